What follows belongs to an exercise in optimizing a design on an open flow for small area; a production flow would make more cautious choices. Only simulation tests tie the RTL to the original design; equivalence was not proved. The runs stand in the order in which they began. Some may have run side by side, so a run need not build on the results above it, and the first need not be the original design. Some runs may be left out. An edit can pass the tests and still lose a function that they never use. Power is estimated from default activity; no workload was simulated.

## flow/config.mk

```make
export PLATFORM = sky130hd
export DESIGN_NAME = MIPS
export DESIGN_NICKNAME = MIPS
export VERILOG_FILES = /design/flow/design.v
export SDC_FILE = /design/flow/constraint.sdc
export NUM_CORES = 4
export LEC_CHECK = 0
export CAP_MARGIN = 20
export CORE_MARGIN = 2
export CORE_UTILIZATION = 40
export SLEW_MARGIN = 20
export SYNTH_MEMORY_MAX_BITS = 8192
```

## flow/constraint.sdc

```tcl
create_clock -name core_clock -period 22.0 [get_ports {Clk}]
set_input_delay 4.4000 -clock core_clock [delete_from_list [all_inputs] [get_ports {Clk}]]
set_output_delay 4.4000 -clock core_clock [all_outputs]
set_load 0.01 [all_outputs]
```

## flow/design.v

```verilog
module MIPS(input logic Clk, input logic reset,
			input  logic [31:0] MemData,
			output logic [31:0] Address,
			output logic [31:0] WriteDataMem,
			output logic [04:0] WriteRegister,
			output logic [31:0] WriteDataReg,
			output logic wr,
			output logic RegWrite
  );
	localparam logic [5:0]
		S_RESET   = 6'd0,
		S_STACK   = 6'd1,
		S_FETCH   = 6'd2,
		S_F1      = 6'd3,
		S_F2      = 6'd4,
		S_DECODE  = 6'd5,
		S_ALU     = 6'd6,    
		S_WB      = 6'd7,    
		S_SLT     = 6'd8,    
		S_LUI     = 6'd9,
		S_BEQ     = 6'd10,   
		S_J       = 6'd11,
		S_JR      = 6'd12,
		S_JALC    = 6'd13,
		S_JAL31   = 6'd14,
		S_RTE     = 6'd15,
		S_NOP     = 6'd16,
		S_BREAK   = 6'd17,
		S_MULT0   = 6'd18,
		S_MULT1   = 6'd19,
		S_MFX     = 6'd20,
		S_MFST    = 6'd21,
		S_SH1     = 6'd22,
		S_SH2     = 6'd23,
		S_SHW     = 6'd24,
		S_LWA     = 6'd25,
		S_LW      = 6'd26,
		S_LWD1    = 6'd27,
		S_LWD2    = 6'd28,
		S_LWWB    = 6'd29,
		S_SWA     = 6'd30,
		S_SW      = 6'd31,
		S_SBA     = 6'd32,   
		S_SBD1    = 6'd33,
		S_SBD2    = 6'd34,
		S_SBD3    = 6'd35,
		S_SBW     = 6'd36,
		S_LBA     = 6'd37,   
		S_LB2     = 6'd38,
		S_LBD1    = 6'd39,
		S_LBD2    = 6'd40,
		S_LB3     = 6'd41,
		S_EX1     = 6'd42,   
		S_EX2     = 6'd43,
		S_EXD1    = 6'd44,
		S_EXD2    = 6'd45,
		S_EXLD    = 6'd46;
	logic [5:0] state, nstate;
	logic [31:0] PC, EPC, IR, A, HI, LO;
	logic [5:0]  cnt;
	logic        eq;
	logic [31:0] regs [0:31];
	wire [5:0]  op    = IR[31:26];
	wire [4:0]  rs    = IR[25:21];
	wire [4:0]  rt    = IR[20:16];
	wire [4:0]  rd    = IR[15:11];
	wire [4:0]  shamt = IR[10:6];
	wire [5:0]  funct = IR[5:0];
	wire [15:0] imm   = IR[15:0];
	wire [31:0] simm  = {{16{imm[15]}}, imm};
	wire [31:0] boff  = {simm[29:0], 2'b00};
	wire [4:0]  raddr = (state == S_F2) ? MemData[25:21] : rt;
	wire [31:0] B     = regs[raddr];
	logic [1:0]  lsel;    
	logic [1:0]  rsel;    
	logic [1:0]  aop;     
	logic [31:0] L, R, Rx, res;
	logic [32:0] sum;
	logic        ovf, lt, zero;
	always_comb begin
		case (lsel)
			2'd0:    L = PC;
			2'd1:    L = A;
			default: L = HI;
		endcase
		case (rsel)
			2'd0: R = B;
			2'd1: R = 32'd4;
			2'd2: R = simm;
			2'd3: R = boff;
		endcase
	end
	assign Rx  = (aop == 2'd1) ? ~R : R;
	assign sum = {1'b0, L} + {1'b0, Rx} + {32'd0, (aop == 2'd1)};
	assign ovf = (L[31] == Rx[31]) && (sum[31] != L[31]);
	assign lt  = (L[31] != R[31]) ? L[31] : sum[31];
	always_comb begin
		case (aop)
			2'd2:    res = L & R;
			2'd3:    res = L ^ R;
			default: res = sum[31:0];
		endcase
	end
	assign zero = (res == 32'd0);
	wire rtype   = (op == 6'h00);
	logic [1:0] iop;
	always_comb begin
		if (rtype) begin
			case (funct[2:1])
				2'b00:   iop = 2'd0;             
				2'b01:   iop = 2'd1;             
				2'b10:   iop = 2'd2;             
				default: iop = 2'd3;             
			endcase
		end else begin
			case (op[2:1])
				2'b00:   iop = 2'd0;             
				2'b10:   iop = 2'd2;             
				default: iop = 2'd3;             
			endcase
		end
	end
	wire trapov = rtype ? (funct == 6'h20 || funct == 6'h22) : (op == 6'h08);
	wire [4:0]  shn   = funct[2] ? A[4:0] : shamt;
	wire        left  = (funct[1:0] == 2'b00);
	wire        arith = funct[0] & funct[1];
	logic [31:0] shin, shout;
	logic [63:0] shr;
	always_comb begin
		for (int i = 0; i < 32; i++) shin[i] = left ? B[31-i] : B[i];
		shr = {{32{arith & B[31]}}, shin} >> shn;
		for (int i = 0; i < 32; i++) shout[i] = left ? shr[31-i] : shr[i];
	end
	always_comb begin
		lsel = 2'd1; rsel = 2'd2; aop = 2'd0;
		case (state)
			S_F2, S_EX1:            begin lsel = 2'd0; rsel = 2'd1; aop = (state == S_EX1) ? 2'd1 : 2'd0; end
			S_DECODE:               begin rsel = 2'd0; aop = 2'd3; end
			S_ALU, S_WB:            begin rsel = rtype ? 2'd0 : 2'd2; aop = iop; end
			S_SLT:                  begin rsel = rtype ? 2'd0 : 2'd2; aop = 2'd1; end
			S_J, S_JR, S_BEQ:       begin lsel = 2'd0; rsel = 2'd3; end
			S_MULT1:                begin lsel = 2'd2; rsel = 2'd0; end
			default: ;
		endcase
	end
	always_comb begin
		nstate = state;
		case (state)
			S_RESET:  nstate = S_STACK;
			S_STACK:  nstate = S_FETCH;
			S_FETCH:  nstate = S_F1;
			S_F1:     nstate = S_F2;
			S_F2:     nstate = S_DECODE;
			S_DECODE: begin
				case (op)
					6'h00: begin
						case (funct)
							6'h20, 6'h21, 6'h22, 6'h23, 6'h24, 6'h26: nstate = S_ALU;
							6'h0d: nstate = S_BREAK;
							6'h00: nstate = (shamt == 5'd0) ? S_NOP : S_SH1;
							6'h02, 6'h03, 6'h04, 6'h07: nstate = S_SH1;
							6'h18: nstate = S_MULT0;
							6'h10, 6'h12: nstate = S_MFX;
							6'h08: nstate = S_JR;
							6'h2a: nstate = S_SLT;
							default: nstate = S_EX1;
						endcase
					end
					6'h10:   nstate = (funct == 6'h10) ? S_RTE : S_EX1;
					6'h24, 6'h25: nstate = S_LBA;
					6'h04, 6'h05: nstate = S_BEQ;
					6'h08, 6'h09, 6'h0c, 6'h0e: nstate = S_ALU;
					6'h23:   nstate = S_LWA;
					6'h2b:   nstate = S_SWA;
					6'h28, 6'h29: nstate = S_SBA;
					6'h0f:   nstate = S_LUI;
					6'h02:   nstate = S_J;
					6'h03:   nstate = S_JALC;
					6'h0a:   nstate = S_SLT;
					default: nstate = S_EX1;
				endcase
			end
			S_ALU:    nstate = (trapov && ovf) ? S_EX1 : S_WB;
			S_JALC:   nstate = S_JAL31;
			S_BREAK:  nstate = S_BREAK;
			S_MULT0:  nstate = S_MULT1;
			S_MULT1:  nstate = (cnt == 6'd33) ? S_FETCH : S_MULT1;
			S_MFX:    nstate = S_MFST;
			S_SH1:    nstate = S_SH2;
			S_SH2:    nstate = S_SHW;
			S_LWA:    nstate = S_LW;
			S_LW:     nstate = S_LWD1;
			S_LWD1:   nstate = S_LWD2;
			S_LWD2:   nstate = S_LWWB;
			S_SWA:    nstate = S_SW;
			S_SBA:    nstate = S_SBD1;
			S_SBD1:   nstate = S_SBD2;
			S_SBD2:   nstate = S_SBD3;
			S_SBD3:   nstate = S_SBW;
			S_LBA:    nstate = S_LB2;
			S_LB2:    nstate = S_LBD1;
			S_LBD1:   nstate = S_LBD2;
			S_LBD2:   nstate = S_LB3;
			S_EX1:    nstate = S_EX2;
			S_EX2:    nstate = S_EXD1;
			S_EXD1:   nstate = S_EXD2;
			S_EXD2:   nstate = S_EXLD;
			default:  nstate = S_FETCH;   
		endcase
	end
	wire addr_alu = (state == S_LW) || (state == S_LWD1) || (state == S_LWD2) ||
	                (state == S_SW) || (state == S_SBD1) || (state == S_SBD2) ||
	                (state == S_SBD3) || (state == S_SBW) || (state == S_LB2) ||
	                (state == S_J) || (state == S_JR);
	wire addr_exc = (state == S_EX2);
	always_comb begin
		if (addr_alu)      Address = res;
		else if (addr_exc) Address = 32'd252;
		else               Address = PC;
	end
	assign wr = (state == S_SW) || (state == S_SBW);
	always_comb begin
		if (state == S_SW)  WriteDataMem = B;
		else if (op[0])     WriteDataMem = {MemData[31:16], B[15:0]};    
		else                WriteDataMem = {MemData[31:8],  B[7:0]};     
	end
	always_comb begin
		RegWrite = 1'b0;
		WriteRegister = rt;
		WriteDataReg = res;
		case (state)
			S_STACK: begin RegWrite = 1'b1; WriteRegister = 5'd29; WriteDataReg = 32'd227; end
			S_WB:    begin RegWrite = 1'b1; WriteRegister = rtype ? rd : rt; end
			S_SLT:   begin RegWrite = 1'b1; WriteRegister = rd; WriteDataReg = {31'd0, lt}; end
			S_LUI:   begin RegWrite = 1'b1; WriteDataReg = {imm, 16'd0}; end
			S_JAL31: begin RegWrite = 1'b1; WriteRegister = 5'd31; WriteDataReg = PC; end
			S_MFST:  begin RegWrite = 1'b1; WriteRegister = rd; WriteDataReg = funct[1] ? LO : HI; end
			S_SHW:   begin RegWrite = 1'b1; WriteRegister = rd; WriteDataReg = shout; end
			S_LWWB:  begin RegWrite = 1'b1; WriteDataReg = MemData; end
			S_LB3:   begin RegWrite = 1'b1; WriteDataReg = op[0] ? {16'd0, A[15:0]} : {24'd0, A[7:0]}; end
			default: ;
		endcase
	end
	always_ff @(posedge Clk) begin
		if (reset) state <= S_RESET;
		else        state <= nstate;
	end
	wire [31:0] wdata = reset ? 32'd0 : WriteDataReg;
	always_ff @(posedge Clk) begin
		for (int i = 0; i < 32; i++)
			if (reset || (RegWrite && WriteRegister == i[4:0]))
				regs[i] <= wdata;
	end
	logic        pc_ld;
	logic [31:0] pc_nx;
	always_comb begin
		pc_ld = 1'b0;
		pc_nx = res;
		case (state)
			S_F2:    pc_ld = 1'b1;
			S_BEQ:   pc_ld = eq ^ op[0];
			S_J, S_JAL31: begin pc_ld = 1'b1; pc_nx = {PC[31:28], IR[25:0], 2'b00}; end
			S_JR:    begin pc_ld = 1'b1; pc_nx = A; end
			S_RTE:   begin pc_ld = 1'b1; pc_nx = EPC; end
			S_EXLD:  begin pc_ld = 1'b1; pc_nx = {24'd0, trapov ? A[7:0] : A[15:8]}; end
			default: ;
		endcase
	end
	always_ff @(posedge Clk) begin
		if (reset)      PC <= 32'd0;
		else if (pc_ld) PC <= pc_nx;
	end
	always_ff @(posedge Clk) begin
		if (reset)               EPC <= 32'd0;
		else if (state == S_EX1) EPC <= res;
	end
	always_ff @(posedge Clk) begin
		if (state == S_F2) IR <= MemData;
	end
	wire a_mem = (state == S_LBD2) || (state == S_EXD2);
	always_ff @(posedge Clk) begin
		if (state == S_F2) A <= B;
		else if (a_mem)    A[15:0] <= MemData[15:0];
	end
	always_ff @(posedge Clk) begin
		if (state == S_DECODE) eq <= zero;
	end
	always_ff @(posedge Clk) begin
		if (reset) begin
			HI <= 32'd0;
			LO <= 32'd0;
		end else if (state == S_MULT0) begin
			HI <= 32'd0;
			LO <= A;
		end else if (state == S_MULT1 && !cnt[5]) begin
			if (LO[0]) begin
				HI <= sum[32:1];
				LO <= {sum[0], LO[31:1]};
			end else begin
				HI <= {1'b0, HI[31:1]};
				LO <= {HI[0], LO[31:1]};
			end
		end
	end
	always_ff @(posedge Clk) begin
		if (state == S_MULT0)      cnt <= 6'd0;
		else if (state == S_MULT1) cnt <= cnt + 6'd1;
	end
endmodule
```

## flow/run.sh

```bash
#!/bin/bash
# synth_recipe.tcl (not shown) runs the flow's synth.tcl, then flattens the netlist and writes it again
# the make line also repeats each setting of config.mk as NAME=value (left out here)
make -C /OpenROAD-flow-scripts/flow DESIGN_CONFIG=/design/flow/config.mk WORK_HOME=/design/flow/orfs CLKGATE_MAP_FILE= SYNTH_SCRIPT=/design/flow/synth_recipe.tcl finish
```

==> impl_metrics.json, run 1 <==
{
  "hold_viol_final": 0,
  "fin_nets": 5670,
  "drc": 0,
  "syn_area_per_cell_um2": 11.13,
  "ir_drop_uv": 74.75,
  "synth.distinct_cells": 109,
  "crit_fanout": 24,
  "post-place-cells": 7447,
  "status": "complete, no violations",
  "synth_nets": 5524,
  "cpMaxStageDelayCell": "nor3_1",
  "crit_top_cell": "a21o_1",
  "cap_viol_max_count": 0,
  "antenna_found_initial": 23,
  "synth_flop_cell": "edfxtp_1",
  "clk_latency_ps": 810,
  "syn-cell-area_um2": 60390,
  "grt_remaining_overflow": 0,
  "totalWireLength_um": 297300,
  "dp_hpwl_um": 191300,
  "ys_ff_latch": 1229,
  "fp.dieH_um": 392.5,
  "async_reset_ff_share_pct": 0,
  "post_cts_resized": 0,
  "fmax_ghz": 0.05663,
  "rsz0062_at_grt": "no",
  "tightest_slew_ps": 1309,
  "area_growth_pct": 16.39,
  "cts.clk_slew.worst_paths_ps": 60,
  "yosysTopAreaCellShare_pct": 54.15,
  "synth_seq_area_share_pct": 58.80,
  "fin_crit_sh_pct": 80.26,
  "slew_headroom_pct": 12.75,
  "arrival_ps": 13260,
  "routabilityCongestion": 1.027,
  "synth_area_leaders": "edfxtp_1, o21ai_0, dfxtp_1",
  "grt_pass1_wl_um": 403600,
  "period_minus_slack_ps": 17660,
  "grt_usage_pct": 37.66,
  "dr.pass1.iters": 9,
  "cp.required_ps": 17600,
  "grt_start_max_net_pins": 73,
  "grt_pass1_vias": 49550,
  "core-area_um2": 150000,
  "crit_buf_inv": 4,
  "yosys_warnings": 2,
  "postRouteAntennaNets": 0,
  "finalNonFillerCells": 7707,
  "leakage_nw": 24.07,
  "die_area_um2": 154100,
  "dieWidth_um": 392.5,
  "cts_setup_buffers": 0,
  "r2r_cells": 30,
  "avgViaCountPerCell": 7.037,
  "htreeDepth": 4,
  "fin_tns_setup_ps": 0,
  "dr_total_vias": 54240,
  "yosysTopAreaCell": "edfxtp_1",
  "power_density_nw_per_um2": 99.91,
  "worst-path-stages": 27,
  "cpPeakStageDelay_ps": 700,
  "cts_buffer_depth": 3,
  "cts_hold_buf": 0,
  "rows": 142,
  "synth_cells": 5424,
  "critPathKind": "input pin to primary output",
  "cts_buffers": 137,
  "critPathTopFamily": "simple AND/OR/NAND/NOR gates",
  "cts_sinks": 1229,
  "wire_per_inst_um": 38.58,
  "hold_depth": 2,
  "synth_edf_count": 1089,
  "clock-root-buffer": "clkbuf_16",
  "cts_tree": "built",
  "cp-end-kind": "primary output",
  "portBuffers": 136,
  "layout-drive-gt1-share_pct": 13.57,
  "boundaryPins": 137,
  "startpoint_type": "input pin",
  "min_path_type": "flip-flop to flip-flop",
  "skew_ps": 45.25,
  "setup_viol": 0,
  "start_util_pct": 40.27,
  "drtIter0Drc": 10690,
  "slew_violations": 0
}
logic make-up after synthesis:
logic type               count (synthesis)  synth area share [%]
AO/OA/AOI/OAI                         1943                 20.76
AND/OR/NAND/NOR                       1505                 12.30
flip-flops                            1229                 58.80
buffers and inverters                  460                 3.081
multiplexers                           157                 2.754
adder cells (fa/ha/maj)                 68                 1.413
XOR/XNOR                                62                0.8993
layer usage:
metal | up-vias | part of all wire (%) | track usage, %
met3 | 1159 | 15 | 12.81
met2 | 5068 | 41 | 53.29
met1 | 26390 | 35 | 47.87
li1 | 21600 | - | -
met5 | - | 0.039 | 0
met4 | 18 | 8.8 | 27.26
tightest hold or removal path: cells and delay by family (launching register included):
kind	cells	cell delay [ps]
simple gates	1	50
compound gates	1	50
flops	1	310
synth_stat cells (47+ instances only):
master    number
a211oi_1     117
a21o_1        47
a21oi_1      277
a222oi_1      49
a22o_1        80
a22oi_1      125
clkbuf_1     329
dfxtp_1      140
edfxtp_1    1089
ha_1          65
mux2i_1      114
nand2_1      424
nand3_1       88
nand4_1      179
nor2_1       379
nor3_1        87
nor4_1        77
o21ai_0      774
o22ai_1       69
or2_2         49
where the power goes:
group / switching [mW] / internal [mW]
Sequential: 0.112 / 3.09
Combinational: 1.12 / 0.378
Clock: 1.01 / 1.32
layout by cell type (no fill, tap or decap), drive strengths merged, types with 32 or more instances in the layout:
master and n:
edfxtp 1089, o21ai 780, nand2 424, nor2 380
buf 291, a21oi 279, nand4 181, clkbuf 171
dfxtp 140, clkdlybuf4s50 135, a22oi 125, a211oi 120
mux2i 114, nand3 89, nor3 89, nor4 86
a22o 80, o22ai 69, ha 65, or2 64
clkinv 50, a222oi 49, a21o 47, xnor2 46
inv 43, mux2 40, o211ai 38, a31oi 38
nand2b 34, a311oi 34, a221oi 34, and2 33
o31ai 32
final cells by class:
class                      instances  area, µm²
clock inverter                    73      819.5
inverter                          41      156.4
multi-input combinational       3735      24080
clock buffer                     171       3628
tap                             2016       2522
antenna                           16      40.04
fill                           13650      79670
sequential                      1229      35500
timing repair buffer             426       3536
state kept, by name (all words and copies together) (netlist names):
name   cells
EPC       32
regs    1024
state      6
HI        32
A         32
PC        32
cnt        6
LO        32
eq         1
IR        32
worst paths after layout:
| path | from | to | slack (ps) |
|---|---|---|---|
| worst max-delay path | MemData[22] | WriteDataReg[31] | 4340 |
| worst min-delay path | EPC[27]$_SDFFE_PP0P_ | EPC[27]$_SDFFE_PP0P_ | 460 |
| worst max register to register | state[2]$_SDFF_PP0_ | regs[29][24]$_DFFE_PP_ | 12180 |
| worst min register to register | EPC[27]$_SDFFE_PP0P_ | EPC[27]$_SDFFE_PP0P_ | 460 |
metrics by stage:
stage                     setup WS, ps  power, mW  hold slack (ps)  cell area [µm²]  utilization (%)
after floorplan                   7989      3.853            435.7            60390                -
after global placement            4803      4.638            442.3            65790            43.87
after detailed placement          4837      4.651            448.7            65790            43.87
after CTS                         4783      6.933            455.3            70240            46.84
after global routing              4196      7.154            468.5            70250            46.85
final                             4342      7.022            458.7            70280            46.87
==> run 2: changes to the inputs <==
==> flow/design.v (replaced) <==
module MIPS(input logic Clk, input logic reset,
			input  logic [31:0] MemData,
			output logic [31:0] Address,
			output logic [31:0] WriteDataMem,
			output logic [04:0] WriteRegister,
			output logic [31:0] WriteDataReg,
			output logic wr,
			output logic RegWrite
  );
	logic [31:0] PC, EPC, IR, A, HI, LO;
	wire [5:0]  op    = IR[31:26];
	wire [4:0]  rt    = IR[20:16];
	wire [4:0]  rd    = IR[15:11];
	wire [4:0]  shamt = IR[10:6];
	wire [5:0]  funct = IR[5:0];
	wire [15:0] imm   = IR[15:0];
	wire [31:0] simm  = {{16{imm[15]}}, imm};
	wire [31:0] boff  = {simm[29:0], 2'b00};
	logic lPC, lA, lHI, lLO;
	logic rB, r4, rImm, rBoff, rFF, rFFFF;
	logic aSub, aAnd, aXor;
	logic adAlu, adExc;
	logic wRes, w227, wLt, wLui, wSh, wMem;
	logic wrRd, wr29, wr31;
	logic pcLd, pRes, pJmp, pA, pEPC;
	logic epcLd, irLd, aLdB, aLdMem, aExcHi, mInit, mStep, rdRs;
	logic ovf, lt;
	mips_ctl u_ctl (
		.Clk(Clk), .reset(reset), .IR(IR), .ovf(ovf), .eq(eq), .lo0(LO[0]),
		.lPC(lPC), .lA(lA), .lHI(lHI), .lLO(lLO),
		.rB(rB), .r4(r4), .rImm(rImm), .rBoff(rBoff), .rFF(rFF), .rFFFF(rFFFF),
		.aSub(aSub), .aAnd(aAnd), .aXor(aXor),
		.adAlu(adAlu), .adExc(adExc), .wr(wr),
		.RegWrite(RegWrite), .wRes(wRes), .w227(w227), .wLt(wLt), .wLui(wLui),
		.wSh(wSh), .wMem(wMem),
		.wrRd(wrRd), .wr29(wr29), .wr31(wr31),
		.pcLd(pcLd), .pRes(pRes), .pJmp(pJmp), .pA(pA), .pEPC(pEPC),
		.epcLd(epcLd), .irLd(irLd), .aLdB(aLdB), .aLdMem(aLdMem), .aExcHi(aExcHi),
		.mInit(mInit), .mStep(mStep), .rdRs(rdRs)
	);
	wire [4:0]  raddr = rdRs ? IR[25:21] : rt;
	logic [31:0] B;
	mips_rf u_rf (.Clk(Clk), .reset(reset), .we(RegWrite), .wa(WriteRegister),
	              .wd(WriteDataReg), .ra(raddr), .rd(B));
	wire [31:0] L = ({32{lPC}} & PC) | ({32{lA}} & A) | ({32{lHI}} & HI) | ({32{lLO}} & LO);
	wire [31:0] R = ({32{rB}} & B) | ({32{r4}} & 32'd4) | ({32{rImm}} & simm) | ({32{rBoff}} & boff) |
	                {16'd0, {8{rFFFF}}, {8{rFF | rFFFF}}};
	wire [31:0] Rx = aSub ? ~R : R;
	logic [32:0] sum;
	mips_add u_add (.a(L), .b(Rx), .ci(aSub), .s(sum));
	assign ovf = (L[31] == Rx[31]) && (sum[31] != L[31]);
	assign lt  = (L[31] != R[31]) ? L[31] : sum[31];
	wire [31:0] res = aAnd ? (L & R) : aXor ? (L ^ R) : sum[31:0];
	wire [4:0]  shn   = funct[2] ? A[4:0] : shamt;
	wire        left  = (funct[1:0] == 2'b00);
	wire        arith = funct[0] & funct[1];
	logic [31:0] shout;
	mips_shift u_sh (.x(B), .n(shn), .left(left), .fill(arith & B[31]), .y(shout));
	assign Address = adAlu ? res : adExc ? 32'd252 : PC;
	assign WriteDataMem = {op[1] ? B[31:16] : MemData[31:16],
	                       (op[1] | op[0]) ? B[15:8] : MemData[15:8], B[7:0]};
	assign WriteRegister = wr29 ? 5'd29 : wr31 ? 5'd31 : wrRd ? rd : rt;
	assign WriteDataReg = ({32{wRes}} & res) | ({32{wSh}} & shout) | ({32{wMem}} & MemData) |
	                      ({32{wLui}} & {imm, 16'd0}) | {24'd0, {8{w227}} & 8'd227} |
	                      {31'd0, wLt & lt};
	wire [31:0] pc_nx = ({32{pRes}} & res) | ({32{pJmp}} & {PC[31:28], IR[25:0], 2'b00}) |
	                    ({32{pA}} & A) | ({32{pEPC}} & EPC);
	always_ff @(posedge Clk) begin
		if (reset)     PC <= 32'd0;
		else if (pcLd) PC <= pc_nx;
	end
	always_ff @(posedge Clk) begin
		if (reset)      EPC <= 32'd0;
		else if (epcLd) EPC <= res;
	end
	always_ff @(posedge Clk) begin
		if (irLd) IR <= MemData;
	end
	always_ff @(posedge Clk) begin
		if (aLdB)        A <= B;
		else if (aLdMem) A[15:0] <= {MemData[15:8], aExcHi ? MemData[15:8] : MemData[7:0]};
	end
	wire eq = (A == B);
	always_ff @(posedge Clk) begin
		if (reset) begin
			HI <= 32'd0;
			LO <= 32'd0;
		end else if (mInit) begin
			HI <= 32'd0;
			LO <= A;
		end else if (mStep) begin
			HI <= sum[32:1];
			LO <= {sum[0], LO[31:1]};
		end
	end
endmodule
module mips_ctl(
	input  logic        Clk, reset,
	input  logic [31:0] IR,
	input  logic        ovf, eq, lo0,
	output logic        lPC, lA, lHI, lLO,
	output logic        rB, r4, rImm, rBoff, rFF, rFFFF,
	output logic        aSub, aAnd, aXor,
	output logic        adAlu, adExc, wr,
	output logic        RegWrite, wRes, w227, wLt, wLui, wSh, wMem,
	output logic        wrRd, wr29, wr31,
	output logic        pcLd, pRes, pJmp, pA, pEPC,
	output logic        epcLd, irLd, aLdB, aLdMem, aExcHi, mInit, mStep, rdRs
);
	localparam logic [5:0]
		S_RESET  = 6'd0,  S_FETCH  = 6'd1,  S_F1    = 6'd2,  S_F2    = 6'd3,
		S_DECODE = 6'd4,  S_ALU    = 6'd5,  S_BEQ   = 6'd6,  S_JALC  = 6'd7,
		S_RTE    = 6'd8,  S_NOP    = 6'd9,  S_BREAK = 6'd10, S_MULT0 = 6'd11,
		S_MULT1  = 6'd12, S_MFX    = 6'd13, S_SH1   = 6'd14, S_SH2   = 6'd15,
		S_LWA    = 6'd16, S_SWA    = 6'd17, S_SBA   = 6'd18, S_LBA   = 6'd19,
		S_LBD1   = 6'd20, S_LBD2   = 6'd21, S_EX1   = 6'd22, S_EX2   = 6'd23,
		S_EXD1   = 6'd24, S_EXD2   = 6'd25, S_EXLD  = 6'd26,
		S_J      = 6'b100000, S_JR   = 6'b100001, S_LW   = 6'b100010, S_LWD1 = 6'b100011,
		S_LWD2   = 6'b100100, S_SBD1 = 6'b100101, S_SBD2 = 6'b100110, S_SBD3 = 6'b100111,
		S_SW     = 6'b101000, S_SBW  = 6'b101001, S_LB2  = 6'b101010,
		S_STACK  = 6'b110000, S_WB   = 6'b110001, S_SLT  = 6'b110010, S_LUI  = 6'b110011,
		S_JAL31  = 6'b110100, S_MFST = 6'b110101, S_SHW  = 6'b110110, S_LWWB = 6'b110111,
		S_LB3    = 6'b111000;
	logic [5:0] state, nstate;
	logic [5:0] cnt;
	wire [5:0] op    = IR[31:26];
	wire [4:0] shamt = IR[10:6];
	wire [5:0] funct = IR[5:0];
	wire rtype = (op == 6'h00);
	wire trapov = rtype ? (funct == 6'h20 || funct == 6'h22) : (op == 6'h08);
	logic iSub, iAnd, iXor;
	always_comb begin
		if (rtype) begin
			iSub = (funct[2:1] == 2'b01);
			iAnd = (funct[2:1] == 2'b10);
			iXor = (funct[2:1] == 2'b11);
		end else begin
			iSub = 1'b0;
			iAnd = (op[2:1] == 2'b10);
			iXor = (op[2:1] == 2'b11);
		end
	end
	always_comb begin
		lPC = 1'b0; lA = 1'b1; lHI = 1'b0; lLO = 1'b0;
		rB = 1'b0; r4 = 1'b0; rImm = 1'b1; rBoff = 1'b0; rFF = 1'b0; rFFFF = 1'b0;
		aSub = 1'b0; aAnd = 1'b0; aXor = 1'b0;
		case (state)
			S_F2:     begin lPC = 1'b1; lA = 1'b0; r4 = 1'b1; rImm = 1'b0; end
			S_EX1:    begin lPC = 1'b1; lA = 1'b0; r4 = 1'b1; rImm = 1'b0; aSub = 1'b1; end
			S_ALU, S_WB: begin rB = rtype; rImm = ~rtype; aSub = iSub; aAnd = iAnd; aXor = iXor; end
			S_SLT:    begin rB = rtype; rImm = ~rtype; aSub = 1'b1; end
			S_J, S_JR, S_BEQ: begin lPC = 1'b1; lA = 1'b0; rBoff = 1'b1; rImm = 1'b0; end
			S_MULT1:  begin lHI = 1'b1; lA = 1'b0; rB = lo0; rImm = 1'b0; end
			S_JAL31:  begin lPC = 1'b1; lA = 1'b0; rImm = 1'b0; end
			S_MFST:   begin lHI = ~funct[1]; lLO = funct[1]; lA = 1'b0; rImm = 1'b0; end
			S_LB3:    begin rImm = 1'b0; rFF = ~op[0]; rFFFF = op[0]; aAnd = 1'b1; end
			S_EXLD:   begin rImm = 1'b0; rFF = 1'b1; aAnd = 1'b1; end
			default: ;
		endcase
	end
	assign adAlu = state[5] & ~state[4];
	assign adExc = (state == S_EX2);
	assign wr    = adAlu & state[3] & ~state[1];     
	assign RegWrite = state[5] & state[4];
	assign w227 = (state == S_STACK);
	assign wRes = (state == S_WB) | (state == S_JAL31) | (state == S_MFST) | (state == S_LB3);
	assign wLt  = (state == S_SLT);
	assign wLui = (state == S_LUI);
	assign wSh  = (state == S_SHW);
	assign wMem = (state == S_LWWB);
	assign wr29 = (state == S_STACK);
	assign wr31 = (state == S_JAL31);
	assign wrRd = (state == S_SLT) | (state == S_MFST) | (state == S_SHW) | ((state == S_WB) & rtype);
	assign pRes = (state == S_F2) | (state == S_BEQ) | (state == S_EXLD);
	assign pJmp = (state == S_J) | (state == S_JAL31);
	assign pA   = (state == S_JR);
	assign pEPC = (state == S_RTE);
	assign pcLd = (state == S_F2) | ((state == S_BEQ) & (eq ^ op[0])) | pJmp | pA | pEPC | (state == S_EXLD);
	assign epcLd  = (state == S_EX1);
	assign irLd   = (state == S_F2);
	assign rdRs   = (state == S_DECODE);
	assign aLdB   = (state == S_DECODE);
	assign aLdMem = (state == S_LBD2) | (state == S_EXD2);
	assign aExcHi = (state == S_EXD2) & ~trapov;
	assign mInit  = (state == S_MULT0);
	assign mStep  = (state == S_MULT1) & ~cnt[5];
	always_comb begin
		nstate = S_FETCH;
		case (state)
			S_RESET:  nstate = S_STACK;
			S_FETCH:  nstate = S_F1;
			S_F1:     nstate = S_F2;
			S_F2:     nstate = S_DECODE;
			S_DECODE: begin
				case (op)
					6'h00: begin
						case (funct)
							6'h20, 6'h21, 6'h22, 6'h23, 6'h24, 6'h26: nstate = S_ALU;
							6'h0d: nstate = S_BREAK;
							6'h00: nstate = (shamt == 5'd0) ? S_NOP : S_SH1;
							6'h02, 6'h03, 6'h04, 6'h07: nstate = S_SH1;
							6'h18: nstate = S_MULT0;
							6'h10, 6'h12: nstate = S_MFX;
							6'h08: nstate = S_JR;
							6'h2a: nstate = S_SLT;
							default: nstate = S_EX1;
						endcase
					end
					6'h10:   nstate = (funct == 6'h10) ? S_RTE : S_EX1;
					6'h24, 6'h25: nstate = S_LBA;
					6'h04, 6'h05: nstate = S_BEQ;
					6'h08, 6'h09, 6'h0c, 6'h0e: nstate = S_ALU;
					6'h23:   nstate = S_LWA;
					6'h2b:   nstate = S_SWA;
					6'h28, 6'h29: nstate = S_SBA;
					6'h0f:   nstate = S_LUI;
					6'h02:   nstate = S_J;
					6'h03:   nstate = S_JALC;
					6'h0a:   nstate = S_SLT;
					default: nstate = S_EX1;
				endcase
			end
			S_ALU:    nstate = (trapov && ovf) ? S_EX1 : S_WB;
			S_JALC:   nstate = S_JAL31;
			S_BREAK:  nstate = S_BREAK;
			S_MULT0:  nstate = S_MULT1;
			S_MULT1:  nstate = (cnt == 6'd33) ? S_FETCH : S_MULT1;
			S_MFX:    nstate = S_MFST;
			S_SH1:    nstate = S_SH2;
			S_SH2:    nstate = S_SHW;
			S_LWA:    nstate = S_LW;
			S_LW:     nstate = S_LWD1;
			S_LWD1:   nstate = S_LWD2;
			S_LWD2:   nstate = S_LWWB;
			S_SWA:    nstate = S_SW;
			S_SBA:    nstate = S_SBD1;
			S_SBD1:   nstate = S_SBD2;
			S_SBD2:   nstate = S_SBD3;
			S_SBD3:   nstate = S_SBW;
			S_LBA:    nstate = S_LB2;
			S_LB2:    nstate = S_LBD1;
			S_LBD1:   nstate = S_LBD2;
			S_LBD2:   nstate = S_LB3;
			S_EX1:    nstate = S_EX2;
			S_EX2:    nstate = S_EXD1;
			S_EXD1:   nstate = S_EXD2;
			S_EXD2:   nstate = S_EXLD;
			default:  nstate = S_FETCH;
		endcase
	end
	always_ff @(posedge Clk) begin
		if (reset) state <= S_RESET;
		else       state <= nstate;
	end
	always_ff @(posedge Clk) begin
		if (state == S_MULT0)      cnt <= 6'd0;
		else if (state == S_MULT1) cnt <= cnt + 6'd1;
	end
endmodule
module mips_rf(input logic Clk, input logic reset, input logic we, input logic [4:0] wa,
               input logic [31:0] wd, input logic [4:0] ra, output logic [31:0] rd);
	logic [31:0] regs [0:31];
	assign rd = regs[ra];
	wire [31:0] wdata = reset ? 32'd0 : wd;
	always_ff @(posedge Clk)
		for (int i = 0; i < 32; i++)
			if (reset || (we && wa == i[4:0]))
				regs[i] <= wdata;
endmodule
module mips_add(input logic [31:0] a, input logic [31:0] b, input logic ci, output logic [32:0] s);
	logic        c16, h0c, h1c;
	logic [15:0] h0, h1;
	mips_add16 u_lo (.a(a[15:0]),  .b(b[15:0]),  .ci(ci),   .s(s[15:0]), .co(c16));
	mips_add16 u_h0 (.a(a[31:16]), .b(b[31:16]), .ci(1'b0), .s(h0),      .co(h0c));
	mips_add16 u_h1 (.a(a[31:16]), .b(b[31:16]), .ci(1'b1), .s(h1),      .co(h1c));
	assign s[31:16] = c16 ? h1 : h0;
	assign s[32]    = c16 ? h1c : h0c;
endmodule
module mips_add16(input logic [15:0] a, input logic [15:0] b, input logic ci,
                  output logic [15:0] s, output logic co);
	logic [16:0] c;
	assign c[0] = ci;
	for (genvar k = 0; k < 16; k++) begin : g_rc
		assign s[k]   = a[k] ^ b[k] ^ c[k];
		assign c[k+1] = (a[k] & b[k]) | (c[k] & (a[k] ^ b[k]));
	end
	assign co = c[16];
endmodule
module mips_shift(input logic [31:0] x, input logic [4:0] n, input logic left, input logic fill,
                  output logic [31:0] y);
	logic [31:0] xin;
	logic [63:0] r;
	always_comb begin
		for (int i = 0; i < 32; i++) xin[i] = left ? x[31-i] : x[i];
		r = {{32{fill}}, xin} >> n;
		for (int i = 0; i < 32; i++) y[i] = left ? r[31-i] : r[i];
	end
endmodule
==> flow/flow/run.sh (new file) <==
#!/bin/bash
# Own layout flow: the standard flow (standard.sh) with these changes,
# all made through ORFS's own variables and Yosys's own commands:
#   - synthesis is synth_recipe.tcl except that ORFS's liberty mapping step
#     (made after the flip-flops are mapped, as in the standard synthesis)
#     maps the register file, control, shifter and top-level datapath with
#     an area-oriented ABC script (flow/abc_area_nobuf.script: dc2, dch,
#     amap, then gate sizing), and the adder modules with ORFS's
#     speed script (flow/split_synth.tcl);
#   - port buffers are sky130_fd_sc_hd__buf_1 (every port still gets one);
#   - clock-tree synthesis inserts no dummy loads, and clusters sinks 20 at
#     a time within 60 um, with clkbuf_16 only.
# Each tool's output: synth_make.log and flow_make.log here, and ORFS's own
# per-step logs under orfs/logs/.
set -euo pipefail
W=$(pwd)
export BUFFER_PORTS_ARGS="-buffer_cell sky130_fd_sc_hd__buf_1"
export CTS_ARGS="-sink_clustering_enable -repair_clock_nets -dont_use_dummy_load -sink_clustering_size 20 -sink_clustering_max_diameter 60 -buf_list sky130_fd_sc_hd__clkbuf_16"
export ABC_SPEED_MODULES="mips_add mips_add16"
export ABC_ALT_MODULES="MIPS mips_rf mips_shift mips_ctl"
export ABC_ALT_SCRIPT="$W/flow/abc_area_nobuf.script"
make -C "$FLOW_HOME" DESIGN_CONFIG="$W/config.mk" WORK_HOME="$W/orfs" CLKGATE_MAP_FILE= \
  SYNTH_SCRIPT="$W/flow/split_synth.tcl" synth > synth_make.log 2>&1
bash standard.sh > flow_make.log 2>&1
==> flow/flow/abc_area_nobuf.script (new file) <==
strash
dc2
dch
amap
topo
stime -c
upsize -c
dnsize -c
==> flow/flow/split_synth.tcl (new file) <==
# The standard flow's synthesis script (synth_recipe.tcl) with one change: ORFS's liberty
# mapping step (its one "abc" call, made after the flip-flops are mapped, so
# the registers are the standard synthesis's) maps the modules in
# ABC_ALT_MODULES with the ABC script ABC_ALT_SCRIPT and the modules in
# ABC_SPEED_MODULES with the script ORFS chose.
proc synth {args} { yosys synth -nofsm -noshare {*}$args }
proc abc {args} {
  set i [lsearch -exact $args -script]
  set alt_args [lreplace $args [expr {$i + 1}] [expr {$i + 1}] $::env(ABC_ALT_SCRIPT)]
  yosys abc {*}$args {*}$::env(ABC_SPEED_MODULES)
  yosys abc {*}$alt_args {*}$::env(ABC_ALT_MODULES)
}
source $::env(SCRIPTS_DIR)/synth.tcl
# left out here: clear keep_hierarchy, flatten, clean up, hide names made inside functions, write 1_2_yosys.v
==> flow/standard.sh (new file) <==
#!/bin/bash
# synth_recipe.tcl (not shown) runs the flow's synth.tcl, then flattens the netlist and writes it again
# the make line also repeats each setting of config.mk as NAME=value (left out here)
make -C /OpenROAD-flow-scripts/flow DESIGN_CONFIG=/design/flow/config.mk WORK_HOME=/design/flow/orfs CLKGATE_MAP_FILE= SYNTH_SCRIPT=/design/flow/synth_recipe.tcl "${@:-finish}"
--- a/flow/config.mk
+++ b/flow/config.mk
@@ -5,8 +5,12 @@
 export SDC_FILE = /design/flow/constraint.sdc
 export NUM_CORES = 4
 export LEC_CHECK = 0
-export CAP_MARGIN = 20
+export CAP_MARGIN = 5
 export CORE_MARGIN = 2
 export CORE_UTILIZATION = 40
-export SLEW_MARGIN = 20
+export CTS_BUF_LIST = sky130_fd_sc_hd__clkbuf_16
+export CTS_CLUSTER_DIAMETER = 60
+export CTS_CLUSTER_SIZE = 20
+export SLEW_MARGIN = 5
+export SYNTH_HIERARCHICAL = 1
 export SYNTH_MEMORY_MAX_BITS = 8192
removed: flow/run.sh
==> run 2 against run 1 <==
  * Total power fell by 15%
  * Critical path depth rose by 19
  * Highest routed layer is now met4
  * Area after synthesis shrank 13%
  * Sequential power shrank 15%
==> impl_metrics.json, run 2 <==
{
  "ir_drop_uv": 57.89,
  "dp_hpwl_um": 132100,
  "htreeDepth": 3,
  "slew_violations": 0,
  "hold_viol_final": 0,
  "skew_ps": 131.7,
  "synth_flop_cell": "edfxtp_1",
  "largest_reg_flops": 1024,
  "cts_buffers": 101,
  "grt_pass1_vias": 37320,
  "fmax_ghz": 0.05254,
  "final_common_cell": "edfxtp_1",
  "grt_pass1_wl_um": 296600,
  "min_path_type": "flip-flop to flip-flop",
  "grt_usage_pct": 31.10,
  "synth_seq_area_share_pct": 67.76,
  "grt_busiest_layer": "met2",
  "synth_area_leaders": "edfxtp_1, dfxtp_1, a222oi_1",
  "cts.clk_slew.worst_paths_ps": 50,
  "cp-end-kind": "primary output",
  "arrival_ps": 14630,
  "slew_headroom_pct": 10.24,
  "power_density_nw_per_um2": 100.3,
  "crit_top_cell": "fa_1",
  "yosys_warnings": 11,
  "totalWireLength_um": 215100,
  "synth_cells": 3727,
  "synth_edf_count": 1088,
  "syn_area_per_cell_um2": 14.05,
  "drc": 0,
  "cts_setup_buffers": 0,
  "status": "complete, no violations",
  "grt_start_max_net_pins": 102,
  "layout-drive-gt1-share_pct": 10.73,
  "fin_crit_sh_pct": 86.51,
  "area_growth_pct": 13.65,
  "critPathTopFamily": "adder cells",
  "tightest_slew_ps": 1338,
  "cts_tree": "built",
  "fin_nets": 4257,
  "yosysTopAreaCell": "edfxtp_1",
  "fp.dieH_um": 365.8,
  "clk_latency_ps": 780,
  "routabilityCongestion": 0.9985,
  "drtIter0Drc": 7686,
  "cp.required_ps": 17600,
  "wire_per_inst_um": 36.58,
  "cap_viol_max_count": 0,
  "met1_usage_pct": 42.54,
  "avgViaCountPerCell": 6.853,
  "rows": 132,
  "start_util_pct": 40.38,
  "postRouteAntennaNets": 0,
  "crit_fanout": 21,
  "yosysTopAreaCellShare_pct": 62.41,
  "fin_tns_setup_ps": 0,
  "cpPeakStageDelay_ps": 690,
  "cts_sinks": 1228,
  "synth.distinct_cells": 77,
  "grt_use_met3_pct": 7.065,
  "synth_common_cells": "edfxtp_1, nor2_1, clkinv_1",
  "mostFrequentLayoutCells": "edfxtp_1, nor2_1, clkinv_1, nand2_1, a222oi_1",
  "core-area_um2": 129600,
  "die_area_um2": 133800,
  "boundaryPins": 137,
  "design_area_um2": 59500,
  "antenna_found_initial": 4,
  "cts_hold_buf": 0,
  "diodes": 0,
  "top_register": "u_rf.regs",
  "grt_remaining_overflow": 0,
  "place_area_um2": 56950,
  "synth_nets": 3843,
  "post_cts_resized": 0,
  "p_total_mw": 5.970,
  "groute.layer.met2.usage_pct": 47.75,
  "ys_ff_latch": 1228,
  "portBuffers": 136,
  "period_minus_slack_ps": 19030,
  "cts_buffer_depth": 3,
  "dr.pass1.iters": 9,
  "yosysMostFrequentCell": "edfxtp_1",
  "rsz0062_at_grt": "no",
  "cpMaxStageDelayCell": "a21oi_1",
  "dr_total_vias": 40300,
  "syn-cell-area_um2": 52350,
  "crit_buf_inv": 12,
  "clock-root-buffer": "clkbuf_16",
  "setup_viol": 0,
  "dieWidth_um": 365.8,
  "startpoint_type": "flip-flop",
  "async_reset_ff_share_pct": 0,
  "leakage_nw": 20.08,
  "critPathKind": "flip-flop to primary output"
}
==> run 2: cell count changes in the layout (fill, tap and decap cells not counted), sizes merged, moves of 69 or more <==
cell / change
o21ai: -624
nand2: -214
a21oi: -168
clkinv: +156
a222oi: +137
clkdlybuf4s50: -135
o22a: +118
nand4: -117
mux2i: -114
o22ai: +86
nor4: -70
clkbuf: -69
==> run 2: final timing paths <==
path	from	endpoint	slack, ps	cells after the start
worst min-delay path	EPC[8]$_SDFFE_PP0P_	EPC[8]$_SDFFE_PP0P_	460	2
worst min register to register	EPC[8]$_SDFFE_PP0P_	EPC[8]$_SDFFE_PP0P_	460	2
worst max register to register	u_ctl.state[3]$_SDFF_PP0_	u_rf.regs[11][29]$_DFFE_PP_	6860	46
worst max-delay path	u_ctl.state[3]$_SDFF_PP0_	WriteDataReg[27]	2970	46
==> run 2: cell type report <==
type	count	area, µm²
Inverter	252	979.7
Multi-Input combinational cell	2243	16460
Fill cell	11580	70150
Sequential cell	1228	35470
Tap cell	1742	2180
Timing Repair Buffer	315	1878
Clock buffer	101	2527
==> run 2: where the power goes <==
group / switching (mW) / total (mW) / leakage [nW] / internal [mW]
registers: 0.0588 / 2.73 / 12.3 / 2.67
logic: 1.14 / 1.65 / 6.56 / 0.514
clock network: 0.791 / 1.59 / 1.24 / 0.801
==> run 2: cell families after synthesis <==
kind of cell | Yosys count | synth area share, %
flops | 1228 | 67.76
simple gates | 844 | 7.952
mux | 17 | 0.4374
compound gates | 1298 | 19.23
fa+ha+maj | 82 | 2.648
other cells | 2 | 0.01435
buf+inv | 256 | 1.960
==> run 2: Yosys stat by module (local to each module, per instance) <==
module | cells inside | area (µm²) | flops+latches | copies in the design
mips_shift | 256 | 1834 | 0 | 1
MIPS | 1270 | 10730 | 192 | 1
mips_add16 | 26 | 357.8 | 0 | 3
mips_add | 21 | 267.8 | 0 | 1
mips_ctl | 284 | 1653 | 12 | 1
mips_rf | 1818 | 36800 | 1024 | 1
==> run 2: through the flow <==
stage               std cells  setup WS (ps)  utilization [%]  hold slack, ps
floorplan                3727           4649                -           433.2
detailed placement       5779           4001            43.92           452.5
CTS                      5880           3176            45.87           461.4
global placement         5779           4062            43.92           450.7
global route             5881           2367            45.89           484.9
finish                   5881           2968            45.89           462.2
==> run 2: worst min-delay path: stages, from the launching register on <==
cell      delay, ps
dfxtp_1         290
clkinv_1         50
a221oi_1         60
==> run 2: metal layers <==
metal | routed length [µm] | part of all wire, %
met5 | 0 | 0
met4 | 10860 | 5.1
met3 | 27510 | 13
met2 | 95250 | 44
met1 | 81490 | 38
==> run 3: changes to the inputs <==
==> flow/run.sh (new file) <==
#!/bin/bash
# synth_recipe.tcl (not shown) runs the flow's synth.tcl, then flattens the netlist and writes it again
# the make line also repeats each setting of config.mk as NAME=value (left out here)
make -C /OpenROAD-flow-scripts/flow DESIGN_CONFIG=/design/flow/config.mk WORK_HOME=/design/flow/orfs CLKGATE_MAP_FILE= SYNTH_SCRIPT=/design/flow/synth_recipe.tcl finish
removed: flow/flow/run.sh
removed: flow/flow/abc_area_nobuf.script
removed: flow/flow/split_synth.tcl
removed: flow/standard.sh
==> run 3 against run 2 <==
  * Area after synthesis rose by 9.4%
  * Combinational power rose by 6%
  * Fmax rose by 0.82%
  * Hold slack improved by 34 ps
  * Setup slack improved by 150 ps
  * Final area rose by 9.4%
  * Non-clock buffer count rose by 19
  * Clock power rose by 19%
  * Synthesized cell count rose by 18%
  * Utilization barely moved
  * Register-to-register slack improved by 1100 ps
  * Largest power group unchanged
==> impl_metrics.json, run 3 <==
{
  "cpMaxStageDelayCell": "mux2_4",
  "grt_start_max_net_pins": 73,
  "synth.distinct_cells": 105,
  "place_area_um2": 61720,
  "cpPeakStageDelay_ps": 790,
  "top_register": "u_rf.regs",
  "clock-root-buffer": "clkbuf_16",
  "cts_sinks": 1228,
  "cts_setup_buffers": 0,
  "cts_buffer_depth": 3,
  "dp_hpwl_um": 146300,
  "synth_cells": 4414,
  "place_ws_ps": 4093,
  "critPathKind": "flip-flop to primary output",
  "start_util_pct": 40.37,
  "grt_pass1_vias": 40210,
  "crit_top_cell": "fa_1",
  "boundaryPins": 137,
  "yosysTopAreaCell": "edfxtp_1",
  "rows": 138,
  "fin_ws_ps": 3123,
  "ir_drop_uv": 87.39,
  "cts_hold_buf": 0,
  "status": "complete, no violations",
  "fin_util_pct": 45.86,
  "tightest_slew_ps": 1332,
  "power_density_nw_per_um2": 97.97,
  "final_common_cell": "edfxtp_1",
  "critPathTopFamily": "adder cells",
  "finalNonFillerCells": 6494,
  "cts_buffers": 98,
  "synth_edf_count": 1088,
  "startpoint_type": "flip-flop",
  "synth_seq_area_share_pct": 61.92,
  "multi_input_area_um2": 20810,
  "async_reset_ff_share_pct": 0,
  "synth_area_leaders": "edfxtp_1, a22oi_1, dfxtp_1",
  "cp.required_ps": 17600,
  "fill_cells": 12710,
  "drc": 0,
  "yosysMostFrequentCell": "edfxtp_1",
  "antenna_found_initial": 9,
  "cts.clk_slew.worst_paths_ps": 60,
  "p_total_mw": 6.377,
  "crit_fanout": 57,
  "fin_nets": 4649,
  "period_minus_slack_ps": 18880,
  "slew_headroom_pct": 10.71,
  "design_area_um2": 65100,
  "routabilityCongestion": 0.9521,
  "regArea_um2": 35470,
  "cap_viol_max_count": 0,
  "avgViaCountPerCell": 6.592,
  "syn-cell-area_um2": 57290,
  "fp.dieH_um": 382.5,
  "die_area_um2": 146300,
  "grt_usage_pct": 30.83,
  "clk_latency_ps": 780,
  "cp-end-kind": "primary output",
  "min_path_type": "flip-flop to flip-flop",
  "wire_per_inst_um": 35.59,
  "slew_violations": 0,
  "synth_flop_cell": "edfxtp_1",
  "postRouteAntennaNets": 0,
  "arrival_ps": 14480,
  "fin_tns_setup_ps": 0,
  "mostFrequentLayoutCells": "edfxtp_1, a22oi_1, nand2_1, nor2_1, mux2i_1",
  "fin_crit_sh_pct": 85.81,
  "core-area_um2": 141900,
  "crit_buf_inv": 9,
  "syn_area_per_cell_um2": 12.98,
  "portBuffers": 136,
  "leakage_nw": 22.92,
  "yosys_warnings": 11,
  "synth_nets": 4530,
  "area_growth_pct": 13.62,
  "setup_viol": 0,
  "largest_reg_flops": 1024,
  "layout-drive-gt1-share_pct": 15.61,
  "grt_pass1_wl_um": 319500,
  "hold_viol_final": 0,
  "dr_total_vias": 42810,
  "cts_tree": "built",
  "post_cts_resized": 0,
  "ys_ff_latch": 1228,
  "post-place-cells": 6323,
  "htreeDepth": 3,
  "yosysTopAreaCellShare_pct": 57.03,
  "skew_ps": 92.35,
  "drtIter0Drc": 6805,
  "rsz0062_at_grt": "no",
  "dr.pass1.iters": 8,
  "fmax_ghz": 0.05297,
  "grt_remaining_overflow": 0,
  "totalWireLength_um": 231100,
  "synth_common_cells": "edfxtp_1, a22oi_1, nand2_1",
  "dieWidth_um": 382.5,
  "whs_ps": 496.5
}
## run 3: cell types whose count changed in the layout (fill, tap and decap cells not counted), moves of 137 or more
cell	previous run	this run
nand2_1	201	363
mux2i_1	0	208
clkinv_1	206	3
a22oi_1	115	438
a222oi_1	186	42
mux2_2	7	144
## run 3: tightest hold or removal path, cell delays in order, from the launching register on
cell	delay, ps
dfxtp_1	320
nor2_1	90
nor3_1	50
## run 3: logic make-up (layout without fill, tap and decap cells)
logic type	after synthesis	in the layout	share of synthesized area, %
AO/OA/AOI/OAI	1082	1082	13.67
XOR/XNOR	74	74	1.144
adder cells (fa/ha/maj)	82	82	2.420
buffers and inverters	374	560	3.031
flip-flops	1228	1228	61.92
multiplexers	397	397	8.043
other	2	6	0.01311
AND/OR/NAND/NOR	1175	1175	9.760
## run 3: cell type report
cell class	count	share of cell area, %
antenna	4	0.01538
clock buffer	98	3.767
clock inverter	69	1.405
inverter	59	0.3402
multi-input combinational	2812	31.97
sequential	1228	54.49
tap	1890	3.633
timing repair buffer	334	4.377
## run 3: per-module statistics from Yosys (local to each module, per instance)
module | flip-flops and latches | cells | times used | cell area [µm²]
MIPS | 192 | 1358 | 1 | 11970
mips_rf | 1024 | 2149 | 1 | 38180
mips_add16 | 0 | 26 | 3 | 357.8
mips_shift | 0 | 455 | 1 | 3580
mips_add | 0 | 21 | 1 | 267.8
mips_ctl | 12 | 353 | 1 | 2225
## run 3: where the power goes
part | total [mW] | switching (mW) | internal [mW] | leakage (nW)
Clock | 1.89 | 0.927 | 0.963 | 1.64
Sequential | 2.73 | 0.0602 | 2.67 | 12.3
Combinational | 1.75 | 1.12 | 0.638 | 9.00
Total | 6.38 | 2.10 | 4.27 | 22.9
## run 3: final timing paths
path,depth (start not counted),slack [ps],endpoint,start
setup reg to reg,41,7920,u_rf.regs[20][18]$_DFFE_PP_,u_ctl.state[4]$_SDFF_PP0_
hold / removal,2,500,PC[15]$_SDFFE_PP0P_,PC[15]$_SDFFE_PP0P_
hold reg to reg,2,500,PC[15]$_SDFFE_PP0P_,PC[15]$_SDFFE_PP0P_
setup / recovery,42,3120,Address[31],u_ctl.state[4]$_SDFF_PP0_
## run 3: routing by layer
metal	global-route usage, %	vias up	routed length, µm
met5	0	-	22
met4	16.89	4	14510
met3	6.882	639	27130
met2	47.38	3167	103400
met1	40.56	21550	86120
li1	-	17440	-
==> run 4: changes to the inputs <==
==> flow/flow/run.sh (new file) <==
#!/bin/bash
# Own layout flow: the standard flow (standard.sh) with these changes,
# all made through ORFS's own variables and Yosys's own commands:
#   - synthesis is synth_recipe.tcl except that ORFS's liberty mapping step
#     (made after the flip-flops are mapped, as in the standard synthesis)
#     maps the register file, control, shifter and top-level datapath with
#     an area-oriented ABC script (flow/abc_area_nobuf.script: dc2, dch,
#     amap), and the adder modules with ORFS's
#     speed script (flow/split_synth.tcl);
#   - port buffers are sky130_fd_sc_hd__buf_1 (every port still gets one);
#   - clock-tree synthesis inserts no dummy loads, and clusters sinks 10 at
#     a time within 35 um, with clkbuf_4 only.
# Each tool's output: synth_make.log and flow_make.log here, and ORFS's own
# per-step logs under orfs/logs/.
set -euo pipefail
W=$(pwd)
export BUFFER_PORTS_ARGS="-buffer_cell sky130_fd_sc_hd__buf_1"
export CTS_ARGS="-sink_clustering_enable -repair_clock_nets -dont_use_dummy_load -sink_clustering_size 10 -sink_clustering_max_diameter 35 -buf_list sky130_fd_sc_hd__clkbuf_4"
export ABC_SPEED_MODULES="mips_add mips_add16"
export ABC_ALT_MODULES="MIPS mips_rf mips_shift mips_ctl"
export ABC_ALT_SCRIPT="$W/flow/abc_area_nobuf.script"
make -C "$FLOW_HOME" DESIGN_CONFIG="$W/config.mk" WORK_HOME="$W/orfs" CLKGATE_MAP_FILE= \
  SYNTH_SCRIPT="$W/flow/split_synth.tcl" synth > synth_make.log 2>&1
bash standard.sh > flow_make.log 2>&1
==> flow/flow/abc_area_nobuf.script (new file) <==
strash
dc2
dch
amap
==> flow/flow/split_synth.tcl (new file) <==
# The standard flow's synthesis script (synth_recipe.tcl) with one change: ORFS's liberty
# mapping step (its one "abc" call, made after the flip-flops are mapped, so
# the registers are the standard synthesis's) maps the modules in
# ABC_ALT_MODULES with the ABC script ABC_ALT_SCRIPT and the modules in
# ABC_SPEED_MODULES with the script ORFS chose.
proc synth {args} { yosys synth -nofsm -noshare {*}$args }
proc abc {args} {
  set i [lsearch -exact $args -script]
  set alt_args [lreplace $args [expr {$i + 1}] [expr {$i + 1}] $::env(ABC_ALT_SCRIPT)]
  yosys abc {*}$args {*}$::env(ABC_SPEED_MODULES)
  yosys abc {*}$alt_args {*}$::env(ABC_ALT_MODULES)
}
source $::env(SCRIPTS_DIR)/synth.tcl
# left out here: clear keep_hierarchy, flatten, clean up, hide names made inside functions, write 1_2_yosys.v
==> flow/standard.sh (new file) <==
#!/bin/bash
# synth_recipe.tcl (not shown) runs the flow's synth.tcl, then flattens the netlist and writes it again
# the make line also repeats each setting of config.mk as NAME=value (left out here)
make -C /OpenROAD-flow-scripts/flow DESIGN_CONFIG=/design/flow/config.mk WORK_HOME=/design/flow/orfs CLKGATE_MAP_FILE= SYNTH_SCRIPT=/design/flow/synth_recipe.tcl "${@:-finish}"
==> flow/config.mk (replaced) <==
export PLATFORM = sky130hd
export DESIGN_NAME = MIPS
export DESIGN_NICKNAME = MIPS
export VERILOG_FILES = /design/flow/design.v
export SDC_FILE = /design/flow/constraint.sdc
export NUM_CORES = 4
export LEC_CHECK = 0
export CAP_MARGIN = 5
export CORE_MARGIN = 2
export CORE_UTILIZATION = 45
export CTS_BUF_LIST = sky130_fd_sc_hd__clkbuf_4
export CTS_CLUSTER_DIAMETER = 35
export CTS_CLUSTER_SIZE = 10
export SLEW_MARGIN = 5
export SYNTH_HIERARCHICAL = 1
export SYNTH_MEMORY_MAX_BITS = 8192
removed: flow/run.sh
==> run 4 against run 3 <==
  * Still clean
  * Register-to-register slack got worse by 1700 ps
  * Hold slack got worse by 44 ps
  * Largest cell class unchanged
  * Fmax fell by 6.2%
  * Setup slack got worse by 1200 ps
  * First-iteration DRC count fell by 0.91%
==> impl_metrics.json, run 4 <==
{
  "cts.clk_slew.worst_paths_ps": 80,
  "skew_ps": 206.7,
  "regArea_um2": 35470,
  "synth_cells": 3727,
  "synth_area_leaders": "edfxtp_1, dfxtp_1, a222oi_1",
  "multi_input_area_um2": 16300,
  "mostFrequentLayoutCells": "edfxtp_1, nor2_1, clkinv_1, nand2_1, clkbuf_4",
  "cp-end-kind": "primary output",
  "yosysMostFrequentCell": "edfxtp_1",
  "synth_flop_cell": "edfxtp_1",
  "cts_buffer_depth": 3,
  "cpPeakStageDelay_ps": 1060,
  "slew_headroom_pct": 8.721,
  "final_common_cell": "edfxtp_1",
  "rows": 124,
  "boundaryPins": 137,
  "largest_reg_flops": 1024,
  "slew_violations": 0,
  "min_from": "LO[28]$_SDFFE_PP0P_",
  "avgViaCountPerCell": 6.998,
  "cpMaxStageDelayCell": "o21ai_0",
  "core-area_um2": 114500,
  "cts_sinks": 1228,
  "async_reset_ff_share_pct": 0,
  "met3_length_um": 27760,
  "start_util_pct": 45.40,
  "grt_usage_pct": 35.09,
  "cap_viol_max_count": 0,
  "tightest_slew_ps": 1355,
  "totalWireLength_um": 210400,
  "yosysTopAreaCell": "edfxtp_1",
  "post_cts_resized": 0,
  "fin_crit_sh_pct": 91.48,
  "cp.required_ps": 17600,
  "fin_nets": 4359,
  "wire_per_inst_um": 36.50,
  "cts_buffers": 195,
  "grt_pass1_vias": 37760,
  "dieWidth_um": 343.9,
  "postRouteAntennaNets": 0,
  "fp.dieH_um": 343.9,
  "grt_start_max_net_pins": 66,
  "crit_buf_inv": 11,
  "routabilityCongestion": 1.052,
  "grt_pass1_wl_um": 290500,
  "fill_cells": 9985,
  "setup_viol": 0,
  "htreeDepth": 4,
  "critPathKind": "flip-flop to primary output",
  "arrival_ps": 15730,
  "layout-drive-gt1-share_pct": 12.17,
  "min_path_type": "flip-flop to flip-flop",
  "synth_seq_area_share_pct": 68.24,
  "wl_met2_um": 93370,
  "drc": 0,
  "cts_setup_buffers": 0,
  "grt_remaining_overflow": 0,
  "die_area_um2": 118300,
  "synth_nets": 3843,
  "critPathTopFamily": "adder cells",
  "ys_ff_latch": 1228,
  "fin_util_pct": 50.69,
  "synth_common_cells": "edfxtp_1, nor2_1, clkinv_1",
  "antenna_found_initial": 6,
  "fin_tns_setup_ps": 0,
  "top_register": "u_rf.regs",
  "syn_area_per_cell_um2": 13.95,
  "yosysTopAreaCellShare_pct": 62.85,
  "crit_fanout": 36,
  "yosys_warnings": 11,
  "rr_startpoint": "u_ctl.state[3]$_SDFF_PP0_",
  "leakage_nw": 19.65,
  "ir_drop_uv": 46.16,
  "portBuffers": 136,
  "cts_tree": "built",
  "clk_latency_ps": 1220,
  "area_growth_pct": 11.64,
  "clock-root-buffer": "clkbuf_4",
  "dr_total_vias": 40330,
  "startpoint_type": "flip-flop",
  "syn-cell-area_um2": 51980,
  "synth_edf_count": 1088,
  "fmax_ghz": 0.04969,
  "met1_length_um": 77470,
  "hold_viol_final": 0,
  "dp_hpwl_um": 132800,
  "crit_top_cell": "fa_1",
  "rsz0062_at_grt": "no",
  "synth.distinct_cells": 58,
  "power_density_nw_per_um2": 95.17,
  "drtIter0Drc": 6743,
  "status": "complete, no violations",
  "period_minus_slack_ps": 20130,
  "dr.pass1.iters": 9,
  "cts_hold_buf": 0,
  "critPathLaunch": "u_ctl.state[3]$_SDFF_PP0_",
  "top_layer_used": "met5"
}
run 4: cell types whose count changed in the layout (fill, tap and decap cells not counted), sizes merged, moves of 142 or more:
| cell | delta |
|---|---|
| nand2 | -154 |
| a222oi | +144 |
| mux2 | -142 |
| clkinv | +185 |
| mux2i | -209 |
| a22oi | -324 |
run 4: layout make-up:
| type | count | share of cell area [%] |
|---|---|---|
| antenna | 11 | 0.04743 |
| timing repair buffer | 323 | 3.327 |
| sequential | 1228 | 61.12 |
| clock buffer | 195 | 2.522 |
| multi-input combinational | 2243 | 28.09 |
| tap | 1512 | 3.260 |
| inverter | 252 | 1.630 |
run 4: metal layers:
| metal | global-route usage [%] | vias up |
|---|---|---|
| li1 | - | 16580 |
| met5 | 0 | - |
| met3 | 9.190 | 548 |
| met2 | 53.63 | 3151 |
| met4 | 17.45 | 2 |
| met1 | 46.55 | 20050 |
run 4: kinds of logic (layout without fill, tap and decap cells):
family                     Yosys count  count (layout)  synth area share [%]
AOI/OAI and AO/OA                 1298            1298                 19.33
adders and majority gates           82              82                 2.667
buffers and inverters              256             770                 1.909
DFF                               1228            1228                 68.24
muxes                               17              17                0.4405
other                                2              13               0.01445
and+or+nand+nor                    844             844                 7.404
run 4: power by group:
group	internal, mW	leakage, nW	switching [mW]
combinational	0.512	6.48	1.13
clock	0.402	0.897	0.751
sequential	2.67	12.3	0.0613
run 4: per-stage QoR:
| stage | setup slack (ps) | hold WS [ps] | std cells | area [µm²] | power [mW] |
|---|---|---|---|---|---|
| after CTS | 2227 | 433.8 | 5753 | 58000 | 5.470 |
| after global routing | 1347 | 480.8 | 5760 | 58030 | 5.719 |
| after detailed placement | 3478 | 455.4 | 5558 | 56540 | 4.343 |
| after global placement | 3597 | 451.7 | 5558 | 56540 | 4.340 |
| after floorplan | 3821 | 433.2 | 3727 | 51980 | 3.718 |
| final | 1874 | 452.1 | 5764 | 58040 | 5.523 |
run 4: path summary, 6_finish.rpt:
path         depth (start not counted)                           to  slack [ps]
max                                 44             WriteDataReg[28]        1870
min                                  2          LO[27]$_SDFFE_PP0P_         450
max reg2reg                         44  u_rf.regs[21][16]$_DFFE_PP_        6260
min reg2reg                          2          LO[27]$_SDFFE_PP0P_         450
run 4: worst register-to-register path: cells and delay by family, from the launching register on:
kind	cells	cell delay (ps)
AO/OA/AOI/OAI	10	3800
adder cells (fa/ha/maj)	16	6000
buffers and inverters	10	2340
flip-flops	1	360
multiplexers	1	400
AND/OR/NAND/NOR	7	2500
run 4: per-module statistics from Yosys (local to each module, per instance):
module	flops+latches	times used	area, µm²
mips_add	0	1	267.8
mips_shift	0	1	1808
MIPS	192	1	10710
mips_add16	0	3	357.8
mips_rf	1024	1	36510
mips_ctl	12	1	1618
==> run 5: changes to the inputs <==
--- a/flow/flow/run.sh
+++ b/flow/flow/run.sh
@@ -4,8 +4,8 @@
 #   - synthesis is synth_recipe.tcl except that ORFS's liberty mapping step
 #     (made after the flip-flops are mapped, as in the standard synthesis)
 #     maps the register file, control, shifter and top-level datapath with
-#     an area-oriented ABC script (flow/abc_area_nobuf.script: dc2, dch,
-#     amap), and the adder modules with ORFS's
+#     an area-oriented ABC script (flow/abc_area_nobuf.script: fraig, dc2, dch -f,
+#     amap -m), and the adder modules with ORFS's
 #     speed script (flow/split_synth.tcl);
 #   - port buffers are sky130_fd_sc_hd__buf_1 (every port still gets one);
 #   - clock-tree synthesis inserts no dummy loads, and clusters sinks 10 at
==> flow/flow/abc_area_nobuf.script (replaced) <==
strash
fraig
dc2
dch -f
amap -m
==> run 5 against run 4 <==
  * Now fails the layout checks on capacitance limit
  * Clock skew fell by 17 ps
  * First-iteration DRC count is 1.5% higher
  * Combinational power is about 30% higher
  * Non-clock buffer count is the same
  * Clock-buffer cell count stayed put
  * Total power up 9.6%
  * Sequential power rose by 1%
  * Critical path type unchanged
  * Largest power group unchanged
==> impl_metrics.json, run 5 <==
{
  "grt_remaining_overflow": 0,
  "slew_headroom_pct": 2.033,
  "fin_nets": 4237,
  "critPathKind": "flip-flop to primary output",
  "cp.required_ps": 17600,
  "antenna_found_initial": 11,
  "leakage_nw": 19.22,
  "synth_area_leaders": "edfxtp_1, dfxtp_1, a222oi_1",
  "grt_busiest_layer": "met2",
  "power_density_nw_per_um2": 104.9,
  "cp-end-kind": "primary output",
  "reg2reg_slack_ps": 5630,
  "die_area_um2": 117600,
  "synth_common_cells": "edfxtp_1, nor2_1, clkinv_1",
  "pwr-share-seq_pct": 45.7,
  "p_int_mw": 3.799,
  "so_faults": "capacitance limit",
  "dr_total_vias": 39810,
  "crit_fanout": 17,
  "clk_latency_ps": 1240,
  "slew_violations": 0,
  "boundaryPins": 137,
  "fin_ws_ps": 1267,
  "synth_edf_count": 1088,
  "r2r-end": "u_rf.regs[9][31]$_DFFE_PP_",
  "fmax_ghz": 0.04823,
  "startpoint_type": "flip-flop",
  "hold_depth": 2,
  "cts.clk_slew.worst_paths_ps": 90,
  "fp.dieH_um": 342.9,
  "switchingPower_mw": 2.253,
  "tightest_slew_ps": 1432,
  "setup_viol": 0,
  "met1_usage_pct": 45.74,
  "mostFrequentLayoutCells": "edfxtp_1, clkinv_1, nor2_1, o22ai_1, a222oi_1",
  "core-area_um2": 114200,
  "yosys_warnings": 11,
  "async_reset_ff_share_pct": 0,
  "drc": 0,
  "syn_area_per_cell_um2": 14.33,
  "dp_hpwl_um": 130300,
  "drtIter0Drc": 6845,
  "cap_viol_max_count": 1,
  "crit_buf_inv": 8,
  "post_cts_resized": 0,
  "layout-drive-gt1-share_pct": 12.60,
  "grt_pass1_vias": 37340,
  "top_register": "u_rf.regs",
  "fin_tns_setup_ps": 0,
  "routabilityCongestion": 1.009,
  "grt_usage_pct": 34.48,
  "p_clk_share_pct": 19.0,
  "area_growth_pct": 11.60,
  "dr.pass1.iters": 8,
  "grt_use_met3_pct": 8.150,
  "rr_startpoint": "u_ctl.state[2]$_SDFF_PP0_",
  "portBuffers": 136,
  "ys_ff_latch": 1228,
  "r2r_cells": 39,
  "wire_per_inst_um": 36.45,
  "rows": 124,
  "totalWireLength_um": 205600,
  "yosysTopAreaCell": "edfxtp_1",
  "crit_top_cell": "fa_1",
  "synth.distinct_cells": 56,
  "cts_buffers": 195,
  "yosysMostFrequentCell": "edfxtp_1",
  "yosysTopAreaCellShare_pct": 63.23,
  "syn-cell-area_um2": 51670,
  "clock-root-buffer": "clkbuf_4",
  "rsz0062_at_grt": "no",
  "critPathTopFamily": "adder cells",
  "synth_seq_area_share_pct": 68.65,
  "cts_buffer_depth": 3,
  "arrival_ps": 16330,
  "final_common_cell": "edfxtp_1",
  "cts_tree": "built",
  "cpPeakStageDelay_ps": 1190,
  "status": "failed layout checks",
  "min_from": "LO[19]$_SDFFE_PP0P_",
  "dieWidth_um": 342.9,
  "postRouteAntennaNets": 0,
  "htreeDepth": 4,
  "ir_drop_uv": 52.80,
  "grt_start_max_net_pins": 60,
  "cts_hold_buf": 0,
  "largest_reg_flops": 1024,
  "hold_path_end": "LO[18]$_SDFFE_PP0P_",
  "hold_viol_final": 0,
  "start_util_pct": 45.25,
  "period_minus_slack_ps": 20730,
  "avgViaCountPerCell": 7.057,
  "swShare_pct": 37.23,
  "cpMaxStageDelayCell": "a2111oi_0",
  "fin_crit_sh_pct": 94.24,
  "place_ws_ps": 2933,
  "p_comb_share_pct": 35.3,
  "cts_setup_buffers": 0,
  "groute.layer.met2.usage_pct": 53.42,
  "synth_nets": 3721,
  "min_path_type": "flip-flop to flip-flop",
  "grt_pass1_wl_um": 285400,
  "synth_cells": 3605,
  "synth_flop_cell": "edfxtp_1",
  "cts_sinks": 1228,
  "skew_ps": 189.2
}
==> run 5: cell types whose count changed in the layout (fill, tap and decap cells not counted), sizes merged, moves of 18 or more <==
cell    delta
a222oi    +19
o22ai     +83
o21a      +19
nand2     -70
clkinv    +18
a21oi     -53
nor2      -97
a22o      -23
==> run 5: how the worst max path moves through the flow <==
stage	from	endpoint	slack [ps]	cells after the start
floorplan	u_ctl.state[2]$_SDFF_PP0_	WriteDataReg[20]	3450	42
global placement	u_ctl.state[2]$_SDFF_PP0_	WriteDataReg[31]	2980	39
detailed placement	u_ctl.state[2]$_SDFF_PP0_	WriteDataReg[31]	2930	39
CTS	u_ctl.state[2]$_SDFF_PP0_	WriteDataReg[31]	1640	39
global route	u_ctl.state[2]$_SDFF_PP0_	WriteDataReg[31]	1020	39
finish	u_ctl.state[2]$_SDFF_PP0_	WriteDataReg[31]	1270	39
==> run 5: per-module statistics from Yosys (local to each module, per instance) <==
module	copies in the design	cells inside	area (µm²)	flip-flops and latches
mips_ctl	1	272	1603	12
MIPS	1	1215	10670	192
mips_rf	1	1762	36310	1024
mips_add	1	21	267.8	0
mips_shift	1	257	1755	0
mips_add16	3	26	357.8	0
==> run 5: per-stage QoR <==
step / total power [mW] / area, µm² / std cells / util (%) / hold WS, ps
after floorplan: 4.038 / 51670 / 3605 / - / 432.7
after global placement: 4.859 / 56130 / 5433 / 49.16 / 449.5
after detailed placement: 4.860 / 56130 / 5433 / 49.16 / 454.6
after CTS: 5.981 / 57600 / 5628 / 50.44 / 456.3
after global routing: 6.260 / 57660 / 5637 / 50.49 / 483.6
final: 6.051 / 57670 / 5641 / 50.50 / 449.3
==> run 5: power groups by stage <==
stage                     registers, mW  logic (mW)  clock network [mW]
after floorplan                    2.80        1.23                   0
after global placement             2.81        2.04                   0
after detailed placement           2.82        2.04                   0
after CTS                          2.77        2.05                1.16
after global routing               2.78        2.23                1.25
final                              2.77        2.14                1.15
==> run 5: kinds of logic (layout without fill, tap and decap cells) <==
family          after synthesis  in the layout  synth area share [%]
buf+inv                     274            788                 2.051
flops                      1228           1228                 68.65
mux                          17             17                0.4431
other cells                   2             12               0.01453
simple gates                695            695                 6.400
compound gates             1307           1307                 19.76
fa+ha+maj                    82             82                 2.683
==> run 5: layer usage <==
layer,vias up,wire [µm],share of wire [%]
li1,16310,-,-
met1,19940,76080,37
met2,2987,93390,45
met3,565,25020,12
met4,6,11090,5.4
met5,-,43,0.021
==> run 5: final cells by class <==
cell class	count	area [µm²]
diodes	10	25.02
multi-input cells	2103	15870
well taps	1512	1892
repair buffers	323	1929
fillers	10020	56520
inverters	270	1013
flip-flops and latches	1228	35470
clock buffers	195	1464
==> run 5: worst register-to-register path, delay by kind of cell, from the launching register on <==
kind | cells | cell delay, ps
AND/OR/NAND/NOR | 7 | 3720
adder cells (fa/ha/maj) | 16 | 6040
flip-flops | 1 | 470
buffers and inverters | 7 | 1410
AO/OA/AOI/OAI | 8 | 3900
multiplexers | 1 | 480
==> run 6: changes to the inputs <==
--- a/flow/flow/run.sh
+++ b/flow/flow/run.sh
@@ -4,8 +4,8 @@
 #   - synthesis is synth_recipe.tcl except that ORFS's liberty mapping step
 #     (made after the flip-flops are mapped, as in the standard synthesis)
 #     maps the register file, control, shifter and top-level datapath with
-#     an area-oriented ABC script (flow/abc_area_nobuf.script: fraig, dc2, dch -f,
-#     amap -m), and the adder modules with ORFS's
+#     an area-oriented ABC script (flow/abc_area_nobuf.script: fraig, dc2, dch,
+#     amap), and the adder modules with ORFS's
 #     speed script (flow/split_synth.tcl);
 #   - port buffers are sky130_fd_sc_hd__buf_1 (every port still gets one);
 #   - clock-tree synthesis inserts no dummy loads, and clusters sinks 10 at
==> flow/flow/abc_area_nobuf.script (replaced) <==
strash
fraig
dc2
dch
amap
==> run 6 against run 5 <==
  * Now clean on timing, DRC and antenna
  * Highest routed layer unchanged
  * Hold slack improved by 3.0 ps
  * Fmax is 2.2% higher
  * Critical endpoint is now WriteDataReg[21]
  * Die area rose by 0.13%
  * Synthesized cell count is 1.6% higher
  * Register-to-register slack better by 670 ps
  * Clock skew up 15 ps
  * Sequential power barely moved
  * Non-clock buffer count fell by 10
  * Total power rose by 0.46%
  * Global-route usage increased by 1.2 points
  * Clock-buffer cell count stayed put
  * Area after synthesis grew 0.14%
==> impl_metrics.json, run 6 <==
{
  "status": "complete, no violations",
  "dp_hpwl_um": 131500,
  "yosysTopAreaCellShare_pct": 63.14,
  "whs_ps": 452.3,
  "slew_violations": 0,
  "boundaryPins": 137,
  "drc": 0,
  "p_int_mw": 3.752,
  "synth_common_cells": "edfxtp_1, nor2_1, clkinv_1",
  "routabilityCongestion": 1.015,
  "grt_usage_pct": 35.70,
  "tightest_slew_ps": 1393,
  "clock-root-buffer": "clkbuf_4",
  "grt_pass1_wl_um": 293000,
  "wire_per_inst_um": 37.54,
  "synth.distinct_cells": 58,
  "largest_reg_flops": 1024,
  "rows": 124,
  "p_clk_share_pct": 19.2,
  "crit_fanout": 41,
  "period_minus_slack_ps": 20290,
  "startpoint_type": "flip-flop",
  "mostFrequentLayoutCells": "edfxtp_1, nor2_1, clkinv_1, a222oi_1, clkbuf_4",
  "swShare_pct": 38.28,
  "crit_top_cell": "fa_1",
  "cts_hold_buf": 0,
  "layout-drive-gt1-share_pct": 12.02,
  "place_ws_ps": 3331,
  "top_register": "u_rf.regs",
  "hold_viol_final": 0,
  "design_area_um2": 57620,
  "cts_tree": "built",
  "core-area_um2": 114200,
  "portBuffers": 136,
  "hold_path_end": "LO[20]$_SDFFE_PP0P_",
  "hold_depth": 2,
  "yosysMostFrequentCell": "edfxtp_1",
  "skew_ps": 204.0,
  "synth_area_leaders": "edfxtp_1, dfxtp_1, a222oi_1",
  "regArea_um2": 35470,
  "critPathKind": "flip-flop to primary output",
  "cp-end-kind": "primary output",
  "fin_tns_setup_ps": 0,
  "power_density_nw_per_um2": 105.5,
  "rr_startpoint": "u_ctl.state[2]$_SDFF_PP0_",
  "cts_sinks": 1228,
  "cts_setup_buffers": 0,
  "rsz0062_at_grt": "no",
  "area_growth_pct": 11.36,
  "async_reset_ff_share_pct": 0,
  "fin_ws_ps": 1710,
  "cp.required_ps": 17600,
  "synth_cells": 3664,
  "final_common_cell": "edfxtp_1",
  "grt_remaining_overflow": 0,
  "antenna_found_initial": 7,
  "synth_flop_cell": "edfxtp_1",
  "totalWireLength_um": 213600,
  "place_area_um2": 56130,
  "arrival_ps": 15890,
  "cts.clk_slew.worst_paths_ps": 80,
  "cap_viol_max_count": 0,
  "clk_latency_ps": 1300,
  "ir_drop_uv": 72.23,
  "start_util_pct": 45.32,
  "synth_seq_area_share_pct": 68.55,
  "grt_start_max_net_pins": 66,
  "setup_viol": 0,
  "synth_nets": 3780,
  "critPathLaunch": "u_ctl.state[2]$_SDFF_PP0_",
  "syn-cell-area_um2": 51750,
  "post_cts_resized": 0,
  "yosysTopAreaCell": "edfxtp_1",
  "synth_edf_count": 1088,
  "r2r-end": "u_rf.regs[18][17]$_DFFE_PP_",
  "fp.dieH_um": 343.1,
  "die_area_um2": 117700,
  "fin_crit_sh_pct": 92.23,
  "leakage_nw": 19.47,
  "fin_nets": 4286,
  "reg2reg_slack_ps": 6300,
  "fmax_ghz": 0.04928,
  "pwr-share-seq_pct": 45.7,
  "dr.pass1.iters": 10,
  "ys_ff_latch": 1228,
  "cts_buffers": 195,
  "cts_buffer_depth": 3,
  "post-place-cells": 5485,
  "slew_headroom_pct": 7.129,
  "dr_total_vias": 40420,
  "r2r_cells": 45,
  "min_path_type": "flip-flop to flip-flop",
  "yosys_warnings": 11,
  "drtIter0Drc": 6674,
  "min_from": "LO[21]$_SDFFE_PP0P_",
  "cpMaxStageDelayCell": "a2111oi_0",
  "finalNonFillerCells": 5690,
  "fill_cells": 9960,
  "avgViaCountPerCell": 7.104,
  "fin_util_pct": 50.46,
  "p_comb_share_pct": 35.1,
  "grt_pass1_vias": 37710,
  "switchingPower_mw": 2.327,
  "htreeDepth": 4,
  "syn_area_per_cell_um2": 14.12,
  "p_total_mw": 6.079,
  "multi_input_area_um2": 15930,
  "postRouteAntennaNets": 0,
  "dieWidth_um": 343.1,
  "cpPeakStageDelay_ps": 580
}
-- run 6: layout make-up --
class | instances | area share (%)
antenna | 10 | 0.04343
multi-input combinational | 2166 | 27.64
inverter | 266 | 1.733
tap | 1512 | 3.283
timing repair buffer | 313 | 3.198
clock buffer | 195 | 2.540
sequential | 1228 | 61.56
-- run 6: how the worst max path moves through the flow --
stage	slack, ps	to	cells past startpoint
finish	1710	WriteDataReg[21]	45
global route	1250	WriteDataReg[21]	45
CTS	2000	WriteDataReg[21]	45
detailed placement	3330	WriteDataReg[21]	45
global placement	3320	WriteDataReg[21]	45
floorplan	3570	WriteDataReg[26]	42
-- run 6: cell families (layout without fill, tap and decap cells) --
kind of cell	after synthesis	after routing	synth area share, %
fa+ha+maj	82	82	2.679
buf+inv	270	774	2.019
mux	17	17	0.4425
compound gates	1280	1280	19.23
flops	1228	1228	68.55
other cells	2	12	0.01451
simple gates	785	785	7.061
-- run 6: worst max-delay path, delay by kind of cell, from the launching register on --
family | cells | cell delay [ps]
simple gates | 7 | 1600
fa+ha+maj | 16 | 6090
compound gates | 9 | 3240
mux | 1 | 340
flops | 1 | 470
buf+inv | 12 | 2890
-- run 6: power groups by stage --
stage	logic [mW]	registers [mW]	clock network, mW
6_report	2.14	2.78	1.17
5_1_grt	2.23	2.79	1.27
4_1_cts	2.05	2.77	1.18
3_5_place_dp	2.04	2.83	0
3_3_place_gp	2.04	2.82	0
2_1_floorplan	1.21	2.81	0
-- run 6: modules after synthesis (local to each module, per instance) --
module | times used | flops+latches | cells | cell area [µm²]
mips_ctl | 1 | 12 | 272 | 1585
mips_add | 1 | 0 | 21 | 267.8
mips_add16 | 3 | 0 | 26 | 357.8
mips_rf | 1 | 1024 | 1767 | 36300
MIPS | 1 | 192 | 1270 | 10710
mips_shift | 1 | 0 | 256 | 1808
-- run 6: metal layers --
layer / vias to the layer above / GRT usage, % / share of wire [%]
met5: - / 0 / 0.013
met4: 4 / 18.44 / 5.9
met3: 682 / 10.31 / 14
met2: 3197 / 54.90 / 44
met1: 20150 / 46.12 / 36
li1: 16390 / - / -
==> run 7: changes to the inputs <==
--- a/flow/design.v
+++ b/flow/design.v
@@ -8,6 +8,7 @@
 			output logic RegWrite
   );
 	logic [31:0] PC, EPC, IR, A, HI, LO;
+	logic        eq;
 	wire [5:0]  op    = IR[31:26];
 	wire [4:0]  rt    = IR[20:16];
 	wire [4:0]  rd    = IR[15:11];
@@ -23,7 +24,7 @@
 	logic wRes, w227, wLt, wLui, wSh, wMem;
 	logic wrRd, wr29, wr31;
 	logic pcLd, pRes, pJmp, pA, pEPC;
-	logic epcLd, irLd, aLdB, aLdMem, aExcHi, mInit, mStep, rdRs;
+	logic epcLd, irLd, aLdB, aLdMem, aExcHi, eqLd, mInit, mStep, rdF2;
 	logic ovf, lt;
 	mips_ctl u_ctl (
 		.Clk(Clk), .reset(reset), .IR(IR), .ovf(ovf), .eq(eq), .lo0(LO[0]),
@@ -36,9 +37,9 @@
 		.wrRd(wrRd), .wr29(wr29), .wr31(wr31),
 		.pcLd(pcLd), .pRes(pRes), .pJmp(pJmp), .pA(pA), .pEPC(pEPC),
 		.epcLd(epcLd), .irLd(irLd), .aLdB(aLdB), .aLdMem(aLdMem), .aExcHi(aExcHi),
-		.mInit(mInit), .mStep(mStep), .rdRs(rdRs)
+		.eqLd(eqLd), .mInit(mInit), .mStep(mStep), .rdF2(rdF2)
 	);
-	wire [4:0]  raddr = rdRs ? IR[25:21] : rt;
+	wire [4:0]  raddr = rdF2 ? MemData[25:21] : rt;
 	logic [31:0] B;
 	mips_rf u_rf (.Clk(Clk), .reset(reset), .we(RegWrite), .wa(WriteRegister),
 	              .wd(WriteDataReg), .ra(raddr), .rd(B));
@@ -80,7 +81,9 @@
 		if (aLdB)        A <= B;
 		else if (aLdMem) A[15:0] <= {MemData[15:8], aExcHi ? MemData[15:8] : MemData[7:0]};
 	end
-	wire eq = (A == B);
+	always_ff @(posedge Clk) begin
+		if (eqLd) eq <= (res == 32'd0);
+	end
 	always_ff @(posedge Clk) begin
 		if (reset) begin
 			HI <= 32'd0;
@@ -105,7 +108,7 @@
 	output logic        RegWrite, wRes, w227, wLt, wLui, wSh, wMem,
 	output logic        wrRd, wr29, wr31,
 	output logic        pcLd, pRes, pJmp, pA, pEPC,
-	output logic        epcLd, irLd, aLdB, aLdMem, aExcHi, mInit, mStep, rdRs
+	output logic        epcLd, irLd, aLdB, aLdMem, aExcHi, eqLd, mInit, mStep, rdF2
 );
 	localparam logic [5:0]
 		S_RESET  = 6'd0,  S_FETCH  = 6'd1,  S_F1    = 6'd2,  S_F2    = 6'd3,
@@ -149,6 +152,7 @@
 			S_EX1:    begin lPC = 1'b1; lA = 1'b0; r4 = 1'b1; rImm = 1'b0; aSub = 1'b1; end
 			S_ALU, S_WB: begin rB = rtype; rImm = ~rtype; aSub = iSub; aAnd = iAnd; aXor = iXor; end
 			S_SLT:    begin rB = rtype; rImm = ~rtype; aSub = 1'b1; end
+			S_DECODE: begin rB = 1'b1; rImm = 1'b0; aXor = 1'b1; end
 			S_J, S_JR, S_BEQ: begin lPC = 1'b1; lA = 1'b0; rBoff = 1'b1; rImm = 1'b0; end
 			S_MULT1:  begin lHI = 1'b1; lA = 1'b0; rB = lo0; rImm = 1'b0; end
 			S_JAL31:  begin lPC = 1'b1; lA = 1'b0; rImm = 1'b0; end
@@ -178,8 +182,9 @@
 	assign pcLd = (state == S_F2) | ((state == S_BEQ) & (eq ^ op[0])) | pJmp | pA | pEPC | (state == S_EXLD);
 	assign epcLd  = (state == S_EX1);
 	assign irLd   = (state == S_F2);
-	assign rdRs   = (state == S_DECODE);
-	assign aLdB   = (state == S_DECODE);
+	assign rdF2   = (state == S_F2);
+	assign aLdB   = (state == S_F2);
+	assign eqLd   = (state == S_DECODE);
 	assign aLdMem = (state == S_LBD2) | (state == S_EXD2);
 	assign aExcHi = (state == S_EXD2) & ~trapov;
 	assign mInit  = (state == S_MULT0);
--- a/flow/config.mk
+++ b/flow/config.mk
@@ -5,12 +5,12 @@
 export SDC_FILE = /design/flow/constraint.sdc
 export NUM_CORES = 4
 export LEC_CHECK = 0
-export CAP_MARGIN = 5
+export CAP_MARGIN = 10
 export CORE_MARGIN = 2
 export CORE_UTILIZATION = 45
 export CTS_BUF_LIST = sky130_fd_sc_hd__clkbuf_4
 export CTS_CLUSTER_DIAMETER = 35
 export CTS_CLUSTER_SIZE = 10
-export SLEW_MARGIN = 5
+export SLEW_MARGIN = 10
 export SYNTH_HIERARCHICAL = 1
 export SYNTH_MEMORY_MAX_BITS = 8192
==> run 7 against run 6 <==
  * Still clean
  * Global-route usage fell by 0.63 points
  * Sequential cell count grew 1
  * Total power up 3.2%
  * Combinational power grew 9.8%
  * Clock power hardly changed
  * Largest power group unchanged
  * Highest routed layer unchanged
==> impl_metrics.json, run 7 <==
{
  "status": "complete, no violations",
  "async_reset_ff_share_pct": 0,
  "yosysTopAreaCell": "edfxtp_1",
  "synth_seq_area_share_pct": 69.02,
  "cts_buffers": 191,
  "dieWidth_um": 342.1,
  "synth_flop_cell": "edfxtp_1",
  "pwr-share-seq_pct": 44.2,
  "skew_ps": 194.8,
  "p_int_mw": 3.825,
  "syn_area_per_cell_um2": 14.29,
  "fin_crit_sh_pct": 94.86,
  "dp_hpwl_um": 129800,
  "fp.dieH_um": 342.1,
  "swShare_pct": 39.03,
  "syn-cell-area_um2": 51440,
  "layout-drive-gt1-share_pct": 12.81,
  "period_minus_slack_ps": 20870,
  "tightest_slew_ps": 1366,
  "largest_reg_flops": 1024,
  "avgViaCountPerCell": 7.067,
  "finalNonFillerCells": 5658,
  "slew_violations": 0,
  "cts_setup_buffers": 0,
  "boundaryPins": 137,
  "fmax_ghz": 0.04792,
  "area_growth_pct": 11.93,
  "grt_remaining_overflow": 0,
  "p_clk_share_pct": 18.4,
  "htreeDepth": 4,
  "cpPeakStageDelay_ps": 930,
  "dr.pass1.iters": 13,
  "start_util_pct": 45.17,
  "portBuffers": 136,
  "rsz0062_at_grt": "no",
  "yosysTopAreaCellShare_pct": 63.58,
  "leakage_nw": 19.53,
  "synth_edf_count": 1089,
  "drc": 0,
  "cp.required_ps": 17600,
  "mostFrequentLayoutCells": "edfxtp_1, nor2_1, a222oi_1, buf_4, clkinv_1",
  "dr_total_vias": 39990,
  "cts_buffer_depth": 3,
  "wire_per_inst_um": 36.81,
  "synth_nets": 3716,
  "ys_ff_latch": 1229,
  "slew_headroom_pct": 8.548,
  "cp-end-kind": "primary output",
  "critPathKind": "input pin to primary output",
  "hold_viol_final": 0,
  "grt_start_max_net_pins": 66,
  "cts_tree": "built",
  "multi_input_area_um2": 15740,
  "drtIter0Drc": 7851,
  "synth_common_cells": "edfxtp_1, nor2_1, a222oi_1",
  "postRouteAntennaNets": 0,
  "fill_cells": 9897,
  "synth_area_leaders": "edfxtp_1, dfxtp_1, a222oi_1",
  "post-place-cells": 5448,
  "cpMaxStageDelayCell": "a21oi_2",
  "rows": 124,
  "fin_tns_setup_ps": 0,
  "yosysMostFrequentCell": "edfxtp_1",
  "whs_ps": 445.4,
  "final_common_cell": "edfxtp_1",
  "clock-root-buffer": "clkbuf_4",
  "power_density_nw_per_um2": 109.0,
  "grt_pass1_wl_um": 287600,
  "clk_latency_ps": 1280,
  "ir_drop_uv": 67.06,
  "post_cts_resized": 0,
  "synth_cells": 3600,
  "regArea_um2": 35500,
  "routabilityCongestion": 1.030,
  "cts.clk_slew.worst_paths_ps": 80,
  "top_register": "u_rf.regs",
  "synth.distinct_cells": 60,
  "totalWireLength_um": 208300,
  "startpoint_type": "input pin",
  "crit_top_cell": "fa_1",
  "setup_viol": 0,
  "p_comb_share_pct": 37.4,
  "critPathTopFamily": "adder cells",
  "fin_nets": 4247,
  "crit_buf_inv": 15,
  "die_area_um2": 117000,
  "arrival_ps": 16470,
  "switchingPower_mw": 2.449,
  "cts_sinks": 1229,
  "antenna_found_initial": 17,
  "cts_hold_buf": 0,
  "core-area_um2": 113900,
  "grt_usage_pct": 35.07,
  "cap_viol_max_count": 0,
  "min_path_type": "flip-flop to flip-flop",
  "grt_pass1_vias": 36970,
  "crit_fanout": 17,
  "yosys_warnings": 11
}
run 7: cell count changes after synthesis, moves of 14 or more:
cell       before  now
nor2_1        289  308
clkinv_1      236  199
a2111oi_0      59   45
nand2_1       181  166
o22ai_1       154  127
o22a_1        122  139
run 7: stage by stage:
step | setup slack, ps | cell area, µm² | power, mW | utilization, %
floorplan | 1341 | 51440 | 4.072 | -
global placement | 1381 | 56040 | 5.051 | 49.21
detailed placement | 1341 | 56040 | 5.059 | 49.21
CTS | 1271 | 57470 | 6.180 | 50.47
global route | 629.5 | 57560 | 6.482 | 50.54
finish | 1131 | 57570 | 6.275 | 50.55
run 7: cell families (layout without fill, tap and decap cells):
group	count (synthesis)	count (layout)	synth area share, %
other	2	19	0.01460
DFF	1229	1229	69.02
and+or+nand+nor	797	797	7.268
muxes	17	17	0.4451
adders and majority gates	82	82	2.695
AOI/OAI and AO/OA	1239	1239	18.78
buffers and inverters	234	763	1.776
run 7: area by class of cell:
cell class	instances	area share, %
flip-flops and latches	1229	61.67
multi-input cells	2137	27.34
repair buffers	343	3.647
well taps	1512	3.286
clock buffers	191	2.491
inverters	229	1.493
diodes	17	0.07389
run 7: layer usage:
layer  vias up  global-route usage (%)  part of all wire [%]
met5         -                       0                 0.082
met4        18                   18.40                   5.9
met3       611                   9.277                    14
met2      3258                   52.50                    44
met1     19860                   47.01                    36
li1      16240                       -                     -
run 7: worst paths after layout:
path                            cells past startpoint                       from             endpoint  slack [ps]
worst max-delay path                               44                MemData[25]     WriteDataReg[26]        1130
worst min-delay path                                2        LO[18]$_SDFFE_PP0P_  LO[17]$_SDFFE_PP0P_         450
worst max register to register                     45  u_ctl.state[1]$_SDFF_PP0_         eq$_DFFE_PP_        7140
worst min register to register                      2        LO[18]$_SDFFE_PP0P_  LO[17]$_SDFFE_PP0P_         450
run 7: power groups by stage:
stage                     clock, mW  sequential [mW]  combinational [mW]
final                          1.15             2.77                2.35
after global routing           1.25             2.79                2.45
after CTS                      1.16             2.77                2.25
after detailed placement          0             2.82                2.23
after global placement            0             2.82                2.23
after floorplan                   0             2.81                1.26
run 7: per-module statistics from Yosys, one instance, submodules excluded:
module,flops+latches,cells inside
MIPS,193,1210
mips_add,0,21
mips_add16,0,26
mips_ctl,12,268
mips_rf,1024,1767
mips_shift,0,256
run 7: worst min-delay path, delay by kind of cell, from the launching register on:
family,cells,cell delay [ps]
flops,1,340
simple gates,2,160

-- afterwards: timing with drivers on the ports --
Ports are ideal in the flow. The routed layouts listed here were re-timed in OpenROAD. Step 1 assumes that a clkbuf_16 drives the clock port and a buf_2 every other input. Step 2 adds t to the input delays and takes it off the output delays; t is the mean of the earliest and latest rising clock arrival at the registers after step 1. Input paths then give back, and output paths get back, about the clock's delay inside the block. Slacks: ideal / step 1 / step 2; pairs: ideal / step 1.
| run | t (ns) | setup WS [ns] | pins driven straight from the clock port |
|---|---|---|---|
| run 1 | 0.859 | 4.342 / 4.312 / 4.312 | 1 |
| run 2 | 0.789 | 2.968 / 2.894 / 3.683 | 1 |
| run 3 | 0.811 | 3.123 / 3.046 / 3.857 | 1 |
| run 4 | 1.187 | 1.874 / 1.806 / 2.992 | 1 |
| run 5 | 1.212 | 1.267 / 1.198 / 2.410 | 1 |
| run 6 | 1.264 | 1.710 / 1.644 / 2.908 | 1 |
| run 7 | 1.256 | 1.131 / 1.038 / 1.038 | 1 |
The setup slack of run 7, which loses most, moves by -0.093 ns with the drivers and by -0.093 ns with both steps.
